From an optimization exercise on the open Yosys and OpenROAD flow, aimed at small area; shortcuts taken in it are not production practice. RTL that was checked went through simulation tests only; none was proved equivalent to the original. Order is by start time. A run may have started before the one above it ended, and the first run may already hold edits. The series may have gaps, and a smaller design here may also do less where the tests do not look. Function not checked in run 2: the RTL went through the layout flow alone. No driver is modelled on the clock port, so clocking that relies on it looks cheaper here than on a real chip. Power figures rest on the tool's default switching activity, not on a simulated workload.

### design/flow/run.sh
#!/bin/bash
# synth_recipe.tcl (not shown) runs the flow's synth.tcl, then flattens the netlist and writes it again
# the make line also repeats each setting of config.mk as NAME=value (left out here)
make -C /OpenROAD-flow-scripts/flow DESIGN_CONFIG=/design/flow/config.mk WORK_HOME=/design/flow/orfs CLKGATE_MAP_FILE= SYNTH_SCRIPT=/design/flow/synth_recipe.tcl finish
### design/flow/config.mk
export PLATFORM = sky130hd
export DESIGN_NAME = uart
export DESIGN_NICKNAME = uart
export VERILOG_FILES = /design/flow/design.v
export SDC_FILE = /design/flow/constraint.sdc
export NUM_CORES = 4
export LEC_CHECK = 0
export CAP_MARGIN = 20
export CORE_MARGIN = 2
export CORE_UTILIZATION = 40
export SLEW_MARGIN = 20
### design/flow/constraint.sdc
create_clock -name core_clock -period 10.0 [get_ports {clk}]
set_input_delay 2.0000 -clock core_clock [delete_from_list [all_inputs] [get_ports {clk}]]
set_output_delay 2.0000 -clock core_clock [all_outputs]
set_load 0.01 [all_outputs]
### design/flow/design.v
`timescale 1ns/1ps
module fifo_tx (
    input  wire       clk_fifo_tx,
    input  wire       rst,
    input  wire [7:0] data_in,
    input  wire       wr_en,
    input  wire       start_tx,
    input  wire       next_frame,
    output reg  [7:0] data_out,
    output reg        fifo_tx_status
);
    reg [7:0] mem [0:15];
    reg [3:0] wr_ptr;
    reg [3:0] rd_ptr;
    reg [4:0] count;
    wire push = wr_en && (count < 16);
    wire load = next_frame || (start_tx && !fifo_tx_status);
    wire pop  = load && (count > 0);
    always @(posedge clk_fifo_tx) begin
        if (push)
            mem[wr_ptr] <= data_in;
        if (pop)
            data_out <= mem[rd_ptr];
    end
    always @(posedge clk_fifo_tx) begin
        if (rst) begin
            wr_ptr <= 0;
            rd_ptr <= 0;
            count  <= 0;
            fifo_tx_status <= 1'b0;
        end else begin
            if (push)
                wr_ptr <= wr_ptr + 1;
            if (load) begin
                if (count > 0) begin
                    rd_ptr <= rd_ptr + 1;
                    fifo_tx_status <= 1'b1;
                end else begin
                    fifo_tx_status <= 1'b0;
                end
            end
            count <= count + push - pop;
        end
    end
endmodule
`timescale 1ns/1ps
module transmitter #(
    parameter BAUD_DIV = 100    
)(
    input  wire [7:0] pc_t,
    input  wire       clk,
    input  wire       rst,
    input  wire       fifo_status,
    output reg        tx,
    output reg        dma_txend
);
    parameter tx_idle  = 2'b00,
              tx_start = 2'b01,
              tx_data  = 2'b10,
              tx_stop  = 2'b11;
    reg [1:0] mode;
    reg [9:0] tsr;
    integer   clk_count;
    integer   index;
    reg       txrdy;
    always @(posedge clk) begin
        if (rst) begin
            mode      <= tx_idle;
            clk_count <= 0;
            index     <= 0;
            txrdy     <= 1'b1;
            tx        <= 1'b1;
            dma_txend <= 1'b0;
        end else begin
            dma_txend <= 1'b0;
            case(mode)
                tx_idle: begin
                    tx <= 1'b1;
                    if (fifo_status && txrdy) begin
                        tsr <= {1'b1, pc_t, 1'b0};  
                        mode <= tx_start;
                        txrdy <= 1'b0;
                        clk_count <= 0;
                        index <= 0;
                        dma_txend <= 1'b1;          
                    end
                end
                tx_start, tx_data, tx_stop: begin
                    tx <= tsr[index];
                    if (clk_count < BAUD_DIV-1) begin
                        clk_count <= clk_count + 1;
                    end else begin
                        clk_count <= 0;
                        index <= index + 1;
                        if (index == 9) begin
                            mode <= tx_idle;
                            txrdy <= 1'b1;
                        end else begin
                            mode <= tx_data;
                        end
                    end
                end
            endcase
        end
    end
endmodule
`timescale 1ns/1ps
module receiver #(
    parameter BAUD_DIV = 100
)(
    input  wire clk_r,
    input  wire rst,
    input  wire rx,
    output reg  dma_rxend,
    output reg [7:0] data_out
);
    parameter rx_idle     = 3'b000,
              rx_start    = 3'b001,
              rx_data     = 3'b010,
              rx_stop     = 3'b011,
              rx_transfer = 3'b100;
    reg [2:0] mode_r;
    reg [9:0] rsr;
    reg [7:0] rhr;
    integer clk_cnt;
    integer index_r;
    reg rxrdy;
    always @(posedge clk_r) begin
        if (rst) begin
            mode_r    <= rx_idle;
            clk_cnt   <= 0;
            index_r   <= 0;
            rxrdy     <= 1'b0;
            dma_rxend <= 1'b0;
        end else begin
        case(mode_r)
            rx_idle: begin
                dma_rxend <= 0;
                if (rx == 1'b0) begin
                    mode_r <= rx_start;
                    clk_cnt <= 0;
                    index_r <= 0;
                end
            end
            rx_start: begin
                if (clk_cnt == (BAUD_DIV/2)) begin
                    if (rx == 1'b0) begin
                        clk_cnt <= 0;
                        mode_r <= rx_data;
                        index_r <= 0;
                    end else
                        mode_r <= rx_idle;
                end else
                    clk_cnt <= clk_cnt + 1;
            end
            rx_data: begin
                if (clk_cnt == BAUD_DIV-1) begin
                    rsr[index_r] <= rx;
                    clk_cnt <= 0;
                    if (index_r < 7) begin
                        index_r <= index_r + 1;
                    end else begin
                        mode_r <= rx_stop;
                    end
                end else
                    clk_cnt <= clk_cnt + 1;
            end
            rx_stop: begin
                if (clk_cnt == BAUD_DIV-1) begin
                    if (rx == 1'b1) begin
                        rhr <= rsr[7:0];
                        data_out <= rsr[7:0];
                        rxrdy <= 1;
                        dma_rxend <= 1;
                        mode_r <= rx_transfer;
                    end else begin
                        mode_r <= rx_idle;
                    end
                    clk_cnt <= 0;
                end else
                    clk_cnt <= clk_cnt + 1;
            end
            rx_transfer: begin
                rxrdy <= 0;
                mode_r <= rx_idle;
            end
        endcase
        end
    end
endmodule
`timescale 1ns/1ps
module uart (
    input  wire       clk,
    input  wire       rst,
    input  wire [7:0] pc_in_t,
    input  wire       wr_en,
    input  wire       start_tx,
    output wire [7:0] pc_out_r,
    output wire       tx,
    input  wire       rx,
    output wire       rx_done
);
    wire [7:0] data;
    wire fifo_status;
    wire dma_txend;
    fifo_tx ft (
        .clk_fifo_tx(clk),
        .rst(rst),
        .data_in(pc_in_t),
        .wr_en(wr_en),
        .start_tx(start_tx),
        .next_frame(dma_txend),
        .data_out(data),
        .fifo_tx_status(fifo_status)
    );
    transmitter #(.BAUD_DIV(100)) t (
        .pc_t(data),
        .clk(clk),
        .rst(rst),
        .fifo_status(fifo_status),
        .tx(tx),
        .dma_txend(dma_txend)
    );
    receiver #(.BAUD_DIV(100)) r (
        .clk_r(clk),
        .rst(rst),
        .rx(rx),
        .dma_rxend(rx_done),
        .data_out(pc_out_r)
    );
endmodule
==> flow_metrics.py, run 1 <==
metrics = {
    "synthesis": {
        "synth_ff_type": "sky130_fd_sc_hd__edfxtp_1",
        "synth.yosys.warnings": 3,
        "syn_nets": 1441,
        "synth_seq_area_share_pct": 53.0,
        "synth_enable_flop_cells": 160,
        "synthesis.area_per_instance_sq_um": 10.5,
        "synthArstFlopShare_pct": 0,
        "ys_ff_latch": 311,
        "synth_cell_types": 75,
        "mappedNetlistArea_sq_um": 14800,
        "syn-instance-count": 1409,
    },
    "floorplan": {
        "num_io_pins": 23,
        "die-width_um": 196,
        "row_count": 70,
        "core_sq_um": 36500,
        "die-height_um": 196,
        "fp.dieArea_sq_um": 38500,
        "initial_utilization_pct": 40.5,
    },
    "cts": {
        "clock_tree.htree_level_count": 2,
        "number_of_instances_resized_during_post_cts_repair": 0,
        "clock_tree.root_cell": "sky130_fd_sc_hd__clkbuf_16",
        "numCtsBuffers": 36,
        "clkSlewWorstSetupHoldPaths_ns": 0.06,
        "cts.sinks": 311,
        "ctsLongestPathBuffers": 3,
        "cts_tree": "built",
        "worstSkewPairLatency_ns": 0.54,
        "cts_setup_buffers": 0,
        "cts_hold_buffers": 0,
    },
    "drt": {
        "detail_route.drc_violations": 0,
        "post_drt_wl_per_cell_um": 17.2,
        "ant_nets": 0,
        "drt_first_pass_iters": 5,
        "routed_wirelength_mm": 32.2,
        "route.detailed.vias_per_inst": 5.66,
        "drt_iter0_markers": 828,
        "dr_total_vias": 10600,
    },
    "placed_design": {
        "io_buffer_count": 22,
        "dp_hpwl_mm": 20.8,
        "dp.cells": 1810,
        "place.gp.congestion": 0.793,
        "dpl-instance-area_sq_um": 15200,
    },
    "timing": {
        "slew_headroom_pct": 23.9,
        "hold_viol": 0,
        "final_critical_path_required_period_ns": 4.36,
        "drv_slew": 0,
        "final.hold.worst_slack_ns": 0.410,
        "tightestPinTransition_ns": 1.13,
        "timing.final.setup_violations": 0,
        "rsz_0062_raised_after_global_routing": "false",
        "min_period_over_period_pct": 43.6,
        "fin_worst_skew_ns": 0.0266,
        "max_clock_freq_mhz": 229,
        "final_layout_setup_total_negative_slack_ns": 0,
    },
    "setup_path": {
        "critPathKind": "reg -> reg",
        "critical-path-slowest-cell": "sky130_fd_sc_hd__nor4_4",
        "startpoint_type": "flip-flop",
        "cp.arrival_ns": 4.64,
        "critical_path_required_ns": 10.27,
        "crit_fanout": 14,
        "crit_path_end_kind": "flip-flop",
        "cpMostUsedCell": "sky130_fd_sc_hd__nand3_1",
        "timing.critical_path.cells": "inv_1, ha_1, nor3b_1, nand3_1, nor3_1, xnor2_1, or4_1, a221o_1, nor4_4, nand3_1, mux2_1",
        "slowest_delay_ns": 0.51,
    },
    "cells_and_area": {
        "post_route_cells_drive_above_1_share_pct": 9.03,
        "sequential_cell_area_sq_um": 7830,
        "finalNetCount": 1412,
        "post-route-cell-area_sq_um": 16400,
        "multiInputGateArea_sq_um": 6440,
        "layout.filler_cells": 3389,
        "diode_count": 0,
        "layoutNonFillerInstCount": 1874,
        "area_growth_syn_to_layout_pct": 11.2,
    },
    "global_routing": {
        "grt_pass1_vias": 9909,
        "overflow": 0,
        "grt_first_pass_wirelength_mm": 52.7,
        "grt_util_all_layers_pct": 16.8,
        "number_of_antenna_violations_at_the_first_check_in_global_routing": 0,
        "grt_start_max_net_pins": 53,
    },
    "power": {
        "vdd_ir_drop_max_v": 0.000159,
        "p_leak_uw": 0.00543,
        "powerDensity_nw_per_um2": 198,
    },
    "status": {
        "status": "no timing/DRC/antenna violations",
    },
    "worst_hold_path": {
        "hold_removal_path_class": "reg -> reg",
    },
    "job": {
        "cap_violations": 0,
    },
}
[worst max-delay path: cells and delay by family (launching register included)]
kind                     cells  cell delay [ns]
adder cells (fa/ha/maj)      1             0.30
flip-flops                   1             0.43
multiplexers                 1             0.34
AO/OA/AOI/OAI                1             0.40
buffers and inverters        1             0.20
AND/OR/NAND/NOR              6             2.35
XOR/XNOR                     1             0.08
[stage by stage]
step | total power (uW) | setup WS (ns) | util (%)
3_5_place_dp | 1980 | 5.30 | 41.7
2_1_floorplan | 1840 | 5.73 | -
3_3_place_gp | 1970 | 5.38 | 41.7
4_1_cts | 3300 | 5.65 | 45.0
6_report | 3250 | 5.64 | 45.0
5_1_grt | 3400 | 5.22 | 45.0
[worst paths after layout]
check | cells after the start | endpoint | slack, ns | start
max reg2reg | 11 | r.rsr[2]$_DFFE_PP_ | 5.64 | r.index_r[0]$_SDFFE_PP0P_
min reg2reg | 0 | t.tsr[6]$_DFFE_PP_ | 0.41 | ft.data_out[5]$_DFFE_PP_
min | 0 | t.tsr[6]$_DFFE_PP_ | 0.41 | ft.data_out[5]$_DFFE_PP_
max | 11 | r.rsr[2]$_DFFE_PP_ | 5.64 | r.index_r[0]$_SDFFE_PP0P_
[sequential cells by signal (all words and copies together) (netlist names), 5 cells and up]
name	count
t.index	32
r.clk_cnt	32
r.rsr	8
r.index_r	32
ft.count	5
t.tsr	8
ft.mem	128
ft.data_out	8
r.data_out	8
t.clk_count	32
[synth_stat cells, types with 7 or more instances]
cell type	n	share of area (%)
sky130_fd_sc_hd__and3_1	42	1.8
sky130_fd_sc_hd__and4_1	9	0.53
sky130_fd_sc_hd__nand2b_1	8	0.34
sky130_fd_sc_hd__nand4b_1	7	0.41
sky130_fd_sc_hd__o21ai_0	67	2.3
sky130_fd_sc_hd__a311oi_1	23	1.4
sky130_fd_sc_hd__xnor2_1	29	1.7
sky130_fd_sc_hd__xor2_1	46	2.7
sky130_fd_sc_hd__edfxtp_1	160	33
sky130_fd_sc_hd__nor4_1	29	1.2
sky130_fd_sc_hd__or3_1	24	1.0
sky130_fd_sc_hd__mux2_1	8	0.61
sky130_fd_sc_hd__buf_1	7	0.18
sky130_fd_sc_hd__ha_1	18	1.5
sky130_fd_sc_hd__nor3_1	31	1.0
sky130_fd_sc_hd__inv_1	31	0.79
sky130_fd_sc_hd__clkbuf_1	81	2.1
sky130_fd_sc_hd__a21oi_1	82	2.8
sky130_fd_sc_hd__nor2_1	172	4.4
sky130_fd_sc_hd__mux4_2	41	6.2
sky130_fd_sc_hd__and2_1	9	0.38
sky130_fd_sc_hd__dfxtp_1	151	20
sky130_fd_sc_hd__a31oi_1	14	0.59
sky130_fd_sc_hd__nand3b_1	8	0.41
sky130_fd_sc_hd__nand4_1	37	1.6
sky130_fd_sc_hd__nand2_1	99	2.5
sky130_fd_sc_hd__nand3_1	59	2.0
sky130_fd_sc_hd__a211oi_1	9	0.46
[placed cells by master (no fill, tap or decap), types with 14 or more instances in the layout]
cell type | Yosys | layout
sky130_fd_sc_hd__inv_1 | 31 | 31
sky130_fd_sc_hd__nand2_1 | 99 | 99
sky130_fd_sc_hd__clkbuf_16 | 0 | 36
sky130_fd_sc_hd__nor2_1 | 172 | 172
sky130_fd_sc_hd__nand4_1 | 37 | 37
sky130_fd_sc_hd__nor4_1 | 29 | 29
sky130_fd_sc_hd__and3_1 | 42 | 42
sky130_fd_sc_hd__o21ai_0 | 67 | 66
sky130_fd_sc_hd__ha_1 | 18 | 18
sky130_fd_sc_hd__clkdlybuf4s50_1 | 0 | 21
sky130_fd_sc_hd__a21oi_1 | 82 | 82
sky130_fd_sc_hd__nor3_1 | 31 | 28
sky130_fd_sc_hd__a31oi_1 | 14 | 14
sky130_fd_sc_hd__or3_1 | 24 | 24
sky130_fd_sc_hd__dfxtp_1 | 151 | 150
sky130_fd_sc_hd__edfxtp_1 | 160 | 160
sky130_fd_sc_hd__a311oi_1 | 23 | 23
sky130_fd_sc_hd__xor2_1 | 46 | 46
sky130_fd_sc_hd__nand3_1 | 59 | 59
sky130_fd_sc_hd__xnor2_1 | 29 | 29
sky130_fd_sc_hd__mux4_2 | 41 | 41
[area by class of cell]
type / instances / area share (%)
Sequential cell: 311 / 47.6
Multi-Input combinational cell: 969 / 39.2
Clock buffer: 46 / 5.77
Tap cell: 468 / 3.56
Timing Repair Buffer: 31 / 1.72
Clock inverter: 18 / 1.43
Inverter: 31 / 0.708
[where the power goes]
part	total, uW	switching, uW	internal, uW	leakage (uW)
sequential	1430	26.4	1410	0.00267
clock	1310	528	783	0.000569
combinational	507	292	215	0.00220
total	3250	847	2410	0.00543
[cell families (layout without fill, tap and decap cells)]
group / after synthesis / count (layout) / synth area share (%)
simple gates: 572 / 572 / 19.7
flops: 311 / 311 / 53.0
compound gates: 249 / 249 / 10.4
buf+inv: 129 / 126 / 3.60
xor+xnor: 75 / 75 / 4.44
mux: 54 / 54 / 7.20
fa+ha+maj: 19 / 19 / 1.66
[layer usage]
layer | share of wire (%) | GRT usage [%] | wire [um] | vias to the layer above
li1 | - | - | - | 5178
met1 | 47 | 23.5 | 15200 | 5171
met2 | 47 | 27.3 | 15000 | 213
met3 | 4.4 | 2.65 | 1430 | 49
met4 | 1.8 | 4.52 | 573 | 0
met5 | 0 | 0 | 0 | -
==> inputs of run 2 (changes only) <==
==> design/flow/design.v (replaced) <==
`timescale 1ns/1ps
module fifo_tx (
    input  wire       clk_fifo_tx,
    input  wire       rst,
    input  wire [7:0] data_in,
    input  wire       wr_en,
    input  wire       start_tx,
    input  wire       next_frame,
    output wire [7:0] data_out,
    output reg        fifo_tx_status
);
    reg [7:0] mem [0:16];
    reg [4:0] count;
    wire push = wr_en && !count[4];
    wire load = next_frame || (start_tx && !fifo_tx_status);
    wire nz   = |count;
    wire pop  = load && nz;
    integer i;
    always @(posedge clk_fifo_tx) begin
        if (push) begin
            mem[0] <= data_in;
            for (i = 1; i < 17; i = i + 1)
                mem[i] <= mem[i-1];
        end
    end
    wire [7:0] m0 = count[4] ? mem[16] : mem[0];
    reg  [7:0] l1 [0:3];
    always @(*) begin
        case (count[1:0])
            2'd0: l1[0] = m0;
            2'd1: l1[0] = mem[1];
            2'd2: l1[0] = mem[2];
            default: l1[0] = mem[3];
        endcase
        for (i = 1; i < 4; i = i + 1)
            case (count[1:0])
                2'd0: l1[i] = mem[4*i];
                2'd1: l1[i] = mem[4*i+1];
                2'd2: l1[i] = mem[4*i+2];
                default: l1[i] = mem[4*i+3];
            endcase
    end
    assign data_out = l1[count[3:2]];
    always @(posedge clk_fifo_tx) begin
        if (rst) begin
            count <= 0;
            fifo_tx_status <= 1'b0;
        end else begin
            if (load)
                fifo_tx_status <= nz;
            count <= count + push - pop;
        end
    end
endmodule
`timescale 1ns/1ps
module transmitter #(
    parameter BAUD_DIV = 100
)(
    input  wire [7:0] pc_t,
    input  wire       clk,
    input  wire       rst,
    input  wire       fifo_status,
    output reg        tx,
    output reg        dma_txend
);
    reg [3:0] index;
    reg [6:0] clk_count;
    reg [7:0] tsr;
    wire idle = index[3] & index[1];
    wire take = idle & fifo_status;
    wire last = (clk_count == 7'd75);
    wire [6:0] cnt_step = {clk_count[5:0], ~(clk_count[6] ^ clk_count[5])};
    reg bitv;
    always @(*) begin
        case (index)
            4'd0: bitv = 1'b0;
            4'd1: bitv = tsr[0];
            4'd2: bitv = tsr[1];
            4'd3: bitv = tsr[2];
            4'd4: bitv = tsr[3];
            4'd5: bitv = tsr[4];
            4'd6: bitv = tsr[5];
            4'd7: bitv = tsr[6];
            4'd8: bitv = tsr[7];
            default: bitv = 1'b1;
        endcase
    end
    always @(posedge clk) begin
        if (take)
            tsr <= pc_t;
        if (idle || last)
            clk_count <= 0;
        else
            clk_count <= cnt_step;
    end
    always @(posedge clk) begin
        if (rst) begin
            index     <= 4'd10;
            tx        <= 1'b1;
            dma_txend <= 1'b0;
        end else begin
            dma_txend <= take;
            tx <= bitv;
            if (take)
                index <= 4'd0;
            else if (!idle && last)
                index <= index + 1;
        end
    end
endmodule
`timescale 1ns/1ps
module receiver #(
    parameter BAUD_DIV = 100
)(
    input  wire clk_r,
    input  wire rst,
    input  wire rx,
    output reg  dma_rxend,
    output reg [7:0] data_out
);
    reg [3:0] state;
    reg [6:0] clk_cnt;
    wire idle  = (state == 4'd8);
    wire last  = (clk_cnt == 7'd75);
    wire [6:0] cnt_step = {clk_cnt[5:0], ~(clk_cnt[6] ^ clk_cnt[5])};
    always @(posedge clk_r) begin
        if (idle)
            clk_cnt <= 7'd43;
        else if (last)
            clk_cnt <= 0;
        else
            clk_cnt <= cnt_step;
        if (!state[3] && last)
            data_out <= {rx, data_out[7:1]};
    end
    always @(posedge clk_r) begin
        if (rst) begin
            state     <= 4'd8;
            dma_rxend <= 1'b0;
        end else begin
            case (state)
                4'd8: begin
                    dma_rxend <= 1'b0;
                    if (!rx) state <= 4'd9;
                end
                4'd9: if (last) state <= rx ? 4'd8 : 4'd0;
                4'd10: if (last) begin
                    if (rx) begin
                        dma_rxend <= 1'b1;
                        state <= 4'd11;
                    end else
                        state <= 4'd8;
                end
                4'd11: state <= 4'd8;
                default: if (last) state <= (state == 4'd7) ? 4'd10 : state + 1;
            endcase
        end
    end
endmodule
`timescale 1ns/1ps
module uart (
    input  wire       clk,
    input  wire       rst,
    input  wire [7:0] pc_in_t,
    input  wire       wr_en,
    input  wire       start_tx,
    output wire [7:0] pc_out_r,
    output wire       tx,
    input  wire       rx,
    output wire       rx_done
);
    wire [7:0] data;
    wire fifo_status;
    wire dma_txend;
    fifo_tx ft (
        .clk_fifo_tx(clk),
        .rst(rst),
        .data_in(pc_in_t),
        .wr_en(wr_en),
        .start_tx(start_tx),
        .next_frame(dma_txend),
        .data_out(data),
        .fifo_tx_status(fifo_status)
    );
    transmitter #(.BAUD_DIV(100)) t (
        .pc_t(data),
        .clk(clk),
        .rst(rst),
        .fifo_status(fifo_status),
        .tx(tx),
        .dma_txend(dma_txend)
    );
    receiver #(.BAUD_DIV(100)) r (
        .clk_r(clk),
        .rst(rst),
        .rx(rx),
        .dma_rxend(rx_done),
        .data_out(pc_out_r)
    );
endmodule
--- a/design/flow/config.mk
+++ b/design/flow/config.mk
@@ -7,5 +7,7 @@
 export LEC_CHECK = 0
 export CAP_MARGIN = 20
 export CORE_MARGIN = 2
-export CORE_UTILIZATION = 40
+export CORE_UTILIZATION = 60
+export CTS_BUF_LIST = sky130_fd_sc_hd__clkbuf_8
+export CTS_CLUSTER_SIZE = 30
 export SLEW_MARGIN = 20
==> flow_metrics.py, run 2 <==
metrics = {
    "cells_and_area": {
        "area_growth_syn_to_layout_pct": 9.45,
        "largest_register_ffs": 136,
        "diode_count": 0,
        "layoutNonFillerInstCount": 683,
        "finalNetCount": 554,
        "top_register": "ft.mem",
        "post_route_cells_drive_above_1_share_pct": 6.53,
        "post-route-cell-area_sq_um": 8030,
        "most-common-layout-cells": "sky130_fd_sc_hd__edfxtp_1 (152), sky130_fd_sc_hd__mux2i_1 (59), sky130_fd_sc_hd__dfxtp_1 (30), sky130_fd_sc_hd__nor2_1 (29), sky130_fd_sc_hd__a21oi_1 (28)",
        "most_frequent_standard_cell_in_the_layout_excluding_fill_and_tap_cells": "sky130_fd_sc_hd__edfxtp_1",
        "layout.filler_cells": 832,
        "biggestRegsByFlops": "ft.mem (136), r.data_out (8), t.tsr (8)",
    },
    "global_routing": {
        "grt_pass1_vias": 3878,
        "number_of_antenna_violations_at_the_first_check_in_global_routing": 0,
        "grt_start_max_net_pins": 78,
        "grt_util_all_layers_pct": 20.9,
        "grt_first_pass_wirelength_mm": 20.3,
        "overflow": 0,
    },
    "synthesis": {
        "synth_xor_xnor_area_share_pct": 0.477,
        "syn_nets": 531,
        "mappedNetlistArea_sq_um": 7340,
        "synthTopCellsByArea": "sky130_fd_sc_hd__edfxtp_1 (62%), sky130_fd_sc_hd__dfxtp_1 (8.5%), sky130_fd_sc_hd__mux2i_1 (8.0%)",
        "yosys.area_share.simple_pct": 7.30,
        "syn-instance-count": 500,
        "cell_with_the_most_instances_after_synthesis": "sky130_fd_sc_hd__edfxtp_1",
        "synth_cell_types": 50,
        "synth_seq_area_share_pct": 70.7,
        "post_synth_mux_area_share_pct": 8.05,
        "synth.yosys.warnings": 5,
        "ys_ff_latch": 183,
        "synth_top_family_by_area": "compound AO/OA/AOI/OAI gates",
        "netlist.top_cell.by_area": "sky130_fd_sc_hd__edfxtp_1",
        "synth_enable_flop_cells": 152,
        "synth_ff_type": "sky130_fd_sc_hd__edfxtp_1",
        "synthesis.area_per_instance_sq_um": 14.7,
        "synthDominantCellAreaShare_pct": 62.2,
        "synth_compound_gate_area_share_pct": 8.17,
        "synthArstFlopShare_pct": 0,
        "synth.cells.most_frequent": "sky130_fd_sc_hd__edfxtp_1 (152), sky130_fd_sc_hd__mux2i_1 (59), sky130_fd_sc_hd__dfxtp_1 (31), sky130_fd_sc_hd__nor2_1 (29), sky130_fd_sc_hd__a21oi_1 (28)",
        "synth-adder-area-share_pct": 3.17,
    },
    "timing": {
        "final.hold.worst_slack_ns": 0.439,
        "timing.final.setup_violations": 0,
        "final_critical_path_required_period_ns": 4.24,
        "slew_headroom_pct": 34.7,
        "rsz_0062_raised_after_global_routing": "false",
        "max_clock_freq_mhz": 236,
        "fin_worst_skew_ns": 0.0140,
        "hold_viol": 0,
        "final_layout_setup_total_negative_slack_ns": 0,
        "tightestPinTransition_ns": 0.979,
        "min_period_over_period_pct": 42.4,
        "setup_slack_ns": 5.76,
        "drv_slew": 0,
    },
    "worst_hold_path": {
        "holdCritStartpoint": "r.clk_cnt[2]$_SDFF_PP0_",
        "hold_removal_path_class": "reg -> reg",
        "worstHoldEndpoint": "r.clk_cnt[3]$_SDFF_PP1_",
        "timing.hold.worst_path_depth": 1,
    },
    "setup_path": {
        "critPathKind": "in -> reg",
        "crit_fanout": 76,
        "critical_path_required_ns": 10.32,
        "worst-r2r-cell-count": 11,
        "crit_path_end_kind": "flip-flop",
        "startpoint_type": "input pin",
        "rrSetupSlack_ns": 6.63,
        "cp-startpoint": "wr_en",
        "reg2reg_to": "ft.count[4]$_SDFF_PP0_",
        "reg2reg_from": "ft.count[0]$_SDFF_PP0_",
        "cp.arrival_ns": 4.56,
    },
    "cts": {
        "clkSlewWorstSetupHoldPaths_ns": 0.09,
        "clock_tree.root_cell": "sky130_fd_sc_hd__clkbuf_8",
        "cts.sinks": 183,
        "worstSkewPairLatency_ns": 0.46,
        "cts_hold_buffers": 0,
        "cts_setup_buffers": 0,
        "number_of_instances_resized_during_post_cts_repair": 0,
        "cts_tree": "built",
        "ctsLongestPathBuffers": 2,
        "clock_tree.htree_level_count": 4,
        "numCtsBuffers": 17,
    },
    "placed_design": {
        "dpl_worst_slack_ns": 5.29,
        "dp_hpwl_mm": 7.62,
        "dp.cells": 651,
        "dpl-instance-area_sq_um": 7680,
        "place.gp.congestion": 0.784,
        "io_buffer_count": 22,
    },
    "drt": {
        "routed_wirelength_mm": 12.8,
        "detail_route.drc_violations": 0,
        "drt_first_pass_iters": 6,
        "dr_total_vias": 4052,
        "route.detailed.vias_per_inst": 5.93,
        "drt_iter0_markers": 459,
        "post_drt_wl_per_cell_um": 18.7,
        "ant_nets": 0,
    },
    "floorplan": {
        "core_sq_um": 12000,
        "row_count": 40,
        "die-height_um": 115,
        "die-width_um": 115,
        "num_io_pins": 23,
        "fp.dieArea_sq_um": 13100,
        "initial_utilization_pct": 61.3,
    },
    "power": {
        "p_leak_uw": 0.00279,
        "vdd_ir_drop_max_v": 0.000164,
        "powerDensity_nw_per_um2": 266,
    },
    "status": {
        "status": "no timing/DRC/antenna violations",
    },
    "job": {
        "cap_violations": 0,
    },
}
[run 2: cell types whose count changed after synthesis, sizes merged, moves of 54 or more]
cell / previous run / this run
a21oi: 82 / 28
nand2: 99 / 19
dfxtp: 151 / 31
clkbuf: 85 / 12
nor2: 172 / 29
mux2i: 4 / 59
[run 2: worst max-delay path, stage by stage]
cell	delay (ns)
sky130_fd_sc_hd__clkdlybuf4s50_1	0.46
sky130_fd_sc_hd__nor2b_4	0.12
sky130_fd_sc_hd__buf_4	0.73
sky130_fd_sc_hd__ha_1	0.31
sky130_fd_sc_hd__inv_1	0.06
sky130_fd_sc_hd__fa_1	0.38
sky130_fd_sc_hd__nor2b_1	0.16
sky130_fd_sc_hd__o21bai_1	0.09
sky130_fd_sc_hd__a21oi_1	0.15
sky130_fd_sc_hd__nor3b_1	0.06
[run 2: through the flow]
stage | utilization (%) | power [uW]
6_report | 67.1 | 2140
4_1_cts | 67.1 | 2150
5_1_grt | 67.1 | 2260
2_1_floorplan | - | 1570
3_5_place_dp | 64.2 | 1710
3_3_place_gp | 64.2 | 1690
[run 2: logic make-up (layout without fill, tap and decap cells)]
logic type	count (synthesis)	in the layout
flip-flops	183	183
XOR/XNOR	4	4
AO/OA/AOI/OAI	96	96
adder cells (fa/ha/maj)	18	18
multiplexers	59	59
buffers and inverters	38	74
AND/OR/NAND/NOR	102	102
[run 2: per-layer routing]
| metal | vias to the layer above | part of all wire (%) | routed length (um) | track usage, % |
|---|---|---|---|---|
| met1 | 1958 | 48 | 6170 | 30.0 |
| li1 | 1952 | - | - | - |
| met3 | 11 | 5.9 | 757 | 7.57 |
| met4 | 0 | 1.0 | 131 | 6.75 |
| met5 | - | 0 | 0 | 0 |
| met2 | 131 | 45 | 5710 | 29.8 |
[run 2: cell type report]
cell class,instances,area (sq um),area share (%)
Sequential cell,183,5190,64.6
Multi-Input combinational cell,279,2000,24.9
Clock buffer,17,234,2.91
Tap cell,147,184,2.29
Timing Repair Buffer,25,246,3.07
Clock inverter,15,113,1.40
Inverter,17,63.8,0.795
[run 2: worst max path at each step]
stage | slack [ns] | end
finish | 5.76 | ft.count[4]$_SDFF_PP0_
global placement | 5.36 | ft.count[4]$_SDFF_PP0_
CTS | 5.77 | ft.count[4]$_SDFF_PP0_
floorplan | 0.28 | ft.count[4]$_SDFF_PP0_
detailed placement | 5.29 | ft.count[4]$_SDFF_PP0_
global route | 5.62 | ft.count[4]$_SDFF_PP0_
[run 2: power breakdown]
| group | leakage (uW) | internal (uW) | switching, uW |
|---|---|---|---|
| logic | 0.000907 | 216 | 322 |
| clock network | 0.000177 | 192 | 251 |
| registers | 0.00170 | 1050 | 105 |
==> inputs of run 3 (changes only) <==
--- a/design/flow/design.v
+++ b/design/flow/design.v
@@ -6,41 +6,32 @@
     input  wire       wr_en,
     input  wire       start_tx,
     input  wire       next_frame,
-    output wire [7:0] data_out,
+    output reg  [7:0] data_out,
     output reg        fifo_tx_status
 );
-    reg [7:0] mem [0:16];
+    reg [7:0] mem [0:15];
     reg [4:0] count;
     wire push = wr_en && !count[4];
     wire load = next_frame || (start_tx && !fifo_tx_status);
     wire nz   = |count;
     wire pop  = load && nz;
+    wire [7:0] rmem [0:15];
+    genvar g;
+    generate
+        for (g = 0; g < 16; g = g + 1) begin : rm
+            assign rmem[g] = mem[(g + 15) % 16];
+        end
+    endgenerate
     integer i;
     always @(posedge clk_fifo_tx) begin
         if (push) begin
             mem[0] <= data_in;
-            for (i = 1; i < 17; i = i + 1)
+            for (i = 1; i < 16; i = i + 1)
                 mem[i] <= mem[i-1];
         end
+        if (pop)
+            data_out <= rmem[count[3:0]];
     end
-    wire [7:0] m0 = count[4] ? mem[16] : mem[0];
-    reg  [7:0] l1 [0:3];
-    always @(*) begin
-        case (count[1:0])
-            2'd0: l1[0] = m0;
-            2'd1: l1[0] = mem[1];
-            2'd2: l1[0] = mem[2];
-            default: l1[0] = mem[3];
-        endcase
-        for (i = 1; i < 4; i = i + 1)
-            case (count[1:0])
-                2'd0: l1[i] = mem[4*i];
-                2'd1: l1[i] = mem[4*i+1];
-                2'd2: l1[i] = mem[4*i+2];
-                default: l1[i] = mem[4*i+3];
-            endcase
-    end
-    assign data_out = l1[count[3:2]];
     always @(posedge clk_fifo_tx) begin
         if (rst) begin
             count <= 0;
==> flow_metrics.py, run 3 <==
metrics = {
    "cells_and_area": {
        "post_route_cells_drive_above_1_share_pct": 8.10,
        "most_frequent_standard_cell_in_the_layout_excluding_fill_and_tap_cells": "sky130_fd_sc_hd__edfxtp_1",
        "top_register": "ft.mem",
        "area_growth_syn_to_layout_pct": 10.0,
        "post-route-cell-area_sq_um": 7890,
        "diode_count": 0,
        "fin_util_pct": 68.3,
        "largest_register_ffs": 128,
        "layout.filler_cells": 827,
        "layoutNonFillerInstCount": 674,
        "finalNetCount": 548,
        "most-common-layout-cells": "sky130_fd_sc_hd__edfxtp_1 (152), sky130_fd_sc_hd__a22oi_1 (31), sky130_fd_sc_hd__dfxtp_1 (31), sky130_fd_sc_hd__a21oi_1 (29), sky130_fd_sc_hd__nor2_1 (25)",
    },
    "drt": {
        "routed_wirelength_mm": 13.1,
        "detail_route_met3_wl_um": 839,
        "detail_route.drc_violations": 0,
        "ant_nets": 0,
        "route.detailed.vias_per_inst": 6.21,
        "highest-signal-layer": "met4",
        "post_drt_wl_per_cell_um": 19.5,
        "route.met2.wl_mm": 6.20,
        "wl_met1_mm": 5.82,
        "dr_total_vias": 4187,
        "drt_first_pass_iters": 5,
        "drt_iter0_markers": 451,
    },
    "floorplan": {
        "die-width_um": 113,
        "row_count": 39,
        "initial_utilization_pct": 62.0,
        "num_io_pins": 23,
        "die-height_um": 113,
        "core_sq_um": 11600,
        "fp.dieArea_sq_um": 12900,
    },
    "synthesis": {
        "synthArstFlopShare_pct": 0,
        "cell_with_the_most_instances_after_synthesis": "sky130_fd_sc_hd__edfxtp_1",
        "synth_cell_types": 53,
        "syn-instance-count": 491,
        "synthTopCellsByArea": "sky130_fd_sc_hd__edfxtp_1 (64%), sky130_fd_sc_hd__dfxtp_1 (8.6%), sky130_fd_sc_hd__a22oi_1 (3.2%)",
        "synth.cells.most_frequent": "sky130_fd_sc_hd__edfxtp_1 (152), sky130_fd_sc_hd__a22oi_1 (31), sky130_fd_sc_hd__dfxtp_1 (31), sky130_fd_sc_hd__a21oi_1 (29), sky130_fd_sc_hd__nor2_1 (25)",
        "synth.yosys.warnings": 4,
        "synth_ff_type": "sky130_fd_sc_hd__edfxtp_1",
        "synth_seq_area_share_pct": 72.3,
        "synthDominantCellAreaShare_pct": 63.6,
        "ys_ff_latch": 183,
        "synthesis.area_per_instance_sq_um": 14.6,
        "mappedNetlistArea_sq_um": 7180,
        "netlist.top_cell.by_area": "sky130_fd_sc_hd__edfxtp_1",
        "synth_enable_flop_cells": 152,
        "syn_nets": 521,
    },
    "setup_path": {
        "reg2reg_to": "ft.count[4]$_SDFF_PP0_",
        "worst-r2r-cell-count": 11,
        "critPathKind": "in -> reg",
        "critical_path_required_ns": 10.37,
        "crit_path_end_kind": "flip-flop",
        "crit_fanout": 9,
        "rrSetupSlack_ns": 6.51,
        "reg2reg_from": "ft.count[0]$_SDFF_PP0_",
        "startpoint_type": "input pin",
        "cp.arrival_ns": 4.85,
    },
    "timing": {
        "min_period_over_period_pct": 44.8,
        "drv_slew": 0,
        "hold_viol": 0,
        "rsz_0062_raised_after_global_routing": "false",
        "max_clock_freq_mhz": 223,
        "final_critical_path_required_period_ns": 4.48,
        "final_layout_setup_total_negative_slack_ns": 0,
        "slew_headroom_pct": 35.5,
        "fin_worst_skew_ns": 0.0130,
        "timing.final.setup_violations": 0,
        "tightestPinTransition_ns": 0.967,
    },
    "power": {
        "vdd_ir_drop_max_v": 0.000194,
        "p_leak_uw": 0.00272,
        "powerDensity_nw_per_um2": 279,
    },
    "cts": {
        "cts_hold_buffers": 0,
        "number_of_instances_resized_during_post_cts_repair": 0,
        "clock_tree.root_cell": "sky130_fd_sc_hd__clkbuf_8",
        "clkSlewWorstSetupHoldPaths_ns": 0.08,
        "clock_tree.htree_level_count": 4,
        "cts_tree": "built",
        "numCtsBuffers": 17,
        "cts_setup_buffers": 0,
        "ctsLongestPathBuffers": 2,
        "worstSkewPairLatency_ns": 0.45,
        "cts.sinks": 183,
    },
    "placed_design": {
        "dp.cells": 642,
        "dp_hpwl_mm": 8.04,
        "dpl-instance-area_sq_um": 7530,
        "place.gp.congestion": 0.817,
        "io_buffer_count": 22,
    },
    "worst_hold_path": {
        "timing.hold.worst_path_depth": 0,
        "holdCritStartpoint": "ft.data_out[0]$_DFFE_PP_",
        "worstHoldEndpoint": "t.tsr[0]$_DFFE_PP_",
        "hold_removal_path_class": "reg -> reg",
    },
    "global_routing": {
        "grt_util_all_layers_pct": 22.2,
        "grt_first_pass_wirelength_mm": 21.5,
        "number_of_antenna_violations_at_the_first_check_in_global_routing": 0,
        "grt_pass1_vias": 4146,
        "overflow": 0,
        "grt_start_max_net_pins": 80,
    },
    "status": {
        "status": "no timing/DRC/antenna violations",
    },
    "job": {
        "cap_violations": 0,
    },
}
-- run 3: cell types whose count changed in the layout (fill, tap and decap cells not counted), sizes merged, moves of 5 or more --
cell    delta
o22ai      -9
and2       +7
nor4       -6
a31oi     +10
buf        +5
nand2      +5
o21bai     -9
a22oi     +24
nand3      +8
mux2i     -54
-- run 3: how the worst max path moves through the flow --
| stage | from | to | slack, ns | cells past startpoint |
|---|---|---|---|---|
| global placement | start_tx | ft.count[4]$_SDFF_PP0_ | 5.12 | 11 |
| detailed placement | start_tx | ft.count[4]$_SDFF_PP0_ | 5.08 | 11 |
| CTS | start_tx | ft.count[4]$_SDFF_PP0_ | 5.57 | 11 |
| finish | start_tx | ft.count[4]$_SDFF_PP0_ | 5.52 | 11 |
| floorplan | wr_en | ft.count[1]$_SDFF_PP0_ | 0.91 | 4 |
| global route | start_tx | ft.count[4]$_SDFF_PP0_ | 5.37 | 11 |
-- run 3: per-layer routing --
| layer | global-route usage, % | vias to the layer above |
|---|---|---|
| li1 | - | 1958 |
| met4 | 8.70 | 0 |
| met2 | 34.2 | 151 |
| met3 | 5.57 | 23 |
| met1 | 30.8 | 2055 |
| met5 | 0 | - |
-- run 3: kinds of logic (layout without fill, tap and decap cells) --
family / after synthesis / after routing / share of synthesized area, %
AOI/OAI and AO/OA: 128 / 128 / 12.5
buffers and inverters: 41 / 81 / 2.49
adders and majority gates: 17 / 17 / 3.07
xor gates and xnor gates: 5 / 5 / 0.610
DFF: 183 / 183 / 72.3
and+or+nand+nor: 111 / 111 / 8.06
muxes: 6 / 6 / 1.01
-- run 3: metrics by stage --
stage	setup WS [ns]	total power [uW]	hold WS, ns
2_1_floorplan	0.905	1590	0.400
3_3_place_gp	5.12	1730	0.403
3_5_place_dp	5.08	1750	0.405
4_1_cts	5.57	2210	0.426
5_1_grt	5.37	2330	0.426
6_report	5.52	2200	0.421
-- run 3: final cells by class --
cell class | count | area (sq um) | share of cell area [%]
clock inverters | 15 | 125 | 1.59
clock buffers | 17 | 234 | 2.96
repair buffers | 30 | 280 | 3.55
flip-flops and latches | 183 | 5180 | 65.7
inverters | 19 | 71.3 | 0.903
well taps | 143 | 179 | 2.27
multi-input cells | 267 | 1820 | 23.0
-- run 3: worst max-delay path, stage by stage --
cell and delay, ns:
sky130_fd_sc_hd__clkdlybuf4s50_1 0.49, sky130_fd_sc_hd__a21oi_1 0.07, sky130_fd_sc_hd__a31oi_1 0.65, sky130_fd_sc_hd__ha_1 0.26, sky130_fd_sc_hd__inv_1 0.05, sky130_fd_sc_hd__ha_1 0.21, sky130_fd_sc_hd__fa_1 0.43, sky130_fd_sc_hd__a21oi_1 0.16
sky130_fd_sc_hd__nor2_1 0.06, sky130_fd_sc_hd__or3_1 0.34, sky130_fd_sc_hd__a21oi_1 0.14
-- run 3: power breakdown --
part           internal, uW  switching [uW]
clock network           214             243
logic                   217             388
registers              1050            84.6
total                  1480             716
==> inputs of run 4 (changes only) <==
==> design/flow/flow/run.sh (new file) <==
#!/bin/bash
# Own layout flow: the standard ORFS flow (standard.sh) with
#  - synthesis mapped by an area-oriented ABC script (flow/area.abc) and
#    without Yosys's separate adder mapping, so ABC maps the adders too;
#    registers come out of the same Yosys steps as the standard synthesis;
#  - input/output ports buffered with buf_1 cells.
# Each tool's output goes to a log file of its own in the work folder.
set -euo pipefail
W=$(pwd)
export MY_ABC_SCRIPT=$W/flow/area.abc
make -C "$FLOW_HOME" DESIGN_CONFIG="$W/config.mk" WORK_HOME="$W/orfs" CLKGATE_MAP_FILE= \
    SYNTH_SCRIPT="$W/flow/synth.tcl" ADDER_MAP_FILE= synth > "$W/synth.log" 2>&1
export BUFFER_PORTS_ARGS="-buffer_cell sky130_fd_sc_hd__buf_1"
bash standard.sh > "$W/layout.log" 2>&1
==> design/flow/flow/area.abc (new file) <==
strash
&get -n
&fraig -x
&put
scorr
dc2
strash
&get -n
&dch -f
&nf -p -R 1000 -a
&put
strash
&get -n
&dch -f
&nf -p -R 1000 -a
&put
==> design/flow/flow/synth.tcl (new file) <==
# The standard synthesis script (synth_recipe.tcl) with one change: the ABC
# call in ORFS's synth.tcl uses the area-oriented script in $MY_ABC_SCRIPT.
proc synth {args} { yosys synth -nofsm -noshare {*}$args }
set fh [open $::env(SCRIPTS_DIR)/synth.tcl]; set src [read $fh]; close $fh
set call {log_cmd abc {*}$abc_args}
if {[string first $call $src] < 0} { error "ABC call not found in synth.tcl" }
set src [string map [list $call {log_cmd abc {*}[lreplace $abc_args 1 1 $::env(MY_ABC_SCRIPT)]}] $src]
eval $src
# left out here: clear keep_hierarchy, flatten, clean up, hide names made inside functions, write 1_2_yosys.v
==> design/flow/standard.sh (new file) <==
#!/bin/bash
# synth_recipe.tcl (not shown) runs the flow's synth.tcl, then flattens the netlist and writes it again
# the make line also repeats each setting of config.mk as NAME=value (left out here)
make -C /OpenROAD-flow-scripts/flow DESIGN_CONFIG=/design/flow/config.mk WORK_HOME=/design/flow/orfs CLKGATE_MAP_FILE= SYNTH_SCRIPT=/design/flow/synth_recipe.tcl "${@:-finish}"
removed: design/flow/run.sh
==> flow_metrics.py, run 4 <==
metrics = {
    "global_routing": {
        "grt_pass1_vias": 3503,
        "grt_first_pass_wirelength_mm": 19.2,
        "number_of_antenna_violations_at_the_first_check_in_global_routing": 0,
        "grt_start_max_net_pins": 81,
        "overflow": 0,
        "grt_util_all_layers_pct": 23.2,
    },
    "cells_and_area": {
        "diode_count": 0,
        "top_register": "ft.mem",
        "area_growth_syn_to_layout_pct": 11.5,
        "most_frequent_standard_cell_in_the_layout_excluding_fill_and_tap_cells": "sky130_fd_sc_hd__edfxtp_1",
        "finalNetCount": 456,
        "largest_register_ffs": 128,
        "most-common-layout-cells": "sky130_fd_sc_hd__edfxtp_1 (152), sky130_fd_sc_hd__dfxtp_1 (31), sky130_fd_sc_hd__nand2_1 (27), sky130_fd_sc_hd__nor2_1 (26)",
        "fin_util_pct": 67.9,
        "post_route_cells_drive_above_1_share_pct": 8.99,
    },
    "placed_design": {
        "dp_hpwl_mm": 7.73,
        "io_buffer_count": 22,
        "place.gp.congestion": 0.756,
    },
    "drt": {
        "drt_iter0_markers": 591,
        "detail_route.drc_violations": 0,
        "dr_total_vias": 3676,
        "drt_first_pass_iters": 5,
        "route.detailed.vias_per_inst": 6.17,
        "ant_nets": 0,
        "post_drt_wl_per_cell_um": 21.1,
        "routed_wirelength_mm": 12.6,
    },
    "synthesis": {
        "ys_ff_latch": 183,
        "synthTopCellsByArea": "sky130_fd_sc_hd__edfxtp_1 (70%), sky130_fd_sc_hd__dfxtp_1 (9.5%), sky130_fd_sc_hd__a222oi_1 (3.4%)",
        "syn_nets": 409,
        "synthesis.area_per_instance_sq_um": 16.5,
        "synth.yosys.warnings": 4,
        "synth_seq_area_share_pct": 79.6,
        "synthDominantCellAreaShare_pct": 70.0,
        "synth_ff_type": "sky130_fd_sc_hd__edfxtp_1",
        "synthArstFlopShare_pct": 0,
        "syn-instance-count": 396,
        "synth.cells.most_frequent": "sky130_fd_sc_hd__edfxtp_1 (152), sky130_fd_sc_hd__dfxtp_1 (31), sky130_fd_sc_hd__nand2_1 (27), sky130_fd_sc_hd__nor2_1 (26), sky130_fd_sc_hd__a222oi_1 (22)",
        "synth_enable_flop_cells": 152,
        "netlist.top_cell.by_area": "sky130_fd_sc_hd__edfxtp_1",
        "cell_with_the_most_instances_after_synthesis": "sky130_fd_sc_hd__edfxtp_1",
        "mappedNetlistArea_sq_um": 6520,
        "synth_cell_types": 34,
    },
    "status": {
        "status": "no timing/DRC/antenna violations",
    },
    "setup_path": {
        "timing.critical_path.cells": "buf_1, nor2b_4, buf_4, and2_0, and2_0, o21bai_1, nand2_1, a21oi_1, nand3_1, a211oi_1",
        "cpMostUsedCell": "sky130_fd_sc_hd__and2_0",
        "critical-path-slowest-cell": "sky130_fd_sc_hd__buf_4",
        "cp.arrival_ns": 4.13,
        "crit_path_end_kind": "flip-flop",
        "critical-path-top-delay-family": "buffers and inverters",
        "startpoint_type": "input pin",
        "crit_fanout": 80,
        "critical_path_required_ns": 10.37,
        "worstPathBufferInverterCount": 2,
        "slowest_delay_ns": 0.73,
        "critPathKind": "in -> reg",
    },
    "floorplan": {
        "fp.dieArea_sq_um": 11700,
        "row_count": 38,
        "num_io_pins": 23,
        "initial_utilization_pct": 60.9,
        "core_sq_um": 10700,
        "die-height_um": 108,
        "die-width_um": 108,
    },
    "timing": {
        "tightestPinTransition_ns": 1.01,
        "rsz_0062_raised_after_global_routing": "false",
        "max_clock_freq_mhz": 266,
        "fin_worst_skew_ns": 0.00933,
        "hold_viol": 0,
        "slew_headroom_pct": 32.6,
        "final_critical_path_required_period_ns": 3.75,
        "final_layout_setup_total_negative_slack_ns": 0,
        "final.hold.worst_slack_ns": 0.424,
        "min_period_over_period_pct": 37.5,
        "timing.final.setup_violations": 0,
        "drv_slew": 0,
    },
    "worst_hold_path": {
        "hold_removal_path_class": "reg -> reg",
    },
    "cts": {
        "number_of_instances_resized_during_post_cts_repair": 0,
        "clock_tree.htree_level_count": 4,
        "worstSkewPairLatency_ns": 0.46,
        "ctsLongestPathBuffers": 2,
        "cts_setup_buffers": 0,
        "clkSlewWorstSetupHoldPaths_ns": 0.09,
        "clock_tree.root_cell": "sky130_fd_sc_hd__clkbuf_8",
        "cts.sinks": 183,
        "cts_hold_buffers": 0,
        "cts_tree": "built",
        "numCtsBuffers": 17,
    },
    "power": {
        "powerDensity_nw_per_um2": 276,
        "vdd_ir_drop_max_v": 0.000174,
        "power_uw": 2010,
        "p_leak_uw": 0.00240,
    },
    "job": {
        "cap_violations": 0,
    },
}
==> run 4: cell count changes after synthesis, moves of 8 or more <==
cell,previous run,this run
sky130_fd_sc_hd__a22oi_1,31,17
sky130_fd_sc_hd__o21ai_0,16,4
sky130_fd_sc_hd__a21oi_1,29,12
sky130_fd_sc_hd__nand3_1,16,7
sky130_fd_sc_hd__and2_1,10,0
sky130_fd_sc_hd__ha_1,16,0
sky130_fd_sc_hd__buf_2,11,0
sky130_fd_sc_hd__inv_1,18,0
sky130_fd_sc_hd__a31oi_1,12,4
sky130_fd_sc_hd__a222oi_1,5,22
sky130_fd_sc_hd__and2_0,0,10
==> run 4: through the flow <==
stage	std cells	area (sq um)	worst slack, ns
2_1_floorplan	396	6520	0.963
5_1_grt	596	7270	6.05
3_5_place_dp	564	6830	5.74
4_1_cts	596	7270	6.25
3_3_place_gp	564	6830	5.87
6_report	596	7270	6.25
==> run 4: path summary, 6_finish.rpt <==
check / startpoint / depth (start not counted) / slack, ns / to
setup reg to reg: ft.count[2]$_SDFF_PP0_ / 12 / 7.12 / ft.count[4]$_SDFF_PP0_
setup / recovery: wr_en / 10 / 6.25 / ft.count[4]$_SDFF_PP0_
hold / removal: ft.data_out[2]$_DFFE_PP_ / 0 / 0.42 / t.tsr[2]$_DFFE_PP_
hold reg to reg: ft.data_out[2]$_DFFE_PP_ / 0 / 0.42 / t.tsr[2]$_DFFE_PP_
==> run 4: power by group <==
group	total, uW	internal [uW]	switching, uW	leakage (uW)
Clock	534	273	261	0.000212
Combinational	358	128	231	0.000464
Sequential	1120	1020	92.4	0.00173
==> run 4: cell families after synthesis <==
kind of cell	count (synthesis)	synth area share (%)
AO/OA/AOI/OAI	76	9.06
XOR/XNOR	9	1.21
buffers and inverters	5	0.288
flip-flops	183	79.6
multiplexers	1	0.346
AND/OR/NAND/NOR	122	9.54
==> run 4: cell type report <==
class	instances	area, sq um
Multi-Input combinational cell	208	1330
Timing Repair Buffer	28	128
Fill cell	757	3430
Tap cell	140	175
Clock buffer	17	234
Sequential cell	183	5180
Clock inverter	15	201
Inverter	5	18.8
==> run 4: layer usage <==
layer	share of wire, %	global-route usage (%)	routed length, um
met1	44	32.6	5510
met2	47	33.8	5880
met5	0	0	0
met4	1.7	8.79	216
met3	7.9	8.20	993
==> inputs of run 5 (changes only) <==
--- a/design/flow/design.v
+++ b/design/flow/design.v
@@ -52,51 +52,50 @@
     input  wire       rst,
     input  wire       fifo_status,
     output reg        tx,
-    output reg        dma_txend
+    output wire       dma_txend
 );
-    reg [3:0] index;
+    localparam IDLE = 4'd15, PRE = 4'd14;
+    reg [3:0] state;
     reg [6:0] clk_count;
     reg [7:0] tsr;
-    wire idle = index[3] & index[1];
-    wire take = idle & fifo_status;
     wire last = (clk_count == 7'd75);
     wire [6:0] cnt_step = {clk_count[5:0], ~(clk_count[6] ^ clk_count[5])};
-    reg bitv;
+    wire idle = (state == IDLE) || (state == 4'd9 && last);
+    wire take = idle & fifo_status;
+    assign dma_txend = (state == PRE);
     always @(*) begin
-        case (index)
-            4'd0: bitv = 1'b0;
-            4'd1: bitv = tsr[0];
-            4'd2: bitv = tsr[1];
-            4'd3: bitv = tsr[2];
-            4'd4: bitv = tsr[3];
-            4'd5: bitv = tsr[4];
-            4'd6: bitv = tsr[5];
-            4'd7: bitv = tsr[6];
-            4'd8: bitv = tsr[7];
-            default: bitv = 1'b1;
+        case (state)
+            4'd0: tx = 1'b0;
+            4'd1: tx = tsr[0];
+            4'd2: tx = tsr[1];
+            4'd3: tx = tsr[2];
+            4'd4: tx = tsr[3];
+            4'd5: tx = tsr[4];
+            4'd6: tx = tsr[5];
+            4'd7: tx = tsr[6];
+            4'd8: tx = tsr[7];
+            default: tx = 1'b1;
         endcase
     end
     always @(posedge clk) begin
         if (take)
             tsr <= pc_t;
-        if (idle || last)
+        if (state[3] & state[2] || last)
             clk_count <= 0;
         else
             clk_count <= cnt_step;
     end
     always @(posedge clk) begin
-        if (rst) begin
-            index     <= 4'd10;
-            tx        <= 1'b1;
-            dma_txend <= 1'b0;
-        end else begin
-            dma_txend <= take;
-            tx <= bitv;
-            if (take)
-                index <= 4'd0;
-            else if (!idle && last)
-                index <= index + 1;
-        end
+        if (rst)
+            state <= IDLE;
+        else if (take)
+            state <= PRE;
+        else if (idle)
+            state <= IDLE;
+        else if (state == PRE)
+            state <= 4'd0;
+        else if (last)
+            state <= state + 1;
     end
 endmodule
 `timescale 1ns/1ps
@@ -106,14 +105,15 @@
     input  wire clk_r,
     input  wire rst,
     input  wire rx,
-    output reg  dma_rxend,
+    output wire dma_rxend,
     output reg [7:0] data_out
 );
     reg [3:0] state;
     reg [6:0] clk_cnt;
-    wire idle  = (state == 4'd8);
+    wire idle  = (state == 4'd8) || (state == 4'd12);
     wire last  = (clk_cnt == 7'd75);
     wire [6:0] cnt_step = {clk_cnt[5:0], ~(clk_cnt[6] ^ clk_cnt[5])};
+    assign dma_rxend = (state == 4'd11) || (state == 4'd12);
     always @(posedge clk_r) begin
         if (idle)
             clk_cnt <= 7'd43;
@@ -126,23 +126,13 @@
     end
     always @(posedge clk_r) begin
         if (rst) begin
-            state     <= 4'd8;
-            dma_rxend <= 1'b0;
+            state <= 4'd8;
         end else begin
             case (state)
-                4'd8: begin
-                    dma_rxend <= 1'b0;
-                    if (!rx) state <= 4'd9;
-                end
+                4'd8, 4'd12: state <= rx ? 4'd8 : 4'd9;
                 4'd9: if (last) state <= rx ? 4'd8 : 4'd0;
-                4'd10: if (last) begin
-                    if (rx) begin
-                        dma_rxend <= 1'b1;
-                        state <= 4'd11;
-                    end else
-                        state <= 4'd8;
-                end
-                4'd11: state <= 4'd8;
+                4'd10: if (last) state <= rx ? 4'd11 : 4'd8;
+                4'd11: state <= 4'd12;
                 default: if (last) state <= (state == 4'd7) ? 4'd10 : state + 1;
             endcase
         end
--- a/design/flow/config.mk
+++ b/design/flow/config.mk
@@ -9,5 +9,6 @@
 export CORE_MARGIN = 2
 export CORE_UTILIZATION = 60
 export CTS_BUF_LIST = sky130_fd_sc_hd__clkbuf_8
+export CTS_CLUSTER_DIAMETER = 100
 export CTS_CLUSTER_SIZE = 30
 export SLEW_MARGIN = 20
==> flow_metrics.py, run 5 <==
metrics = {
    "cts": {
        "cts.sinks": 180,
        "cts_setup_buffers": 0,
        "numCtsBuffers": 17,
        "cts_hold_buffers": 0,
        "clock_tree.root_cell": "sky130_fd_sc_hd__clkbuf_8",
        "worstSkewPairLatency_ns": 0.46,
        "clock_tree.htree_level_count": 4,
        "number_of_instances_resized_during_post_cts_repair": 0,
        "cts_tree": "built",
        "clkSlewWorstSetupHoldPaths_ns": 0.08,
        "ctsLongestPathBuffers": 2,
    },
    "drt": {
        "route.met2.wl_mm": 5.82,
        "wl_met1_mm": 5.32,
        "highest-signal-layer": "met4",
        "drt_first_pass_iters": 5,
        "detail_route_met3_wl_mm": 1.15,
        "post_drt_wl_per_cell_um": 21.2,
        "drt_iter0_markers": 684,
        "route.detailed.vias_per_inst": 6.37,
        "routed_wirelength_mm": 12.6,
        "ant_nets": 0,
        "dr_total_vias": 3784,
        "detail_route.drc_violations": 0,
    },
    "global_routing": {
        "grt_first_pass_wirelength_mm": 19.8,
        "grt_util_all_layers_pct": 23.8,
        "grt_pass1_vias": 3639,
        "overflow": 0,
        "grt_start_max_net_pins": 74,
        "number_of_antenna_violations_at_the_first_check_in_global_routing": 0,
    },
    "synthesis": {
        "synth_ff_type": "sky130_fd_sc_hd__edfxtp_1",
        "synth.yosys.warnings": 4,
        "synth_enable_flop_cells": 152,
        "syn_nets": 413,
        "ys_ff_latch": 180,
        "netlist.top_cell.by_area": "sky130_fd_sc_hd__edfxtp_1",
        "mappedNetlistArea_sq_um": 6470,
        "cell_with_the_most_instances_after_synthesis": "sky130_fd_sc_hd__edfxtp_1",
        "synthesis.area_per_instance_sq_um": 16.2,
        "synth_cell_types": 35,
        "synth_seq_area_share_pct": 79.2,
        "synthArstFlopShare_pct": 0,
        "synthDominantCellAreaShare_pct": 70.6,
        "synth.cells.most_frequent": "sky130_fd_sc_hd__edfxtp_1 (152), sky130_fd_sc_hd__nand2_1 (34), sky130_fd_sc_hd__a222oi_1 (28), sky130_fd_sc_hd__dfxtp_1 (28), sky130_fd_sc_hd__nor2_1 (28)",
        "syn-instance-count": 400,
        "synthTopCellsByArea": "sky130_fd_sc_hd__edfxtp_1 (71%), sky130_fd_sc_hd__dfxtp_1 (8.7%), sky130_fd_sc_hd__a222oi_1 (4.3%)",
    },
    "floorplan": {
        "fp.dieArea_sq_um": 11600,
        "initial_utilization_pct": 62.1,
        "num_io_pins": 23,
        "core_sq_um": 10400,
        "die-width_um": 108,
        "row_count": 37,
        "die-height_um": 108,
    },
    "placed_design": {
        "dp_hpwl_mm": 7.59,
        "dpl_worst_slack_ns": 5.96,
        "place.gp.congestion": 0.763,
        "io_buffer_count": 22,
    },
    "cells_and_area": {
        "largest_register_ffs": 128,
        "diode_count": 0,
        "post_route_cells_drive_above_1_share_pct": 7.21,
        "top_register": "ft.mem",
        "most-common-layout-cells": "sky130_fd_sc_hd__edfxtp_1 (152), sky130_fd_sc_hd__nand2_1 (34), sky130_fd_sc_hd__nor2_1 (28), sky130_fd_sc_hd__a222oi_1 (28), sky130_fd_sc_hd__dfxtp_1 (28)",
        "area_growth_syn_to_layout_pct": 10.7,
        "finalNetCount": 458,
        "most_frequent_standard_cell_in_the_layout_excluding_fill_and_tap_cells": "sky130_fd_sc_hd__edfxtp_1",
    },
    "power": {
        "p_int_uw": 1390,
        "powerDensity_nw_per_um2": 276,
        "pwr-share-seq_pct": 56.3,
        "vdd_ir_drop_max_v": 0.000208,
        "power.net_switching_uw": 582,
        "p_leak_uw": 0.00244,
        "power_frac_clock_pct": 24.1,
        "combPwrFrac_pct": 19.6,
        "power.share.switching_pct": 29.5,
    },
    "timing": {
        "fin_worst_skew_ns": 0.0134,
        "min_period_over_period_pct": 38.7,
        "hold_viol": 0,
        "final_critical_path_required_period_ns": 3.87,
        "final_layout_setup_total_negative_slack_ns": 0,
        "slew_headroom_pct": 30.0,
        "timing.final.setup_violations": 0,
        "drv_slew": 0,
        "setup_slack_ns": 6.13,
        "rsz_0062_raised_after_global_routing": "false",
        "max_clock_freq_mhz": 259,
        "tightestPinTransition_ns": 1.05,
    },
    "setup_path": {
        "cp.arrival_ns": 1.87,
        "crit_path_end_kind": "output pin",
        "critPathKind": "reg -> out",
        "crit_fanout": 6,
        "startpoint_type": "flip-flop",
        "critical_path_required_ns": 8.00,
    },
    "job": {
        "cap_violations": 0,
    },
    "worst_hold_path": {
        "hold_removal_path_class": "reg -> reg",
    },
    "status": {
        "status": "no timing/DRC/antenna violations",
    },
}
==> run 5: cell types whose count changed after synthesis, sizes merged, moves of 3 or more <==
cell,delta
nor3,-4
and2,-3
o211ai,+3
nand2,+7
dfxtp,-3
xnor2,-3
a222oi,+6
nor2b,+3
a22oi,-10
nand3,+7
==> run 5: area by class of cell <==
cell class / count / area, sq um
Timing Repair Buffer: 26 / 113
Clock buffer: 21 / 289
Multi-Input combinational cell: 216 / 1350
Inverter: 4 / 15.0
Sequential cell: 180 / 5120
Fill cell: 735 / 3250
Tap cell: 136 / 170
Clock inverter: 11 / 98.8
==> run 5: metrics by stage <==
| step | hold slack (ns) | cell area, sq um | total power, uW | instances | util [%] |
|---|---|---|---|---|---|
| after floorplan | 0.400 | 6470 | 1370 | 400 | - |
| after global placement | 0.403 | 6770 | 1490 | 562 | 65.0 |
| after detailed placement | 0.408 | 6770 | 1510 | 562 | 65.0 |
| after CTS | 0.430 | 7160 | 1980 | 594 | 68.8 |
| after global routing | 0.440 | 7160 | 2080 | 594 | 68.8 |
| final | 0.428 | 7160 | 1970 | 594 | 68.8 |
==> run 5: worst paths after layout <==
check	startpoint	endpoint	slack, ns	depth (start not counted)
hold reg to reg	ft.data_out[2]$_DFFE_PP_	t.tsr[2]$_DFFE_PP_	0.43	0
setup / recovery	t.state[1]$_SDFFE_PP1P_	tx	6.13	7
hold / removal	ft.data_out[2]$_DFFE_PP_	t.tsr[2]$_DFFE_PP_	0.43	0
setup reg to reg	ft.count[2]$_SDFF_PP0_	ft.count[4]$_SDFF_PP0_	6.49	12
==> run 5: kinds of logic after synthesis <==
kind of cell    synth area share (%)
mux                            0.155
compound gates                  10.1
flops                           79.2
buf+inv                        0.232
xor+xnor                       0.542
simple gates                    9.71
==> run 5: worst max-delay path: stages (launching register included) <==
cell	delay, ns
sky130_fd_sc_hd__dfxtp_1	0.42
sky130_fd_sc_hd__nor2b_1	0.28
sky130_fd_sc_hd__a221o_1	0.20
sky130_fd_sc_hd__a21oi_1	0.04
sky130_fd_sc_hd__a31oi_1	0.14
sky130_fd_sc_hd__nor2_1	0.05
sky130_fd_sc_hd__a21oi_1	0.13
sky130_fd_sc_hd__buf_1	0.16
==> run 5: power groups by stage <==
stage	logic, uW	clock network, uW	registers (uW)
floorplan	270	0	1100
global placement	373	0	1120
detailed placement	382	0	1130
CTS	385	485	1110
global route	431	516	1130
finish	387	475	1110
==> run 5: metal layers <==
| layer | up-vias | track usage [%] |
|---|---|---|
| li1 | 1725 | - |
| met1 | 1844 | 35.1 |
| met3 | 20 | 6.84 |
| met5 | - | 0 |
| met4 | 0 | 9.25 |
| met2 | 195 | 34.0 |
==> inputs of run 6 (changes only) <==
--- a/design/flow/config.mk
+++ b/design/flow/config.mk
@@ -8,7 +8,6 @@
 export CAP_MARGIN = 20
 export CORE_MARGIN = 2
 export CORE_UTILIZATION = 60
-export CTS_BUF_LIST = sky130_fd_sc_hd__clkbuf_8
-export CTS_CLUSTER_DIAMETER = 100
-export CTS_CLUSTER_SIZE = 30
+export CTS_BUF_LIST = sky130_fd_sc_hd__clkbuf_4 sky130_fd_sc_hd__clkbuf_8
+export CTS_CLUSTER_SIZE = 20
 export SLEW_MARGIN = 20
==> flow_metrics.py, run 6 <==
metrics = {
    "global_routing": {
        "number_of_antenna_violations_at_the_first_check_in_global_routing": 0,
        "grt_start_max_net_pins": 74,
        "grt_util_all_layers_pct": 23.9,
        "overflow": 0,
        "grt_first_pass_wirelength_mm": 19.8,
        "grt_pass1_vias": 3627,
    },
    "timing": {
        "min_period_over_period_pct": 38.6,
        "hold_viol": 0,
        "max_clock_freq_mhz": 259,
        "timing.final.setup_violations": 0,
        "tightestPinTransition_ns": 1.06,
        "rsz_0062_raised_after_global_routing": "false",
        "slew_headroom_pct": 29.1,
        "drv_slew": 0,
        "final_critical_path_required_period_ns": 3.86,
        "fin_worst_skew_ns": 0.0111,
        "setup_slack_ns": 6.14,
        "final.hold.worst_slack_ns": 0.429,
        "final_layout_setup_total_negative_slack_ns": 0,
    },
    "power": {
        "powerDensity_nw_per_um2": 278,
        "power.net_switching_uw": 581,
        "p_int_uw": 1420,
        "combPwrFrac_pct": 19.4,
        "power_frac_clock_pct": 25.0,
        "power_uw": 2000,
        "pwr-share-seq_pct": 55.6,
        "power.share.switching_pct": 29.1,
        "vdd_ir_drop_max_v": 0.000207,
        "p_leak_uw": 0.00243,
    },
    "cts": {
        "cts_setup_buffers": 0,
        "numCtsBuffers": 17,
        "clock_tree.htree_level_count": 4,
        "clock_tree.root_cell": "sky130_fd_sc_hd__clkbuf_8",
        "cts_tree": "built",
        "worstSkewPairLatency_ns": 0.45,
        "cts_hold_buffers": 0,
        "clkSlewWorstSetupHoldPaths_ns": 0.08,
        "cts.sinks": 180,
        "number_of_instances_resized_during_post_cts_repair": 0,
        "ctsLongestPathBuffers": 2,
    },
    "synthesis": {
        "synthesis.area_per_instance_sq_um": 16.2,
        "mappedNetlistArea_sq_um": 6470,
        "post_synth_mux_area_share_pct": 0.155,
        "syn_nets": 413,
        "synth_xor_xnor_area_share_pct": 0.542,
        "synthArstFlopShare_pct": 0,
        "synth_compound_gate_area_share_pct": 10.1,
        "synth.cells.most_frequent": "sky130_fd_sc_hd__edfxtp_1 (152), sky130_fd_sc_hd__nand2_1 (34), sky130_fd_sc_hd__a222oi_1 (28), sky130_fd_sc_hd__dfxtp_1 (28), sky130_fd_sc_hd__nor2_1 (28)",
        "synth_enable_flop_cells": 152,
        "synth_cell_types": 35,
        "synth-adder-area-share_pct": 0,
        "yosys.area_share.simple_pct": 9.71,
        "cell_with_the_most_instances_after_synthesis": "sky130_fd_sc_hd__edfxtp_1",
        "netlist.top_cell.by_area": "sky130_fd_sc_hd__edfxtp_1",
        "synth.yosys.warnings": 4,
        "ys_ff_latch": 180,
        "synth_top_family_by_area": "compound AO/OA/AOI/OAI gates",
        "synth_ff_type": "sky130_fd_sc_hd__edfxtp_1",
        "synth_seq_area_share_pct": 79.2,
        "syn-instance-count": 400,
        "synthDominantCellAreaShare_pct": 70.6,
        "synthTopCellsByArea": "sky130_fd_sc_hd__edfxtp_1 (71%), sky130_fd_sc_hd__dfxtp_1 (8.7%), sky130_fd_sc_hd__a222oi_1 (4.3%)",
    },
    "setup_path": {
        "worst-r2r-cell-count": 12,
        "critical_path_required_ns": 8.00,
        "critPathKind": "reg -> out",
        "cp-startpoint": "t.state[1]$_SDFFE_PP1P_",
        "crit_fanout": 6,
        "crit_path_end_kind": "output pin",
        "cp.arrival_ns": 1.86,
        "reg2reg_from": "ft.count[2]$_SDFF_PP0_",
        "reg2reg_to": "ft.count[4]$_SDFF_PP0_",
        "startpoint_type": "flip-flop",
        "rrSetupSlack_ns": 6.46,
        "crit_path_end": "tx",
    },
    "cells_and_area": {
        "diode_count": 0,
        "largest_register_ffs": 128,
        "multiInputGateArea_sq_um": 1350,
        "post-route-cell-area_sq_um": 7190,
        "layout.filler_cells": 728,
        "top_register": "ft.mem",
        "area_growth_syn_to_layout_pct": 11.1,
        "post_route_cells_drive_above_1_share_pct": 8.73,
        "most-common-layout-cells": "sky130_fd_sc_hd__edfxtp_1 (152), sky130_fd_sc_hd__nand2_1 (34), sky130_fd_sc_hd__nor2_1 (28), sky130_fd_sc_hd__a222oi_1 (28), sky130_fd_sc_hd__dfxtp_1 (28)",
        "most_frequent_standard_cell_in_the_layout_excluding_fill_and_tap_cells": "sky130_fd_sc_hd__edfxtp_1",
        "sequential_cell_area_sq_um": 5120,
        "finalNetCount": 458,
    },
    "drt": {
        "detail_route.drc_violations": 0,
        "post_drt_wl_per_cell_um": 21.1,
        "ant_nets": 0,
        "drt_first_pass_iters": 7,
        "dr_total_vias": 3758,
        "drt_iter0_markers": 737,
        "route.detailed.vias_per_inst": 6.33,
        "routed_wirelength_mm": 12.5,
    },
    "status": {
        "status": "no timing/DRC/antenna violations",
    },
    "worst_hold_path": {
        "hold_removal_path_class": "reg -> reg",
    },
    "placed_design": {
        "dpl_worst_slack_ns": 5.96,
        "io_buffer_count": 22,
        "place.gp.congestion": 0.763,
        "dpl-instance-area_sq_um": 6770,
        "dp_hpwl_mm": 7.59,
    },
    "floorplan": {
        "fp.dieArea_sq_um": 11600,
        "die-height_um": 108,
        "num_io_pins": 23,
        "initial_utilization_pct": 62.1,
        "row_count": 37,
        "die-width_um": 108,
        "core_sq_um": 10400,
    },
    "job": {
        "cap_violations": 0,
    },
}
-- run 6: cell counts after synthesis --
No cell type changed its count.
-- run 6: worst min-delay path by stage --
| stage | endpoint | from | depth (start not counted) |
|---|---|---|---|
| after floorplan | t.tsr[0]$_DFFE_PP_ | ft.data_out[0]$_DFFE_PP_ | 0 |
| after global placement | t.tsr[6]$_DFFE_PP_ | ft.data_out[6]$_DFFE_PP_ | 0 |
| after detailed placement | t.tsr[2]$_DFFE_PP_ | ft.data_out[2]$_DFFE_PP_ | 0 |
| after CTS | t.tsr[2]$_DFFE_PP_ | ft.data_out[2]$_DFFE_PP_ | 0 |
| after global routing | t.tsr[3]$_DFFE_PP_ | ft.data_out[3]$_DFFE_PP_ | 0 |
| final | t.tsr[4]$_DFFE_PP_ | ft.data_out[4]$_DFFE_PP_ | 0 |
-- run 6: kinds of logic after synthesis --
group / Yosys count
simple gates: 128
flops: 180
compound gates: 83
mux: 1
xor+xnor: 4
buf+inv: 4
-- run 6: critical path, cell delays in order (launching register included) --
cell and delay (ns):
sky130_fd_sc_hd__dfxtp_1 0.42, sky130_fd_sc_hd__nor2b_1 0.29, sky130_fd_sc_hd__a221o_1 0.20, sky130_fd_sc_hd__a21oi_1 0.04, sky130_fd_sc_hd__a31oi_1 0.14, sky130_fd_sc_hd__nor2_1 0.05
sky130_fd_sc_hd__a21oi_1 0.13, sky130_fd_sc_hd__buf_1 0.16
-- run 6: layer usage --
layer | track usage, % | share of wire, % | vias to the layer above
li1 | - | - | 1726
met1 | 35.2 | 43 | 1823
met2 | 33.8 | 46 | 188
met3 | 7.75 | 9.3 | 21
met4 | 8.42 | 2.2 | 0
met5 | 0 | 0 | -
-- run 6: per-stage QoR --
step / utilization [%] / std cells
6_report: 69.0 / 594
5_1_grt: 69.0 / 594
4_1_cts: 69.0 / 594
3_5_place_dp: 65.0 / 562
3_3_place_gp: 65.0 / 562
2_1_floorplan: - / 400
-- run 6: cell type report --
cell class / count / area share [%]
sequential: 180 / 71.3
multi-input combinational: 216 / 18.8
clock buffer: 28 / 4.75
tap: 136 / 2.37
timing repair buffer: 26 / 1.57
clock inverter: 4 / 1.01
inverter: 4 / 0.209
-- run 6: power by group through the flow --
| stage | clock, uW | combinational, uW | sequential, uW |
|---|---|---|---|
| after floorplan | 0 | 270 | 1100 |
| after global placement | 0 | 373 | 1120 |
| after detailed placement | 0 | 382 | 1130 |
| after CTS | 512 | 385 | 1110 |
| after global routing | 544 | 431 | 1130 |
| final | 500 | 388 | 1110 |
==> inputs of run 7 (changes only) <==
==> design/flow/flow/run.sh (replaced) <==
#!/bin/bash
# Own layout flow: the standard ORFS flow (standard.sh) with
#  - synthesis mapped by an area-oriented ABC script (flow/area.abc) and
#    without Yosys's separate adder mapping, so ABC maps the adders too;
#    registers come out of the same Yosys steps as the standard synthesis;
#  - input/output ports buffered with buf_1 cells;
#  - clock tree options from flow/cts.args (no dummy loads).
# Each tool's output goes to a log file of its own in the work folder.
set -euo pipefail
W=$(pwd)
export MY_ABC_SCRIPT=$W/flow/area.abc
make -C "$FLOW_HOME" DESIGN_CONFIG="$W/config.mk" WORK_HOME="$W/orfs" CLKGATE_MAP_FILE= \
    SYNTH_SCRIPT="$W/flow/synth.tcl" ADDER_MAP_FILE= synth > "$W/synth.log" 2>&1
export BUFFER_PORTS_ARGS="-buffer_cell sky130_fd_sc_hd__buf_1"
# clock_tree_synthesis arguments, if flow/cts.args gives them
if [[ -f "$W/flow/cts.args" ]]; then
    CTS_ARGS=$(cat "$W/flow/cts.args")
    export CTS_ARGS
fi
bash standard.sh > "$W/layout.log" 2>&1
==> design/flow/flow/cts.args (new file) <==
-sink_clustering_enable -repair_clock_nets -dont_use_dummy_load -buf_list sky130_fd_sc_hd__clkbuf_8
==> design/flow/config.mk (replaced) <==
export PLATFORM = sky130hd
export DESIGN_NAME = uart
export DESIGN_NICKNAME = uart
export VERILOG_FILES = /design/flow/design.v
export SDC_FILE = /design/flow/constraint.sdc
export NUM_CORES = 4
export LEC_CHECK = 0
export CAP_MARGIN = 20
export CORE_MARGIN = 2
export CORE_UTILIZATION = 80
export SLEW_MARGIN = 20
==> flow_metrics.py, run 7 <==
metrics = {
    "worst_hold_path": {
        "hold_removal_path_class": "reg -> reg",
        "worstHoldEndpoint": "t.tsr[6]$_DFFE_PP_",
        "holdCritStartpoint": "ft.data_out[6]$_DFFE_PP_",
        "timing.hold.worst_path_depth": 0,
    },
    "cells_and_area": {
        "sequential_cell_area_sq_um": 5120,
        "top_register": "ft.mem",
        "post_route_cells_drive_above_1_share_pct": 5.41,
        "most-common-layout-cells": "sky130_fd_sc_hd__edfxtp_1 (152), sky130_fd_sc_hd__nand2_1 (34), sky130_fd_sc_hd__nor2_1 (28), sky130_fd_sc_hd__a222oi_1 (28), sky130_fd_sc_hd__dfxtp_1 (28)",
        "finalNetCount": 459,
        "most_frequent_standard_cell_in_the_layout_excluding_fill_and_tap_cells": "sky130_fd_sc_hd__edfxtp_1",
        "area_growth_syn_to_layout_pct": 7.64,
        "largest_register_ffs": 128,
        "layout.filler_cells": 273,
        "multiInputGateArea_sq_um": 1340,
        "diode_count": 0,
    },
    "synthesis": {
        "syn-instance-count": 400,
        "synth_enable_flop_cells": 152,
        "synth_ff_type": "sky130_fd_sc_hd__edfxtp_1",
        "synthDominantCellAreaShare_pct": 70.6,
        "syn_nets": 413,
        "cell_with_the_most_instances_after_synthesis": "sky130_fd_sc_hd__edfxtp_1",
        "synth.cells.most_frequent": "sky130_fd_sc_hd__edfxtp_1 (152), sky130_fd_sc_hd__nand2_1 (34), sky130_fd_sc_hd__a222oi_1 (28), sky130_fd_sc_hd__dfxtp_1 (28), sky130_fd_sc_hd__nor2_1 (28)",
        "synth_seq_area_share_pct": 79.2,
        "ys_ff_latch": 180,
        "synthArstFlopShare_pct": 0,
        "netlist.top_cell.by_area": "sky130_fd_sc_hd__edfxtp_1",
        "synth.yosys.warnings": 4,
        "synthesis.area_per_instance_sq_um": 16.2,
        "synthTopCellsByArea": "sky130_fd_sc_hd__edfxtp_1 (71%), sky130_fd_sc_hd__dfxtp_1 (8.7%), sky130_fd_sc_hd__a222oi_1 (4.3%)",
        "synth_cell_types": 35,
        "mappedNetlistArea_sq_um": 6470,
    },
    "drt": {
        "routed_wirelength_mm": 13.8,
        "route.detailed.vias_per_inst": 7.48,
        "drt_first_pass_iters": 8,
        "dr_total_vias": 4083,
        "post_drt_wl_per_cell_um": 25.3,
        "detail_route.drc_violations": 0,
        "drt_iter0_markers": 746,
        "ant_nets": 0,
    },
    "cts": {
        "clkSlewWorstSetupHoldPaths_ns": 0.09,
        "cts_setup_buffers": 0,
        "cts_hold_buffers": 0,
        "numCtsBuffers": 17,
        "cts.sinks": 180,
        "cts_tree": "built",
        "worstSkewPairLatency_ns": 0.45,
        "number_of_instances_resized_during_post_cts_repair": 0,
    },
    "setup_path": {
        "crit_path_end_kind": "output pin",
        "worst-r2r-cell-count": 12,
        "startpoint_type": "flip-flop",
        "reg2reg_from": "ft.count[2]$_SDFF_PP0_",
        "slowest_delay_ns": 0.42,
        "critical-path-slowest-cell": "sky130_fd_sc_hd__dfxtp_1",
        "critical_path_required_ns": 8.00,
        "rrSetupSlack_ns": 6.71,
        "critical-path-top-delay-family": "compound AO/OA/AOI/OAI gates",
        "crit_fanout": 6,
        "reg2reg_to": "ft.count[4]$_SDFF_PP0_",
        "timing.critical_path.cells": "nor2b_1, a221o_1, a21oi_1, a31oi_1, nor2_1, a21oi_1, buf_1",
        "cell_depth_of_the_worst_setup_path": 7,
        "worstPathBufferInverterCount": 1,
        "cp-startpoint": "t.state[1]$_SDFFE_PP1P_",
        "cpMostUsedCell": "sky130_fd_sc_hd__a21oi_1",
        "cp.arrival_ns": 1.93,
        "critPathKind": "reg -> out",
    },
    "placed_design": {
        "dp_hpwl_mm": 8.49,
        "place.gp.congestion": 0.837,
        "dpl_worst_slack_ns": 5.81,
        "io_buffer_count": 22,
    },
    "global_routing": {
        "overflow": 0,
        "grt_first_pass_wirelength_mm": 21.1,
        "grt_start_max_net_pins": 68,
        "grt_util_all_layers_pct": 33.8,
        "number_of_antenna_violations_at_the_first_check_in_global_routing": 0,
        "grt_pass1_vias": 3909,
    },
    "timing": {
        "final.hold.worst_slack_ns": 0.396,
        "setup_slack_ns": 6.07,
        "final_critical_path_required_period_ns": 3.93,
        "rsz_0062_raised_after_global_routing": "false",
        "tightestPinTransition_ns": 1.07,
        "min_period_over_period_pct": 39.3,
        "timing.final.setup_violations": 0,
        "fin_worst_skew_ns": 0.0280,
        "drv_slew": 0,
        "final_layout_setup_total_negative_slack_ns": 0,
        "hold_viol": 0,
        "slew_headroom_pct": 27.7,
        "max_clock_freq_mhz": 255,
    },
    "power": {
        "vdd_ir_drop_max_v": 0.000176,
        "power_frac_clock_pct": 19.2,
        "powerDensity_nw_per_um2": 273,
        "pwr-share-seq_pct": 59.1,
        "power.share.switching_pct": 31.2,
        "power.net_switching_uw": 593,
        "combPwrFrac_pct": 21.6,
        "p_leak_uw": 0.00234,
        "p_int_uw": 1310,
    },
    "floorplan": {
        "fp.dieArea_sq_um": 8820,
        "num_io_pins": 23,
        "initial_utilization_pct": 83.3,
        "row_count": 32,
        "die-width_um": 93.9,
        "core_sq_um": 7770,
        "die-height_um": 93.9,
    },
    "job": {
        "cap_violations": 0,
    },
    "status": {
        "status": "no timing/DRC/antenna violations",
    },
}
## run 7: area by class of cell
type	count	area share, %
sequential	180	73.6
multi-input combinational	216	19.3
clock buffer	17	3.36
tap	102	1.83
timing repair buffer	27	1.73
inverter	4	0.216
## run 7: layer usage
layer	part of all wire [%]	vias up	track usage [%]
met5	0	-	0
met4	4.5	0	19.4
met3	13	68	8.19
met2	48	366	52.3
met1	35	1946	44.5
li1	-	1703	-
## run 7: worst max-delay path by stage
stage                                   endpoint  slack [ns]
after global placement    ft.count[4]$_SDFF_PP0_        6.05
after floorplan           ft.count[4]$_SDFF_PP0_        0.96
after global routing                          tx        5.94
after detailed placement  ft.count[4]$_SDFF_PP0_        5.81
final                                         tx        6.07
after CTS                                     tx        6.11
## run 7: per-stage QoR
stage	cells	util (%)	instance area, sq um	total power, uW
6_report	546	89.6	6960	1900
5_1_grt	546	89.6	6960	1960
4_1_cts	546	89.6	6960	1880
3_5_place_dp	529	86.6	6720	1520
3_3_place_gp	529	86.6	6720	1480
2_1_floorplan	400	-	6470	1370
## run 7: cells by family (layout without fill, tap and decap cells)
group           Yosys count  after routing  synth area share, %
mux                       1              1                0.155
flops                   180            180                 79.2
xor+xnor                  4              4                0.542
simple gates            128            128                 9.71
compound gates           83             83                 10.1
buf+inv                   4             48                0.232
## run 7: power groups by stage
| stage | Combinational (uW) | Clock [uW] | Sequential, uW |
|---|---|---|---|
| global placement | 363 | 0 | 1110 |
| CTS | 398 | 364 | 1120 |
| global route | 440 | 388 | 1140 |
| detailed placement | 391 | 0 | 1130 |
| floorplan | 270 | 0 | 1100 |
| finish | 411 | 365 | 1120 |
==> inputs of run 8 (changes only) <==
--- a/design/flow/config.mk
+++ b/design/flow/config.mk
@@ -7,5 +7,5 @@
 export LEC_CHECK = 0
 export CAP_MARGIN = 20
 export CORE_MARGIN = 2
-export CORE_UTILIZATION = 80
+export CORE_UTILIZATION = 70
 export SLEW_MARGIN = 20
==> flow_metrics.py, run 8 <==
metrics = {
    "setup_path": {
        "critical_path_required_ns": 8.00,
        "critPathKind": "reg -> out",
        "cp.arrival_ns": 1.86,
        "crit_fanout": 6,
        "crit_path_end_kind": "output pin",
        "startpoint_type": "flip-flop",
        "rrSetupSlack_ns": 6.57,
    },
    "drt": {
        "post_drt_wl_per_cell_um": 22.6,
        "drt_iter0_markers": 483,
        "dr_total_vias": 3774,
        "ant_nets": 0,
        "routed_wirelength_mm": 12.6,
        "detail_route.drc_violations": 0,
        "drt_first_pass_iters": 7,
        "route.detailed.vias_per_inst": 6.79,
    },
    "synthesis": {
        "mappedNetlistArea_sq_um": 6470,
        "syn-instance-count": 400,
        "synthArstFlopShare_pct": 0,
        "syn_nets": 413,
        "cell_with_the_most_instances_after_synthesis": "sky130_fd_sc_hd__edfxtp_1",
        "synthesis.area_per_instance_sq_um": 16.2,
        "synth_ff_type": "sky130_fd_sc_hd__edfxtp_1",
        "ys_ff_latch": 180,
        "synthDominantCellAreaShare_pct": 70.6,
        "synth_seq_area_share_pct": 79.2,
        "netlist.top_cell.by_area": "sky130_fd_sc_hd__edfxtp_1",
        "synthTopCellsByArea": "sky130_fd_sc_hd__edfxtp_1 (71%), sky130_fd_sc_hd__dfxtp_1 (8.7%), sky130_fd_sc_hd__a222oi_1 (4.3%)",
        "synth.yosys.warnings": 4,
        "synth.cells.most_frequent": "sky130_fd_sc_hd__edfxtp_1 (152), sky130_fd_sc_hd__nand2_1 (34), sky130_fd_sc_hd__a222oi_1 (28), sky130_fd_sc_hd__dfxtp_1 (28), sky130_fd_sc_hd__nor2_1 (28)",
        "synth_enable_flop_cells": 152,
        "synth_cell_types": 35,
    },
    "power": {
        "p_leak_uw": 0.00235,
        "vdd_ir_drop_max_v": 0.000162,
        "power.net_switching_uw": 561,
        "pwr-share-seq_pct": 59.6,
        "powerDensity_nw_per_um2": 267,
        "power_uw": 1870,
        "power_frac_clock_pct": 19.3,
        "p_int_uw": 1310,
        "combPwrFrac_pct": 21.1,
        "power.share.switching_pct": 30.1,
    },
    "floorplan": {
        "num_io_pins": 23,
        "core_sq_um": 9110,
        "die-width_um": 100,
        "row_count": 35,
        "die-height_um": 100,
        "fp.dieArea_sq_um": 10000,
        "initial_utilization_pct": 71.0,
    },
    "cells_and_area": {
        "finalNetCount": 460,
        "area_growth_syn_to_layout_pct": 8.24,
        "diode_count": 0,
        "top_register": "ft.mem",
        "largest_register_ffs": 128,
        "post_route_cells_drive_above_1_share_pct": 5.62,
        "most_frequent_standard_cell_in_the_layout_excluding_fill_and_tap_cells": "sky130_fd_sc_hd__edfxtp_1",
        "layout.filler_cells": 554,
        "sequential_cell_area_sq_um": 5120,
        "most-common-layout-cells": "sky130_fd_sc_hd__edfxtp_1 (152), sky130_fd_sc_hd__nand2_1 (34), sky130_fd_sc_hd__nor2_1 (28), sky130_fd_sc_hd__a222oi_1 (28), sky130_fd_sc_hd__dfxtp_1 (28)",
        "multiInputGateArea_sq_um": 1340,
    },
    "global_routing": {
        "grt_pass1_vias": 3705,
        "number_of_antenna_violations_at_the_first_check_in_global_routing": 0,
        "grt_util_all_layers_pct": 27.3,
        "grt_start_max_net_pins": 85,
        "overflow": 0,
        "grt_first_pass_wirelength_mm": 19.9,
    },
    "timing": {
        "hold_viol": 0,
        "tightestPinTransition_ns": 1.01,
        "final_critical_path_required_period_ns": 3.86,
        "slew_headroom_pct": 33.0,
        "fin_worst_skew_ns": 0.0314,
        "drv_slew": 0,
        "min_period_over_period_pct": 38.6,
        "max_clock_freq_mhz": 259,
        "final_layout_setup_total_negative_slack_ns": 0,
        "timing.final.setup_violations": 0,
        "rsz_0062_raised_after_global_routing": "false",
    },
    "placed_design": {
        "io_buffer_count": 22,
        "place.gp.congestion": 0.831,
        "dp_hpwl_mm": 7.88,
    },
    "cts": {
        "clkSlewWorstSetupHoldPaths_ns": 0.08,
        "cts.sinks": 180,
        "number_of_instances_resized_during_post_cts_repair": 0,
        "worstSkewPairLatency_ns": 0.45,
        "cts_tree": "built",
        "cts_hold_buffers": 0,
        "numCtsBuffers": 17,
        "cts_setup_buffers": 0,
    },
    "job": {
        "cap_violations": 0,
    },
    "worst_hold_path": {
        "hold_removal_path_class": "reg -> reg",
    },
    "status": {
        "status": "no timing/DRC/antenna violations",
    },
}
[run 8: cell types whose count changed in the layout (fill, tap and decap cells not counted), sizes merged]
cell  before  now
buf       27   28
[run 8: power by group through the flow]
| stage | Sequential (uW) | Clock (uW) | Combinational (uW) |
|---|---|---|---|
| floorplan | 1100 | 0 | 270 |
| global placement | 1120 | 0 | 367 |
| detailed placement | 1120 | 0 | 388 |
| CTS | 1110 | 367 | 389 |
| global route | 1130 | 394 | 434 |
| finish | 1110 | 360 | 394 |
[run 8: worst paths after layout]
path,endpoint,cells past startpoint,startpoint
worst max-delay path,tx,7,t.state[1]$_SDFFE_PP1P_
worst min-delay path,t.tsr[5]$_DFFE_PP_,0,ft.data_out[5]$_DFFE_PP_
worst max register to register,ft.count[4]$_SDFF_PP0_,12,ft.count[2]$_SDFF_PP0_
worst min register to register,t.tsr[5]$_DFFE_PP_,0,ft.data_out[5]$_DFFE_PP_
[run 8: layer usage]
layer  vias up  track usage (%)  part of all wire, %
li1       1705                -                    -
met2       197             41.9                   48
met4         0             12.2                  2.9
met1      1842             37.2                   40
met5         -                0                    0
met3        30             7.80                  8.9
[run 8: critical path: stages, from the launching register on]
cell                      delay (ns)
sky130_fd_sc_hd__dfxtp_1        0.40
sky130_fd_sc_hd__nor2b_1        0.30
sky130_fd_sc_hd__a221o_1        0.21
sky130_fd_sc_hd__a21oi_1        0.04
sky130_fd_sc_hd__a31oi_1        0.14
sky130_fd_sc_hd__nor2_1         0.05
sky130_fd_sc_hd__a21oi_1        0.12
sky130_fd_sc_hd__buf_1          0.17
[run 8: cell type report]
type | instances | share of cell area (%)
sequential | 180 | 73.2
multi-input combinational | 216 | 19.2
clock buffer | 17 | 3.34
timing repair buffer | 28 | 2.11
tap | 111 | 1.98
inverter | 4 | 0.214
[run 8: metrics by stage]
step,utilization [%],instance area (sq um),instances,setup slack [ns],hold WS (ns)
floorplan,-,6470,400,0.965,0.400
global placement,74.0,6740,538,5.62,0.403
detailed placement,74.3,6770,539,5.82,0.405
CTS,76.9,7000,556,6.13,0.404
global route,76.9,7000,556,6.03,0.401
finish,76.9,7000,556,6.14,0.406
[run 8: cell families (layout without fill, tap and decap cells)]
kind of cell / count (synthesis) / count (layout) / synth area share [%]
compound gates: 83 / 83 / 10.1
xor+xnor: 4 / 4 / 0.542
buf+inv: 4 / 49 / 0.232
flops: 180 / 180 / 79.2
mux: 1 / 1 / 0.155
simple gates: 128 / 128 / 9.71

-- what the ideal ports hide --
How much do the figures lean on ideal ports? The routed layouts below were timed once more, with nothing changed but the port constraints. Step 1 assumes that a clkbuf_16 drives the clock port and a buf_2 every other input. Step 2, shift: input delay + t, output delay - t, t = (earliest + latest rising clock arrival at the registers) / 2. This alone moves slack from input paths to output paths. a / b / c = ideal / step 1 / step 2; a / b = the first two.
| run | shift t [ns] | setup slack, ns | hold WS [ns] |
|---|---|---|---|
| run 1 | 0.579 | 5.637 / 5.637 / 5.350 | 0.410 / 0.410 / 0.410 |
| run 2 | 0.495 | 5.760 / 5.770 / 5.275 | 0.439 / 0.439 / 0.439 |
| run 3 | 0.481 | 5.524 / 5.532 / 5.051 | 0.421 / 0.421 / 0.421 |
| run 4 | 0.487 | 6.247 / 6.251 / 5.764 | 0.424 / 0.424 / 0.424 |
| run 5 | 0.486 | 6.133 / 6.098 / 5.949 | 0.428 / 0.428 / 0.428 |
| run 6 | 0.481 | 6.136 / 6.101 / 5.951 | 0.429 / 0.429 / 0.429 |
| run 7 | 0.470 | 6.071 / 6.036 / 5.781 | 0.396 / 0.396 / 0.396 |
| run 8 | 0.469 | 6.136 / 6.104 / 5.788 | 0.406 / 0.406 / 0.406 |
After both steps setup and hold are still met in every run listed. For run 2, which loses most, drivers alone change the setup slack by +0.010 ns; drivers and shift together by -0.485 ns.
